Background: an optimization exercise with open tools, aiming at small area. Do not read the settings as production practice. At most, simulation tests tie the RTL to the original design; equivalence was not proved. Runs are listed by start time; runs that overlapped did not see each other's results, and the first one shown may already differ from the original design. Some runs may be left out. An edit can pass the tests and still lose a function that they never use. No functional check of the RTL was part of runs 3 to 6.

**run.sh**
```bash
#!/bin/bash
# synth_recipe.tcl (not shown) runs the flow's synth.tcl, then flattens the netlist and writes it again
# the make line also repeats each setting of config.mk as NAME=value (left out here)
make -C /OpenROAD-flow-scripts/flow DESIGN_CONFIG=/design/flow/config.mk WORK_HOME=/design/flow/orfs CLKGATE_MAP_FILE= SYNTH_SCRIPT=/design/flow/synth_recipe.tcl finish
```
**config.mk**
```make
export PLATFORM = sky130hd
export DESIGN_NAME = sram_logger
export DESIGN_NICKNAME = sram_logger
export VERILOG_FILES = /design/flow/design.v
export SDC_FILE = /design/flow/constraint.sdc
export NUM_CORES = 4
export LEC_CHECK = 0
export CAP_MARGIN = 20
export CORE_MARGIN = 2
export CORE_UTILIZATION = 40
export SLEW_MARGIN = 20
```
**constraint.sdc**
```tcl
create_clock -name core_clock -period 10.0 [get_ports {CLK_48MHZ}]
set_input_delay 2.0000 -clock core_clock [delete_from_list [all_inputs] [get_ports {CLK_48MHZ}]]
set_output_delay 2.0000 -clock core_clock [all_outputs]
set_load 0.01 [all_outputs]
```
**design.v**
```verilog
module memory_controller( CLK_48MHZ,RESET,SRAM_STATUS,READ_CMD, GEIG_DATA, MAG_DATA
,READ_ADDRESS,READ_CHIP_SELECT,WRITE_ADDRESS,WRITE_CHIP_SELECT
,NEXT_READ,NEXT_WRITE,DATA_OUT,ADDRESS_OUT,CHIP_SELECT,CMD_OUT);
input CLK_48MHZ,RESET,SRAM_STATUS, READ_CMD;
input [79:0] GEIG_DATA;
input [79:0] MAG_DATA;
output [17:0] READ_ADDRESS;
output READ_CHIP_SELECT;
output [17:0] WRITE_ADDRESS;
output WRITE_CHIP_SELECT;
output NEXT_READ, NEXT_WRITE;
output [15:0] DATA_OUT;
output [17:0] ADDRESS_OUT;
output CHIP_SELECT;
output [1:0] CMD_OUT;
reg [79:0] geig_prev;
reg [79:0] geig_buffer;
parameter new_geig_cmd =2'b01;
parameter num_geig_cycles = 5;
reg [79:0] mag_prev;
reg [79:0] mag_buffer;
parameter new_mag_cmd =2'b10;
parameter num_mag_cycles = 5;
reg [79:0] data_buffer;
reg read_prev;
parameter new_read_cmd = 2'b11;
reg [7:0] schedule;
reg [2:0] num_cycles;
reg [2:0] write_count;
reg busy_hold;
reg next_write;
reg next_read;
reg [17:0] address_out;
reg chip_select;
reg [15:0] data_out;
reg [1:0] cmd_out;
assign NEXT_WRITE = next_write;
assign NEXT_READ = next_read;
assign CMD_OUT = cmd_out;
assign ADDRESS_OUT=address_out;
assign CHIP_SELECT=chip_select;
assign DATA_OUT = data_out;
reg [17:0] r_address;
reg r_chip_select;
reg [17:0] w_address;
reg w_chip_select;
assign READ_ADDRESS = r_address;
assign READ_CHIP_SELECT = r_chip_select;
assign WRITE_ADDRESS = w_address;
assign WRITE_CHIP_SELECT = w_chip_select;
always @(posedge CLK_48MHZ or negedge RESET)
begin
if (RESET==1'b0) begin
    schedule = 8'b00000000;
    busy_hold = 1'b0;
    write_count=4'b0000;
    next_write<=0;
    next_read<=0;
    cmd_out<=2'b00;
    num_cycles=0;
    address_out<=17'b0;
    chip_select<=1'b0;
    data_out<=0;
    mag_prev=80'b0;
    geig_prev=80'b0;
    geig_buffer=80'b0;
    mag_buffer=80'b0;
    data_buffer=80'b0;
    read_prev=1'b0;
    r_address<=18'b0;
    r_chip_select<=1'b0;
    w_address<=18'b0;
    w_chip_select<=1'b0;
end else begin
if (schedule[1:0] ==2'b00) begin
    schedule=schedule>>2;
end
if (geig_prev!=GEIG_DATA) begin
    geig_buffer = GEIG_DATA;
    geig_prev = GEIG_DATA;
    if (schedule[1:0] == 2'b00) begin
        schedule[1:0] = new_geig_cmd;
    end else if (schedule[3:2] ==2'b00) begin
        schedule[3:2] = new_geig_cmd;
    end else if (schedule[5:4] == 2'b00) begin
        schedule[5:4] = new_geig_cmd;
    end else begin
        schedule[7:6] = new_geig_cmd;
    end
end else begin
    geig_prev= GEIG_DATA;
end
if (mag_prev!=MAG_DATA) begin
    mag_buffer = MAG_DATA;
    mag_prev = MAG_DATA;
    if (schedule[1:0] == 2'b00) begin
        schedule[1:0] = new_mag_cmd;
    end else if (schedule[3:2] ==2'b00) begin
        schedule[3:2] = new_mag_cmd;
    end else if (schedule[5:4] == 2'b00) begin
        schedule[5:4] = new_mag_cmd;
    end else begin
        schedule[7:6] = new_mag_cmd;
    end
end else begin
    mag_prev=MAG_DATA;
end
if ((READ_CMD ==1'b1) && (read_prev ==1'b0) && (RESET==1'b1))begin
    read_prev=READ_CMD;
    if (schedule[1:0] == 2'b00) begin
        schedule[1:0] = new_read_cmd;
    end else if (schedule[3:2] ==2'b00) begin
        schedule[3:2] = new_read_cmd;
    end else if (schedule[5:4] == 2'b00) begin
        schedule[5:4] = new_read_cmd;
    end else begin
        schedule[7:6] = new_read_cmd;
    end
end else begin
    read_prev = READ_CMD;
end
if (((schedule[1:0] == new_geig_cmd) || (schedule[1:0] == new_mag_cmd)) && (RESET==1'b1)) begin
    if ((schedule[1:0] == new_geig_cmd) && (write_count==0)) begin
        num_cycles=num_geig_cycles;
        data_buffer[79:0] = geig_buffer;
    end else if ((schedule[1:0] == new_mag_cmd) && (write_count==0)) begin
        num_cycles = num_mag_cycles;
        data_buffer[79:0]=mag_buffer;
    end
    if (write_count<num_cycles) begin
        if ((busy_hold==1) && (SRAM_STATUS==1)) begin
            cmd_out<=2'b00;
        end
        if ((busy_hold==1'b1)&&(SRAM_STATUS==1'b0)) begin
            next_write<=1'b1;
            if (next_write==1'b0) begin
                if (w_address == 18'b111111111111111111) begin
                    w_address <= 18'b000000000000000000;
                    w_chip_select <= !w_chip_select;
                end else begin
                    w_address <= w_address+1;
                end
            end
            data_buffer = data_buffer >>16;
            busy_hold=1'b0;
            write_count=write_count+1;
        end else if ((SRAM_STATUS==1'b0) && (busy_hold==0)) begin
            next_write<=1'b0;
            cmd_out<=2'b10;
            address_out<=WRITE_ADDRESS;
            chip_select<=WRITE_CHIP_SELECT;
            data_out<=data_buffer[15:0];
            busy_hold=1'b1;
        end
    end else if (write_count==num_cycles) begin
        write_count=0;
        schedule=schedule>>2;
    end
end else if ((schedule[1:0]==new_read_cmd) && (RESET==1'b1)) begin
    if (READ_ADDRESS == WRITE_ADDRESS) begin 
        schedule=schedule>>2;
    end else begin
        if ((SRAM_STATUS==1'b1) && (busy_hold==1)) begin
            cmd_out<=2'b00;
        end    
        if ((SRAM_STATUS==1'b0) && (busy_hold==1)) begin
            next_read<=1'b1;
            if (next_read==1'b0) begin
                if (r_address == 18'b111111111111111111) begin
                    r_address <= 18'b000000000000000000;
                    r_chip_select <= !r_chip_select;
                end else begin
                    r_address <= r_address+1;
                end
            end
            busy_hold=0;
            schedule=schedule>>2;
        end else if ((SRAM_STATUS==1'b0) && (busy_hold==0)) begin
            next_read<=1'b0;
            cmd_out<=2'b01;
            address_out<=READ_ADDRESS;
            chip_select<=READ_CHIP_SELECT;
            busy_hold=1'b1;
        end
    end
end
end  
end
endmodule
module sram_interface(CLK_48MHZ,RESET,ADDRESS_IN,DATA_IN,CMD_IN, CHIP_SELECT,
SRAM_D_IN, SRAM_D_OUT, SRAM_D_OE,
SRAM_A0,SRAM_A1,SRAM_A2,SRAM_A3,SRAM_A4,SRAM_A5,SRAM_A6,SRAM_A7,SRAM_A8,SRAM_A9,SRAM_A10,SRAM_A11,
SRAM_A12,SRAM_A13, SRAM_A14, SRAM_A15, SRAM_A16, SRAM_A17,
SRAM_SRBS0,SRAM_SRBS1,SRAM_SRBS2,SRAM_SRBS3,SRAM_CE,SRAM_WE,SRAM_OE,
STATUS,DATA_READ);
input CLK_48MHZ, RESET;
input [17:0] ADDRESS_IN;
input CHIP_SELECT;
input [15:0] DATA_IN;
input [1:0] CMD_IN;
output SRAM_A0,SRAM_A1,SRAM_A2,SRAM_A3,SRAM_A4,SRAM_A5,SRAM_A6,SRAM_A7,SRAM_A8,SRAM_A9,SRAM_A10,SRAM_A11,
SRAM_A12, SRAM_A13, SRAM_A14, SRAM_A15, SRAM_A16, SRAM_A17;
output SRAM_SRBS0,SRAM_SRBS1,SRAM_SRBS2,SRAM_SRBS3,SRAM_CE,SRAM_WE,SRAM_OE;
output STATUS;
output [15:0] DATA_READ;
input [31:0] SRAM_D_IN;
output [15:0] SRAM_D_OUT;
output SRAM_D_OE;
wire SRAM_D0,SRAM_D1,SRAM_D2,SRAM_D3,SRAM_D4,SRAM_D5,SRAM_D6,SRAM_D7,SRAM_D8,SRAM_D9,SRAM_D10,SRAM_D11,
SRAM_D12,SRAM_D13,SRAM_D14,SRAM_D15,SRAM_D16,SRAM_D17,SRAM_D18,SRAM_D19,SRAM_D20,SRAM_D21,SRAM_D22,SRAM_D23,
SRAM_D24,SRAM_D25,SRAM_D26,SRAM_D27,SRAM_D28,SRAM_D29,SRAM_D30,SRAM_D31;
assign {SRAM_D31,SRAM_D30,SRAM_D29,SRAM_D28,SRAM_D27,SRAM_D26,SRAM_D25,SRAM_D24,
        SRAM_D23,SRAM_D22,SRAM_D21,SRAM_D20,SRAM_D19,SRAM_D18,SRAM_D17,SRAM_D16,
        SRAM_D15,SRAM_D14,SRAM_D13,SRAM_D12,SRAM_D11,SRAM_D10,SRAM_D9,SRAM_D8,
        SRAM_D7,SRAM_D6,SRAM_D5,SRAM_D4,SRAM_D3,SRAM_D2,SRAM_D1,SRAM_D0} = SRAM_D_IN;
reg [15:0] dout;     
reg [15:0] dread;    
reg [17:0] address;  
reg ce,we,oe,srbs0,srbs1,srbs2,srbs3;    
reg weVAL;                   
reg busy;                    
reg write_cycle;             
reg [3:0] write_counter;     
reg read_cycle;              
reg [3:0] read_counter;      
assign SRAM_A0 = address[0];
assign SRAM_A1 = address[1];
assign SRAM_A2 = address[2];
assign SRAM_A3 = address[3];
assign SRAM_A4 = address[4];
assign SRAM_A5 = address[5];
assign SRAM_A6 = address[6];
assign SRAM_A7 = address[7];
assign SRAM_A8 = address[8];
assign SRAM_A9 = address[9];
assign SRAM_A10 = address[10];
assign SRAM_A11 = address[11];
assign SRAM_A12 = address[12];
assign SRAM_A13 = address[13];
assign SRAM_A14 = address[14];
assign SRAM_A15 = address[15];
assign SRAM_A16 = address[16];
assign SRAM_A17 = address[17];
assign SRAM_D_OUT = dout;
assign SRAM_D_OE = weVAL;
assign DATA_READ[0] = dread[0];
assign DATA_READ[1] = dread[1];
assign DATA_READ[2] = dread[2];
assign DATA_READ[3] = dread[3];
assign DATA_READ[4] = dread[4];
assign DATA_READ[5] = dread[5];
assign DATA_READ[6] = dread[6];
assign DATA_READ[7] = dread[7];
assign DATA_READ[8] = dread[8];
assign DATA_READ[9] = dread[9];
assign DATA_READ[10] = dread[10];
assign DATA_READ[11] = dread[11];
assign DATA_READ[12] = dread[12];
assign DATA_READ[13] = dread[13];
assign DATA_READ[14] = dread[14];
assign DATA_READ[15] = dread[15];
assign SRAM_CE = ce;
assign SRAM_WE = we;
assign SRAM_OE = oe;
assign SRAM_SRBS0 = srbs0;
assign SRAM_SRBS1 = srbs1;
assign SRAM_SRBS2 = srbs2;
assign SRAM_SRBS3 = srbs3;
assign STATUS=busy;
always @(negedge CLK_48MHZ or negedge RESET)
begin
if (RESET==1'b0) begin
    dout = 16'b0;
    dread <= 16'b0;
    address = 18'b0;
    ce = 1'b0;
    we = 1'b1;
    oe = 1'b1;
    srbs0 = 1'b1;
    srbs1 = 1'b1;
    srbs2 = 1'b1;
    srbs3 = 1'b1;
    weVAL = 1'b0;
    write_cycle =1'b0;
    write_counter = 4'b0;
    read_counter = 4'b0;
    read_cycle = 1'b0;
    busy = 1'b0;
end else begin
    if (busy==0) begin
        if (CMD_IN==2) begin
            write_cycle=1;
        end else if (CMD_IN==1) begin
            read_cycle=1;
        end
    end
    if (write_cycle==1'b1) begin
        if (write_counter==0) begin
            busy=1'b1;
            address = ADDRESS_IN;
            if (CHIP_SELECT==1'b0) begin
                srbs0=1'b0;
                srbs1=1'b0;
                srbs2=1'b1;
                srbs3=1'b1;
            end else begin
                srbs0=1'b1;
                srbs1=1'b1;
                srbs2=1'b0;
                srbs3=1'b0;
            end
            oe=1'b1;
            we=1'b0;
            ce=1'b0;
            weVAL=1'b1;
            dout=DATA_IN;
            write_counter=write_counter+1;
        end else if (write_counter==1) begin
            srbs0=1'b1;
            srbs1=1'b1;
            srbs2=1'b1;
            srbs3=1'b1;
            oe=1'b1;
            we=1'b1;
            ce=1'b0;
            weVAL=1'b0;
            write_counter=0;
            write_cycle=1'b0;
            busy=1'b0;
        end
    end  
    if (read_cycle==1'b1) begin
        if (read_counter==0) begin
            busy=1'b1;
            address = ADDRESS_IN;  
            ce=1'b0;
            oe=1'b0;
            we=1'b1;
            if (CHIP_SELECT==1'b0) begin
                srbs0=1'b0;
                srbs1=1'b0;
                srbs2=1'b1;
                srbs3=1'b1;
            end else begin
                srbs0=1'b1;
                srbs1=1'b1;
                srbs2=1'b0;
                srbs3=1'b0;
            end
            read_counter=read_counter+1;
        end else if (read_counter==1) begin
            if (CHIP_SELECT==1'b0) begin
                dread[0]<=SRAM_D0;
                dread[1]<=SRAM_D1;
                dread[2]<=SRAM_D2;
                dread[3]<=SRAM_D3;
                dread[4]<=SRAM_D4;
                dread[5]<=SRAM_D5;
                dread[6]<=SRAM_D6;
                dread[7]<=SRAM_D7;
                dread[8]<=SRAM_D8;
                dread[9]<=SRAM_D9;
                dread[10]<=SRAM_D10;
                dread[11]<=SRAM_D11;
                dread[12]<=SRAM_D12;
                dread[13]<=SRAM_D13;
                dread[14]<=SRAM_D14;
                dread[15]<=SRAM_D15;
            end else begin
                dread[0]<=SRAM_D16;
                dread[1]<=SRAM_D17;
                dread[2]<=SRAM_D18;
                dread[3]<=SRAM_D19;
                dread[4]<=SRAM_D20;
                dread[5]<=SRAM_D21;
                dread[6]<=SRAM_D22;
                dread[7]<=SRAM_D23;
                dread[8]<=SRAM_D24;
                dread[9]<=SRAM_D25;
                dread[10]<=SRAM_D26;
                dread[11]<=SRAM_D27;
                dread[12]<=SRAM_D28;
                dread[13]<=SRAM_D29;
                dread[14]<=SRAM_D30;
                dread[15]<=SRAM_D31;
            end
            read_counter=read_counter+1;
        end else if (read_counter == 2) begin
            oe=1'b1;
            we=1'b1;
            srbs0=1'b1;
            srbs1=1'b1;
            srbs2=1'b1;
            srbs3=1'b1;
            ce=1'b0;
            read_cycle=1'b0;
            read_counter=0;
            busy=1'b0;
        end
    end  
end  
end  
endmodule
module sram_logger(
    input         CLK_48MHZ,
    input         RESET,           
    input         READ_CMD,
    input  [79:0] GEIG_DATA,
    input  [79:0] MAG_DATA,
    input  [31:0] SRAM_D_IN,
    output [17:0] SRAM_A,
    output [3:0]  SRAM_SRBS,
    output        SRAM_CE,
    output        SRAM_WE,
    output        SRAM_OE,
    output [15:0] SRAM_D_OUT,
    output        SRAM_D_OE,
    output [15:0] DATA_READ,
    output [17:0] W_ADDRESS,
    output        W_CHIP_SELECT,
    output [17:0] R_ADDRESS,
    output        R_CHIP_SELECT
);
wire        sram_status;
wire        chip_select;
wire [15:0] data_out;
wire [17:0] address_out;
wire [1:0]  cmd_out;
memory_controller memory_controller_0(
    .CLK_48MHZ         ( CLK_48MHZ ),
    .RESET             ( RESET ),
    .SRAM_STATUS       ( sram_status ),
    .READ_CMD          ( READ_CMD ),
    .GEIG_DATA         ( GEIG_DATA ),
    .MAG_DATA          ( MAG_DATA ),
    .READ_ADDRESS      ( R_ADDRESS ),
    .READ_CHIP_SELECT  ( R_CHIP_SELECT ),
    .WRITE_ADDRESS     ( W_ADDRESS ),
    .WRITE_CHIP_SELECT ( W_CHIP_SELECT ),
    .NEXT_READ         ( ),
    .NEXT_WRITE        ( ),
    .DATA_OUT          ( data_out ),
    .ADDRESS_OUT       ( address_out ),
    .CHIP_SELECT       ( chip_select ),
    .CMD_OUT           ( cmd_out )
);
sram_interface sram_interface_0(
    .CLK_48MHZ   ( CLK_48MHZ ),
    .RESET       ( RESET ),
    .ADDRESS_IN  ( address_out ),
    .DATA_IN     ( data_out ),
    .CMD_IN      ( cmd_out ),
    .CHIP_SELECT ( chip_select ),
    .SRAM_D_IN   ( SRAM_D_IN ),
    .SRAM_D_OUT  ( SRAM_D_OUT ),
    .SRAM_D_OE   ( SRAM_D_OE ),
    .SRAM_A0 ( SRAM_A[0] ),   .SRAM_A1 ( SRAM_A[1] ),   .SRAM_A2 ( SRAM_A[2] ),
    .SRAM_A3 ( SRAM_A[3] ),   .SRAM_A4 ( SRAM_A[4] ),   .SRAM_A5 ( SRAM_A[5] ),
    .SRAM_A6 ( SRAM_A[6] ),   .SRAM_A7 ( SRAM_A[7] ),   .SRAM_A8 ( SRAM_A[8] ),
    .SRAM_A9 ( SRAM_A[9] ),   .SRAM_A10 ( SRAM_A[10] ), .SRAM_A11 ( SRAM_A[11] ),
    .SRAM_A12 ( SRAM_A[12] ), .SRAM_A13 ( SRAM_A[13] ), .SRAM_A14 ( SRAM_A[14] ),
    .SRAM_A15 ( SRAM_A[15] ), .SRAM_A16 ( SRAM_A[16] ), .SRAM_A17 ( SRAM_A[17] ),
    .SRAM_SRBS0 ( SRAM_SRBS[0] ), .SRAM_SRBS1 ( SRAM_SRBS[1] ),
    .SRAM_SRBS2 ( SRAM_SRBS[2] ), .SRAM_SRBS3 ( SRAM_SRBS[3] ),
    .SRAM_CE ( SRAM_CE ),
    .SRAM_WE ( SRAM_WE ),
    .SRAM_OE ( SRAM_OE ),
    .STATUS  ( sram_status ),
    .DATA_READ ( DATA_READ )
);
endmodule
```
==> results of run 1 <==
[synthesized netlist by cell type (all sizes together) (5+ instances only)]
| library cell | instances | area, um2 |
|---|---|---|
| ha | 21 | 262.8 |
| nand3 | 19 | 95.09 |
| nor2b | 6 | 37.54 |
| xor2 | 103 | 902.1 |
| o21ai | 164 | 820.8 |
| and2 | 9 | 56.30 |
| mux2 | 108 | 1220 |
| clkbuf | 95 | 356.6 |
| or2 | 7 | 43.80 |
| nor3 | 11 | 60.06 |
| a21oi | 95 | 475.5 |
| o31ai | 5 | 37.54 |
| xnor2 | 105 | 919.6 |
| nand2 | 463 | 1738 |
| dfrtn | 63 | 1577 |
| a22o | 5 | 43.79 |
| o31a | 7 | 61.31 |
| dfstp | 6 | 157.7 |
| buf | 45 | 316.6 |
| nand4 | 35 | 219.0 |
| and3 | 6 | 37.54 |
| a31oi | 77 | 481.7 |
| nor2 | 71 | 284.0 |
| and4 | 5 | 43.79 |
| o221ai | 66 | 584.3 |
| inv | 27 | 101.4 |
| nor4 | 31 | 209.0 |
| mux2i | 35 | 350.3 |
| dfrtp | 493 | 12340 |
[registers in the layout, indices dropped and copies added (netlist names), 4 cells and up]
register,flops
sram_interface_0.dout,16
sram_interface_0.dread,16
memory_controller_0.schedule,8
memory_controller_0.mag_prev,80
memory_controller_0.data_out,16
memory_controller_0.address_out,18
sram_interface_0.read_counter,4
memory_controller_0.mag_buffer,80
sram_interface_0.write_counter,4
memory_controller_0.r_address,18
memory_controller_0.geig_buffer,80
memory_controller_0.w_address,18
memory_controller_0.geig_prev,80
memory_controller_0.data_buffer,80
sram_interface_0.address,18
[worst min-delay path by stage]
stage / start / to / slack (ns) / depth (start not counted)
after floorplan: sram_interface_0.write_counter[2] / sram_interface_0.write_counter[2] / 0.39 / 1
after global placement: sram_interface_0.write_counter[3] / sram_interface_0.write_counter[3] / 0.33 / 0
after detailed placement: sram_interface_0.write_counter[3] / sram_interface_0.write_counter[3] / 0.33 / 0
after CTS: sram_interface_0.write_counter[3] / sram_interface_0.write_counter[3] / 0.33 / 0
after global routing: sram_interface_0.write_counter[3] / sram_interface_0.write_counter[3] / 0.34 / 0
final: sram_interface_0.write_counter[3] / sram_interface_0.write_counter[3] / 0.32 / 0
[cell type report]
cell class / count / area share, %
Antenna cell: 7 / 0.05902
Tap cell: 782 / 3.297
Timing Repair Buffer: 312 / 10.52
Clock buffer: 86 / 5.721
Multi-Input combinational cell: 1497 / 31.47
Sequential cell: 562 / 47.41
Clock inverter: 32 / 1.189
Inverter: 26 / 0.3289
[logic make-up after synthesis]
| group | synth area share [%] |
|---|---|
| and+or+nand+nor | 12.09 |
| DFF | 58.22 |
| AOI/OAI and AO/OA | 11.32 |
| xor gates and xnor gates | 7.538 |
| buffers and inverters | 3.205 |
| muxes | 6.497 |
| adders and majority gates | 1.129 |
[stage by stage]
| step | hold WS [ns] | cell area [um2] | utilization, % | instances | setup slack (ns) |
|---|---|---|---|---|---|
| 2_1_floorplan | 0.3893 | 24170 | - | 2226 | 2.391 |
| 3_3_place_gp | 0.3257 | 27590 | 45.97 | 3179 | 1.965 |
| 3_5_place_dp | 0.3256 | 27590 | 45.97 | 3179 | 1.953 |
| 4_1_cts | 0.3266 | 29640 | 49.39 | 3296 | 1.300 |
| 5_1_grt | 0.3399 | 29660 | 49.42 | 3299 | 1.274 |
| 6_report | 0.3227 | 29680 | 49.45 | 3304 | 1.327 |
[routing by layer]
metal	vias up	wire length, um	GRT usage [%]
met1	8835	33170	33.24
li1	8182	-	-
met3	87	4876	4.829
met5	-	0	0
met4	0	1673	5.818
met2	539	32920	35.46
==> impl_metrics.ini, run 1 <==
[layout]
area_growth_pct = 22.79
layout_commonest_cell = dfrtp_1
drive_above_1_share_pct = 10.06
register_area_um2 = 14070
fill_cells = 5382
mostFrequentLayoutCells = 493 x dfrtp_1, 461 x nand2_1, 289 x clkdlybuf4s50_1
multi_input_area_um2 = 9340
layout.nets = 2680

[floorplan]
die_h_um = 249.8
die_x_um = 249.8
rows = 90
design.core.area_um2 = 60020
die_area_um2 = 62400
io_pins = 291
start_util_pct = 40.27

[worst_setup_path]
end_kind = primary output
worstSetupPathType = reg2out
reg2reg_slack_ns = 2.25
timing.rr.start = memory_controller_0.cmd_out[0]
startpoint = sram_interface_0.oe
critical-path-top-delay-family = buffers and inverters
endpoint = SRAM_OE
startpoint_type = register
critPathBufInv = 1
reg2reg_to = sram_interface_0.srbs1
reg2reg_depth = 8
cp_max_fo = 2
path_depth = 1
slowest_delay_ns = 0.54
arrival_ns = 6.67
cp_cell_sequence = clkdlybuf4s50_1
cp_slowest_cell = clkdlybuf4s50_1
required_ns = 8.00

[drt]
dr.pass1.iters = 5
wl_mm = 72.64
avgRoutedWirePerCell_um = 21.98
num_vias = 17643
vias_per_cell = 5.340
final_antenna_net_count = 0
first_iter_violations = 1636
drcViolationCount = 0

[clocking]
clockBufferDepth = 3
root_buffer = clkbuf_16
cts_tree = built
post_cts_resized = 0
clock_latency_ns = 0.65
cts_buffers = 59
cts.sinks = 562
hold_buffers = 0
cts_max_level = 2
cts_setup_buffers = 0
path_clk_slew_ns = 0.04

[min_path]
hold_path_class = reg2reg

[synth]
ys_types = 64
synthesis.area_um2 = 24170
yosysSeqAreaShare_pct = 58.22
synth-edff-count = 0
synth_seq_cells = 562
ys.flop_type = dfrtp_1
avgSynthCellArea_um2 = 10.86
netlist_instances = 2226
yosysWarnings = 2
ys_async_sr_fraction_pct = 100.0

[placement]
dp_hpwl_mm = 52.65
routabilityCongestion = 0.8867
port_buffers = 290

[sta]
tns_ns = 0
rsz0062_at_grt = no
tightest_slew_ns = 1.023
slew_viol_final = 0
setup_viol_count_final = 0
hold_viol_final = 0
clock_skew_ns = 0.07826
relSlewSlack_pct = 31.68

[global_route]
grt_usage_pct = 23.05
antenna_found_initial = 5
globalRoute.totalOverflow = 0
grt_max_degree = 169
grt_pass1_wl_mm = 109.8
grt_pass1_vias = 17355

[flow_run]
maxCapViolCount = 0

[status]
status = no timing/DRC/antenna violations
Power of run 1 is not shown: the default activity estimate is doubtful for this run.
==> run 2: changes to the inputs <==
==> design.v (replaced) <==
module sram_logger(
    input         CLK_48MHZ,
    input         RESET,           
    input         READ_CMD,
    input  [79:0] GEIG_DATA,
    input  [79:0] MAG_DATA,
    input  [31:0] SRAM_D_IN,
    output [17:0] SRAM_A,
    output [3:0]  SRAM_SRBS,
    output        SRAM_CE,
    output        SRAM_WE,
    output        SRAM_OE,
    output [15:0] SRAM_D_OUT,
    output        SRAM_D_OE,
    output [15:0] DATA_READ,
    output [17:0] W_ADDRESS,
    output        W_CHIP_SELECT,
    output [17:0] R_ADDRESS,
    output        R_CHIP_SELECT
);
reg [79:0] geig_prev;
reg [79:0] mag_prev;
reg        read_prev;
reg [7:0]  schedule;      
reg [2:0]  write_count;   
reg [1:0]  phase;         
reg [79:0] data_buffer;   
reg [17:0] w_address;
reg        w_chip_select;
reg [17:0] r_address;
reg        r_chip_select;
reg [17:0] sram_a;
reg        sram_cs;       
reg        sram_we;
reg        sram_oe;
reg [15:0] dread;
wire geig_new = (GEIG_DATA != geig_prev);
wire mag_new  = (MAG_DATA != mag_prev);
wire read_new = READ_CMD & ~read_prev;
reg [7:0] sched_ins;
always @(*) begin
    sched_ins = schedule;
    if (geig_new) begin
        if (sched_ins[1:0] == 2'b00)      sched_ins[1:0] = 2'd1;
        else if (sched_ins[3:2] == 2'b00) sched_ins[3:2] = 2'd1;
        else if (sched_ins[5:4] == 2'b00) sched_ins[5:4] = 2'd1;
        else                              sched_ins[7:6] = 2'd1;
    end
    if (mag_new) begin
        if (sched_ins[1:0] == 2'b00)      sched_ins[1:0] = 2'd2;
        else if (sched_ins[3:2] == 2'b00) sched_ins[3:2] = 2'd2;
        else if (sched_ins[5:4] == 2'b00) sched_ins[5:4] = 2'd2;
        else                              sched_ins[7:6] = 2'd2;
    end
    if (read_new) begin
        if (sched_ins[1:0] == 2'b00)      sched_ins[1:0] = 2'd3;
        else if (sched_ins[3:2] == 2'b00) sched_ins[3:2] = 2'd3;
        else if (sched_ins[5:4] == 2'b00) sched_ins[5:4] = 2'd3;
        else                              sched_ins[7:6] = 2'd3;
    end
end
wire head_write = sched_ins[0] ^ sched_ins[1];
wire head_read  = sched_ins[0] & sched_ins[1];
wire head_geig  = sched_ins[0];            
wire [79:0] src = head_geig ? GEIG_DATA : MAG_DATA;
wire write_done  = head_write & (write_count == 3'd5);
wire write_word  = head_write & ~write_count[2] | head_write & (write_count == 3'd4);
wire read_drop   = head_read & (r_address == w_address);
wire read_go     = head_read & ~read_drop;
wire write_step3 = write_word & (phase == 2'd2);
wire read_step3  = read_go & (phase == 2'd3);
wire shift       = write_done | read_drop | read_step3;
wire [18:0] addr_inc = {sram_cs, sram_a} + 19'd1;
always @(posedge CLK_48MHZ or negedge RESET) begin
    if (!RESET) begin
        geig_prev     <= 80'b0;
        mag_prev      <= 80'b0;
        read_prev     <= 1'b0;
        schedule      <= 8'b0;
        write_count   <= 3'b0;
        phase         <= 2'b0;
        w_address     <= 18'b0;
        w_chip_select <= 1'b0;
        r_address     <= 18'b0;
        r_chip_select <= 1'b0;
    end else begin
        geig_prev <= GEIG_DATA;
        mag_prev  <= MAG_DATA;
        read_prev <= READ_CMD;
        schedule  <= shift ? {2'b00, sched_ins[7:2]} : sched_ins;
        if (write_done)
            write_count <= 3'd0;
        else if (write_step3)
            write_count <= write_count + 3'd1;
        if (write_step3 | read_step3)
            phase <= 2'd0;
        else if (write_word | read_go)
            phase <= phase + 2'd1;
        if (write_step3)
            {w_chip_select, w_address} <= addr_inc;
        if (read_step3)
            {r_chip_select, r_address} <= addr_inc;
    end
end
always @(posedge CLK_48MHZ) begin
    if (head_write & (write_count == 3'd0) & (phase == 2'd0))
        data_buffer[15:0] <= src[15:0];
    if (head_write & (write_count == 3'd0))
        data_buffer[79:16] <= src[79:16];
end
wire [7:0] head = schedule;
wire cyc_write = (head[0] ^ head[1]);
wire cyc_read  = (head[0] & head[1]);
always @(negedge CLK_48MHZ or negedge RESET) begin
    if (!RESET) begin
        sram_a  <= 18'b0;
        sram_we <= 1'b1;
        sram_oe <= 1'b1;
        dread   <= 16'b0;
    end else begin
        if (phase == 2'd1)
            sram_a <= cyc_read ? r_address : w_address;
        sram_we <= ~(cyc_write & (phase == 2'd1));
        sram_oe <= ~(cyc_read & (phase == 2'd1 | phase == 2'd2));
        if (cyc_read & (phase == 2'd2))
            dread <= sram_cs ? SRAM_D_IN[31:16] : SRAM_D_IN[15:0];
    end
end
always @(negedge CLK_48MHZ) begin
    if (phase == 2'd1)
        sram_cs <= cyc_read ? r_chip_select : w_chip_select;
end
wire sram_active = ~sram_we | ~sram_oe;
assign SRAM_A        = sram_a;
assign SRAM_SRBS     = {~(sram_active & sram_cs), ~(sram_active & sram_cs),
                        ~(sram_active & ~sram_cs), ~(sram_active & ~sram_cs)};
assign SRAM_CE       = 1'b0;
assign SRAM_WE       = sram_we;
assign SRAM_OE       = sram_oe;
assign SRAM_D_OE     = ~sram_we;
assign SRAM_D_OUT    = (write_count == 3'd0) ? data_buffer[15:0]  :
                       (write_count == 3'd1) ? data_buffer[31:16] :
                       (write_count == 3'd2) ? data_buffer[47:32] :
                       (write_count == 3'd3) ? data_buffer[63:48] :
                                               data_buffer[79:64];
assign DATA_READ     = dread;
assign W_ADDRESS     = w_address;
assign W_CHIP_SELECT = w_chip_select;
assign R_ADDRESS     = r_address;
assign R_CHIP_SELECT = r_chip_select;
endmodule
==> run 2 against run 1 <==
- design area is 36% lower
- critical path depth is 2 higher
- die area is 40% lower
- sequential cell count is 233 lower
- sequential share of layout area is 1.8 points lower
- critical path type unchanged
- core utilization is 3.8 points higher
- final cell count is 41% lower
- synthesized area is 40% lower
- register-to-register slack better by 0.50 ns
- via count is 44% lower
- clock-buffer cell count is 38 lower
==> impl_metrics.ini, run 2 <==
[sta]
clock_skew_ns = 0.06278
tns_ns = 0
relSlewSlack_pct = 31.12
slew_viol_final = 0
setup_viol_count_final = 0
hold_viol_final = 0
tightest_slew_ns = 1.033
hold_ws_ns = 0.4806
rsz0062_at_grt = no

[floorplan]
rows = 69
start_util_pct = 40.54
die_area_um2 = 37580
io_pins = 291
die_x_um = 193.9
die_h_um = 193.9
design.core.area_um2 = 35570

[worst_setup_path]
reg2reg_slack_ns = 2.75
startpoint = sram_cs
worstSetupPathType = reg2out
timing.rr.start = schedule[1]
cp_max_fo = 18
cp_slowest_cell = clkdlybuf4s50_1
critPathBufInv = 2
reg2reg_to = dread[10]
end_kind = primary output
cp_cell_sequence = buf_4, nand2b_1, clkdlybuf4s50_1
critical-path-top-delay-family = buffers and inverters
reg2reg_depth = 4
startpoint_type = register
slowest_delay_ns = 0.53
required_ns = 8.00
arrival_ns = 6.95

[clocking]
cts_tree = built
cts_buffers = 37
cts.sinks = 329
clock_latency_ns = 0.57
root_buffer = clkbuf_16
clockBufferDepth = 3
hold_buffers = 0
post_cts_resized = 0
cts_setup_buffers = 0
cts_max_level = 2
path_clk_slew_ns = 0.04

[min_path]
min-delay-start = dread[13]
hold_path_class = reg2reg
min_to = dread[13]
whs_path_depth = 2

[global_route]
grt_pass1_wl_mm = 62.42
grt_max_degree = 127
grt_usage_pct = 21.61
globalRoute.totalOverflow = 0
antenna_found_initial = 5
grt_pass1_vias = 10059

[flow_run]
maxCapViolCount = 0

[synth]
synth_top_cell_area_share_pct = 36.79
ys_top_cells_by_count = 212 x dfrtp_1, 135 x xnor2_1, 87 x nor2_1
synth_seq_cells = 329
yosysTopAreaCell = dfrtp_1
ys_types = 55
synth-edff-count = 81
ys_async_sr_fraction_pct = 75.38
avgSynthCellArea_um2 = 12.52
ys.flop_type = dfrtp_1
ys_top_cells_by_area = dfrtp_1 37%, edfxtp_1 17%, xnor2_1 8.2%
yosysMostFrequentCell = dfrtp_1
netlist_instances = 1152
yosysSeqAreaShare_pct = 59.93
synthesis.area_um2 = 14420
yosysWarnings = 1

[layout]
multi_input_area_um2 = 5450
insertedDiodeCount = 0
layout.nets = 1657
area_growth_pct = 31.44
largest_registers = data_buffer x80, geig_prev x80, mag_prev x80
mostFrequentLayoutCells = 288 x clkdlybuf4s50_1, 212 x dfrtp_1, 135 x xnor2_1
design_area_um2 = 18950
layout_commonest_cell = clkdlybuf4s50_1
drive_above_1_share_pct = 9.892
fill_cells = 3137
register_area_um2 = 8641

[drt]
final_antenna_net_count = 0
avgRoutedWirePerCell_um = 20.93
dr.pass1.iters = 5
num_vias = 9870
wl_mm = 40.55
first_iter_violations = 598
vias_per_cell = 5.096
drcViolationCount = 0

[placement]
dp_hpwl_mm = 29.95
routabilityCongestion = 0.8232
port_buffers = 289
dpl_cell_area_um2 = 17740

[status]
status = no timing/DRC/antenna violations
## run 2: per-layer routing
| metal | track usage, % | wire [um] |
|---|---|---|
| met1 | 30.03 | 18270 |
| met2 | 35.50 | 19260 |
| met3 | 4.157 | 2296 |
| met4 | 4.433 | 674 |
| met5 | 0 | 51 |
## run 2: per-stage QoR
step                utilization [%]  cells  worst slack (ns)
global placement              49.88   1867             1.661
floorplan                         -   1152             1.439
finish                        53.28   1937             1.054
global route                  53.28   1937            0.9345
detailed placement            49.88   1867             1.638
CTS                           53.20   1936             1.037
## run 2: cell type report
class                      instances  share of cell area (%)
clock buffer                      48                   5.427
clock inverter                    22                  0.8318
inverter                          20                  0.3961
multi-input combinational        754                   28.76
sequential                       329                   45.59
tap                              461                   3.044
timing repair buffer             303                   15.95
## run 2: cells by family after synthesis
family,Yosys count,synth area share (%)
xor+xnor,191,11.60
mux,135,10.10
flops,329,59.93
other cells,1,0.02601
buf+inv,69,2.300
fa+ha+maj,14,1.215
compound gates,164,6.638
simple gates,249,8.192
## run 2: worst reg2reg max path, stage by stage, from the launching register on
cell     delay (ns)
dfrtp_1        0.44
ha_1           0.18
buf_4          0.36
and2_1         0.88
a21oi_1        0.18
## run 2: how the worst max path moves through the flow
stage               slack (ns)  depth (start not counted)            to
global placement          1.66                          3  SRAM_SRBS[1]
detailed placement        1.64                          3  SRAM_SRBS[0]
global route              0.93                          3  SRAM_SRBS[1]
floorplan                 1.44                          4  SRAM_SRBS[3]
finish                    1.05                          3  SRAM_SRBS[0]
CTS                       1.04                          3  SRAM_SRBS[0]
Power of run 2 is not shown: the default activity estimate is doubtful for this run.
==> run 3: changes to the inputs <==
--- a/design.v
+++ b/design.v
@@ -31,11 +31,12 @@
 reg        r_chip_select;
 reg [17:0] sram_a;
 reg        sram_cs;       
-reg        sram_we;
-reg        sram_oe;
+reg        sram_wr;       
+reg        sram_rd;       
 reg [15:0] dread;
-wire geig_new = (GEIG_DATA != geig_prev);
-wire mag_new  = (MAG_DATA != mag_prev);
+reg  first;
+wire geig_new = first ? (|GEIG_DATA) : (GEIG_DATA != geig_prev);
+wire mag_new  = first ? (|MAG_DATA)  : (MAG_DATA != mag_prev);
 wire read_new = READ_CMD & ~read_prev;
 reg [7:0] sched_ins;
 always @(*) begin
@@ -73,8 +74,7 @@
 wire [18:0] addr_inc = {sram_cs, sram_a} + 19'd1;
 always @(posedge CLK_48MHZ or negedge RESET) begin
     if (!RESET) begin
-        geig_prev     <= 80'b0;
-        mag_prev      <= 80'b0;
+        first         <= 1'b1;
         read_prev     <= 1'b0;
         schedule      <= 8'b0;
         write_count   <= 3'b0;
@@ -84,8 +84,7 @@
         r_address     <= 18'b0;
         r_chip_select <= 1'b0;
     end else begin
-        geig_prev <= GEIG_DATA;
-        mag_prev  <= MAG_DATA;
+        first     <= 1'b0;
         read_prev <= READ_CMD;
         schedule  <= shift ? {2'b00, sched_ins[7:2]} : sched_ins;
         if (write_done)
@@ -103,6 +102,10 @@
     end
 end
 always @(posedge CLK_48MHZ) begin
+    geig_prev <= GEIG_DATA;
+    mag_prev  <= MAG_DATA;
+end
+always @(posedge CLK_48MHZ) begin
     if (head_write & (write_count == 3'd0) & (phase == 2'd0))
         data_buffer[15:0] <= src[15:0];
     if (head_write & (write_count == 3'd0))
@@ -114,14 +117,14 @@
 always @(negedge CLK_48MHZ or negedge RESET) begin
     if (!RESET) begin
         sram_a  <= 18'b0;
-        sram_we <= 1'b1;
-        sram_oe <= 1'b1;
+        sram_wr <= 1'b0;
+        sram_rd <= 1'b0;
         dread   <= 16'b0;
     end else begin
         if (phase == 2'd1)
             sram_a <= cyc_read ? r_address : w_address;
-        sram_we <= ~(cyc_write & (phase == 2'd1));
-        sram_oe <= ~(cyc_read & (phase == 2'd1 | phase == 2'd2));
+        sram_wr <= cyc_write & (phase == 2'd1);
+        sram_rd <= cyc_read & (phase == 2'd1 | phase == 2'd2);
         if (cyc_read & (phase == 2'd2))
             dread <= sram_cs ? SRAM_D_IN[31:16] : SRAM_D_IN[15:0];
     end
@@ -130,14 +133,14 @@
     if (phase == 2'd1)
         sram_cs <= cyc_read ? r_chip_select : w_chip_select;
 end
-wire sram_active = ~sram_we | ~sram_oe;
+wire sram_active = sram_wr | sram_rd;
 assign SRAM_A        = sram_a;
 assign SRAM_SRBS     = {~(sram_active & sram_cs), ~(sram_active & sram_cs),
                         ~(sram_active & ~sram_cs), ~(sram_active & ~sram_cs)};
 assign SRAM_CE       = 1'b0;
-assign SRAM_WE       = sram_we;
-assign SRAM_OE       = sram_oe;
-assign SRAM_D_OE     = ~sram_we;
+assign SRAM_WE       = ~sram_wr;
+assign SRAM_OE       = ~sram_rd;
+assign SRAM_D_OE     = sram_wr;
 assign SRAM_D_OUT    = (write_count == 3'd0) ? data_buffer[15:0]  :
                        (write_count == 3'd1) ? data_buffer[31:16] :
                        (write_count == 3'd2) ? data_buffer[47:32] :
==> flow/run.sh (new file) <==
#!/bin/bash
# The standard layout (standard.sh, all steps from synthesis to finish),
# with one change: the port buffers that ORFS inserts on every input and output
# are sky130_fd_sc_hd__buf_1 instead of the tool's default pick.
# make's full output goes to flow_make.log in this folder; each ORFS step also
# keeps its own log under orfs/logs/.
set -euo pipefail
export BUFFER_PORTS_ARGS="-buffer_cell sky130_fd_sc_hd__buf_1"
bash standard.sh finish > flow_make.log 2>&1
==> standard.sh (new file) <==
#!/bin/bash
# synth_recipe.tcl (not shown) runs the flow's synth.tcl, then flattens the netlist and writes it again
# the make line also repeats each setting of config.mk as NAME=value (left out here)
make -C /OpenROAD-flow-scripts/flow DESIGN_CONFIG=/design/flow/config.mk WORK_HOME=/design/flow/orfs CLKGATE_MAP_FILE= SYNTH_SCRIPT=/design/flow/synth_recipe.tcl "${@:-finish}"
--- a/config.mk
+++ b/config.mk
@@ -8,4 +8,5 @@
 export CAP_MARGIN = 20
 export CORE_MARGIN = 2
 export CORE_UTILIZATION = 40
+export CTS_BUF_LIST = sky130_fd_sc_hd__clkbuf_8
 export SLEW_MARGIN = 20
removed: run.sh
==> run 3 against run 2 <==
- still clean on timing, DRC and antenna
- synthesized cell count grew 6.0%
- die area shrank 0.38%
- register-to-register slack lost 0.04 ns
- design area shrank 9.9%
- worst setup slack gained 0.35 ns
- clock-buffer cell count grew 24
- via count grew 9.1%
- critical path type unchanged
- largest cell class unchanged
==> impl_metrics.ini, run 3 <==
[status]
status = no timing/DRC/antenna violations

[floorplan]
design.core.area_um2 = 35480
die_x_um = 193.5
rows = 69
start_util_pct = 40.48
die_area_um2 = 37440
die_h_um = 193.5
io_pins = 291

[synth]
avgSynthCellArea_um2 = 11.76
yosysMostFrequentCell = dfxtp_1
ys_top_cells_by_count = 160 x dfxtp_1, 103 x xnor2_1, 85 x nor2_1
netlist_instances = 1221
ys_async_sr_fraction_pct = 26.97
ys.flop_type = dfxtp_1
synth-edff-count = 81
synthesis.area_um2 = 14360
yosysWarnings = 1
synth_top_cell_area_share_pct = 22.30
yosysSeqAreaShare_pct = 54.75
ys_types = 67
ys_top_cells_by_area = dfxtp_1 22%, edfxtp_1 17%, dfrtp_1 9.1%
synth_seq_cells = 330
yosysTopAreaCell = dfxtp_1

[sta]
relSlewSlack_pct = 34.97
hold_viol_final = 0
worst_slack_ns = 1.406
tightest_slew_ns = 0.9754
rsz0062_at_grt = no
slew_viol_final = 0
setup_viol_count_final = 0
clock_skew_ns = 0.06275
tns_ns = 0

[global_route]
grt_max_degree = 65
grt_usage_pct = 24.23
grt_pass1_wl_mm = 68.01
grt_pass1_vias = 10612
antenna_found_initial = 3
globalRoute.totalOverflow = 0

[clocking]
root_buffer = clkbuf_8
hold_buffers = 0
cts_max_level = 2
cts_setup_buffers = 0
clock_latency_ns = 0.62
cts_buffers = 55
path_clk_slew_ns = 0.04
cts.sinks = 330
post_cts_resized = 0
cts_tree = built
clockBufferDepth = 3

[layout]
drive_above_1_share_pct = 13.25
largest_registers = data_buffer x80, geig_prev x80, mag_prev x80
area_growth_pct = 18.91
insertedDiodeCount = 0
design_area_um2 = 17080
mostFrequentLayoutCells = 288 x buf_1, 160 x dfxtp_1, 103 x xnor2_1
layout.cells.non_filler = 2046
layout_commonest_cell = buf_1
layout.nets = 1747

[drt]
avgRoutedWirePerCell_um = 22.46
num_vias = 10768
dr.pass1.iters = 5
vias_per_cell = 5.263
wl_mm = 45.96
final_antenna_net_count = 0
drcViolationCount = 0
first_iter_violations = 684

[worst_setup_path]
critPathBufInv = 2
required_ns = 8.00
arrival_ns = 6.59
end_kind = primary output
slowest_delay_ns = 0.35
startpoint_type = register
critical-path-top-delay-family = buffers and inverters
cp_cell_sequence = buf_4, o21bai_1, buf_1
worstSetupPathType = reg2out
cp_max_fo = 18
cp_slowest_cell = edfxtp_1

[placement]
port_buffers = 289
routabilityCongestion = 0.9364
dpl_cell_area_um2 = 15930
dp_hpwl_mm = 35.25
dp_cells = 1943
pre_cts_ws_ns = 2.007

[flow_run]
maxCapViolCount = 0

[min_path]
hold_path_class = reg2reg
==> run 3: changes by cell type in the layout (fill, tap and decap cells not counted), sizes merged, moves of 18 or more <==
cell           previous run  this run
buf                      15       300
clkbuf                   48        73
clkdlybuf4s50           288         0
dfrtp                   212        52
dfxtp                     0       160
inv                      25        69
mux2                     84       112
nand2                    58        18
nand2b                    3        21
nor2b                     1        55
nor4                     17        52
o21ai                    46         6
xnor2                   135       103
xor2                     56        32
==> run 3: logic make-up (layout without fill, tap and decap cells) <==
family / count (synthesis) / in the layout / synth area share [%]
flip-flops: 330 / 330 / 54.75
adder cells (fa/ha/maj): 14 / 14 / 1.202
XOR/XNOR: 135 / 135 / 8.232
multiplexers: 173 / 173 / 13.40
other: 1 / 2 / 0.02611
AO/OA/AOI/OAI: 158 / 158 / 7.632
buffers and inverters: 90 / 453 / 2.753
AND/OR/NAND/NOR: 320 / 320 / 12.00
==> run 3: tightest hold or removal path, delay by kind of cell, from the launching register on <==
kind / cells / cell delay [ns]
AND/OR/NAND/NOR: 1 / 0.05
flip-flops: 1 / 0.40
AO/OA/AOI/OAI: 1 / 0.11
==> run 3: stage by stage <==
step                utilization (%)  hold slack, ns
floorplan                         -          0.5057
global placement              44.89          0.4783
detailed placement            44.89          0.4889
CTS                           48.11          0.4888
global route                  48.13          0.5120
finish                        48.13          0.4834
==> run 3: worst paths after layout <==
| kind | startpoint | to | slack [ns] | cells past startpoint |
|---|---|---|---|---|
| min | dread[12] | dread[12] | 0.48 | 2 |
| max | sram_cs | SRAM_SRBS[0] | 1.41 | 3 |
| max in group asynchronous | RESET | dread[13] | 2.91 | 2 |
| max reg2reg | sram_a[2] | r_address[17] | 2.71 | 7 |
| min reg2reg | dread[12] | dread[12] | 0.48 | 2 |
| min in group asynchronous | RESET | r_address[10] | 1.34 | 1 |
==> run 3: cell type report <==
class                   count  area (um2)
flip-flops and latches    330        7864
multi-input cells         802        6133
clock inverters            32       155.1
inverters                  48       180.2
well taps                 461       576.8
fillers                  3305       18400
clock buffers              72       991.0
repair buffers            301        1179
==> run 3: metal layers <==
layer / routed length [um] / up-vias / track usage (%)
met5: 40 / - / 0
met3: 3447 / 95 / 4.916
met1: 20630 / 5188 / 34.18
met2: 20510 / 445 / 37.50
met4: 1326 / 6 / 7.436
li1: - / 5034 / -
Power of run 3 is not shown: the default activity estimate is doubtful for this run.
==> run 4: changes to the inputs <==
==> run.sh (new file) <==
#!/bin/bash
# synth_recipe.tcl (not shown) runs the flow's synth.tcl, then flattens the netlist and writes it again
# the make line also repeats each setting of config.mk as NAME=value (left out here)
make -C /OpenROAD-flow-scripts/flow DESIGN_CONFIG=/design/flow/config.mk WORK_HOME=/design/flow/orfs CLKGATE_MAP_FILE= SYNTH_SCRIPT=/design/flow/synth_recipe.tcl finish
removed: flow/run.sh
removed: standard.sh
==> run 4 against run 3 <==
- still clean
- critical path depth did not move
- via count rose by 0.77%
- global-route usage rose by 0.95 points
- synthesized cell count did not move
- clock-buffer cell count fell by 8
- clock skew rose by 0.0036 ns
- first-iteration DRC count rose by 20%
- sequential cell count did not move
- worst setup slack got worse by 0.50 ns
- routed wire length rose by 4.7%
- largest cell class unchanged
- highest routed layer is now met4
==> impl_metrics.ini, run 4 <==
[sta]
tightest_slew_ns = 1.041
slew_viol_final = 0
relSlewSlack_pct = 30.62
setup_viol_count_final = 0
clock_skew_ns = 0.06633
hold_viol_final = 0
tns_ns = 0
rsz0062_at_grt = no

[drt]
vias_per_cell = 5.296
num_vias = 10851
first_iter_violations = 819
avgRoutedWirePerCell_um = 23.49
drcViolationCount = 0
dr.pass1.iters = 5
wl_mm = 48.13
final_antenna_net_count = 0

[placement]
port_buffers = 289
dp_hpwl_mm = 37.23
routabilityCongestion = 0.9246

[clocking]
hold_buffers = 0
cts.sinks = 330
cts_buffers = 56
clock_latency_ns = 0.62
cts_setup_buffers = 0
root_buffer = clkbuf_8
cts_tree = built
path_clk_slew_ns = 0.04
clockBufferDepth = 3
cts_max_level = 2
post_cts_resized = 0

[worst_setup_path]
reg2reg_to = dread[5]
worstSetupPathType = reg2out
endpoint = SRAM_SRBS[3]
cp_max_fo = 14
arrival_ns = 7.09
end_kind = primary output
reg2reg_slack_ns = 2.65
reg2reg_depth = 4
required_ns = 8.00
timing.rr.start = schedule[0]
startpoint_type = register
startpoint = sram_cs

[layout]
insertedDiodeCount = 0
layout_commonest_cell = clkdlybuf4s50_1
drive_above_1_share_pct = 12.53
area_growth_pct = 31.07
largest_registers = data_buffer x80, geig_prev x80, mag_prev x80
layout.nets = 1748
mostFrequentLayoutCells = 288 x clkdlybuf4s50_1, 160 x dfxtp_1, 103 x xnor2_1

[global_route]
grt_pass1_wl_mm = 70.37
grt_max_degree = 71
antenna_found_initial = 0
grt_pass1_vias = 10723
grt_usage_pct = 25.19
globalRoute.totalOverflow = 0

[floorplan]
rows = 69
die_x_um = 193.5
die_area_um2 = 37440
design.core.area_um2 = 35480
die_h_um = 193.5
start_util_pct = 40.48
io_pins = 291

[synth]
netlist_instances = 1221
ys_top_cells_by_area = dfxtp_1 22%, edfxtp_1 17%, dfrtp_1 9.1%
ys.flop_type = dfxtp_1
synthesis.area_um2 = 14360
yosysTopAreaCell = dfxtp_1
avgSynthCellArea_um2 = 11.76
yosysSeqAreaShare_pct = 54.75
ys_async_sr_fraction_pct = 26.97
ys_types = 67
synth_seq_cells = 330
ys_top_cells_by_count = 160 x dfxtp_1, 103 x xnor2_1, 85 x nor2_1
synth_top_cell_area_share_pct = 22.30
yosysMostFrequentCell = dfxtp_1
synth-edff-count = 81
yosysWarnings = 1

[min_path]
hold_path_class = reg2reg

[status]
status = no timing/DRC/antenna violations

[flow_run]
maxCapViolCount = 0
-- run 4: how the worst min path moves through the flow --
stage / startpoint / endpoint / slack (ns) / depth (start not counted)
floorplan: schedule[7] / schedule[7] / 0.51 / 2
global placement: dread[0] / dread[0] / 0.48 / 2
detailed placement: dread[8] / dread[8] / 0.49 / 2
CTS: dread[8] / dread[8] / 0.49 / 2
global route: dread[6] / dread[6] / 0.51 / 2
finish: dread[3] / dread[3] / 0.48 / 2
-- run 4: area by class of cell --
cell class | instances | area [um2]
Fill cell | 3130 | 16660
Sequential cell | 330 | 7864
Multi-Input combinational cell | 802 | 6131
Timing Repair Buffer | 301 | 2980
Clock buffer | 64 | 880.8
Tap cell | 461 | 576.8
Clock inverter | 43 | 212.7
Inverter | 48 | 180.2
-- run 4: cell families (layout without fill, tap and decap cells) --
family / after synthesis / count (layout) / share of synthesized area, %
and+or+nand+nor: 320 / 320 / 12.00
buffers and inverters: 90 / 456 / 2.753
other: 1 / 2 / 0.02611
DFF: 330 / 330 / 54.75
adders and majority gates: 14 / 14 / 1.202
xor gates and xnor gates: 135 / 135 / 8.232
muxes: 173 / 173 / 13.40
AOI/OAI and AO/OA: 158 / 158 / 7.632
-- run 4: critical path: stages, from the launching register on --
cell and delay (ns):
edfxtp_1 0.50, buf_4 0.27, o21ai_0 0.13, clkdlybuf4s50_1 0.58
-- run 4: routing by layer --
metal / global-route usage (%) / wire length (um) / vias up
li1: - / - / 5046
met1: 35.82 / 22180 / 5215
met2: 38.74 / 21270 / 505
met3: 5.248 / 3456 / 85
met4: 7.323 / 1232 / 0
met5: 0 / 0 / -
-- run 4: stage by stage --
step           hold WS [ns]  setup slack, ns  instance area [um2]  util, %  std cells
2_1_floorplan        0.5057            1.309                14370        -       1222
3_3_place_gp         0.4783            1.546                17730    49.98       1943
3_5_place_dp         0.4860            1.531                17730    49.98       1943
4_1_cts              0.4858           0.8848                18820    53.05       2049
5_1_grt              0.5135           0.8474                18830    53.06       2049
6_report             0.4812           0.9065                18830    53.06       2049
Power of run 4 is not shown: the default activity estimate is doubtful for this run.
==> run 5: changes to the inputs <==
--- a/design.v
+++ b/design.v
@@ -24,7 +24,7 @@
 reg [7:0]  schedule;      
 reg [2:0]  write_count;   
 reg [1:0]  phase;         
-reg [79:0] data_buffer;   
+reg [63:0] data_buffer;   
 reg [17:0] w_address;
 reg        w_chip_select;
 reg [17:0] r_address;
@@ -108,8 +108,10 @@
 always @(posedge CLK_48MHZ) begin
     if (head_write & (write_count == 3'd0) & (phase == 2'd0))
         data_buffer[15:0] <= src[15:0];
+    if (head_write & (write_count == 3'd0) & (phase == 2'd2))
+        data_buffer[15:0] <= src[79:64];
     if (head_write & (write_count == 3'd0))
-        data_buffer[79:16] <= src[79:16];
+        data_buffer[63:16] <= src[63:16];
 end
 wire [7:0] head = schedule;
 wire cyc_write = (head[0] ^ head[1]);
@@ -141,11 +143,10 @@
 assign SRAM_WE       = ~sram_wr;
 assign SRAM_OE       = ~sram_rd;
 assign SRAM_D_OE     = sram_wr;
-assign SRAM_D_OUT    = (write_count == 3'd0) ? data_buffer[15:0]  :
-                       (write_count == 3'd1) ? data_buffer[31:16] :
-                       (write_count == 3'd2) ? data_buffer[47:32] :
-                       (write_count == 3'd3) ? data_buffer[63:48] :
-                                               data_buffer[79:64];
+assign SRAM_D_OUT    = (write_count[1:0] == 2'd1) ? data_buffer[31:16] :
+                       (write_count[1:0] == 2'd2) ? data_buffer[47:32] :
+                       (write_count[1:0] == 2'd3) ? data_buffer[63:48] :
+                                                    data_buffer[15:0];
 assign DATA_READ     = dread;
 assign W_ADDRESS     = w_address;
 assign W_CHIP_SELECT = w_chip_select;
==> flow/run.sh (new file) <==
#!/bin/bash
# The standard layout (standard.sh, all steps from synthesis to finish),
# with two changes:
#  - the port buffers that ORFS inserts on every input and output are
#    sky130_fd_sc_hd__buf_1 instead of the tool's default pick;
#  - clock tree synthesis clusters more flip-flops per leaf buffer and adds no
#    dummy loads.
# make's full output goes to flow_make.log in this folder; each ORFS step also
# keeps its own log under orfs/logs/.
set -euo pipefail
export BUFFER_PORTS_ARGS="-buffer_cell sky130_fd_sc_hd__buf_1"
export CTS_ARGS="-sink_clustering_enable -repair_clock_nets -sink_clustering_size 15 -sink_clustering_max_diameter 60 -buf_list sky130_fd_sc_hd__clkbuf_8 -dont_use_dummy_load"
bash standard.sh finish > flow_make.log 2>&1
==> standard.sh (new file) <==
#!/bin/bash
# synth_recipe.tcl (not shown) runs the flow's synth.tcl, then flattens the netlist and writes it again
# the make line also repeats each setting of config.mk as NAME=value (left out here)
make -C /OpenROAD-flow-scripts/flow DESIGN_CONFIG=/design/flow/config.mk WORK_HOME=/design/flow/orfs CLKGATE_MAP_FILE= SYNTH_SCRIPT=/design/flow/synth_recipe.tcl "${@:-finish}"
--- a/config.mk
+++ b/config.mk
@@ -8,5 +8,4 @@
 export CAP_MARGIN = 20
 export CORE_MARGIN = 2
 export CORE_UTILIZATION = 40
-export CTS_BUF_LIST = sky130_fd_sc_hd__clkbuf_8
 export SLEW_MARGIN = 20
removed: run.sh
==> run 5 against run 4 <==
- clock skew decreased by 0.0015 ns
- synthesized area decreased by 4.6%
- still clean on timing, DRC and antenna
- clock-buffer cell count decreased by 35
- routed wire length decreased by 12%
- core utilization decreased by 6.5 points
- worst setup slack improved by 0.53 ns
- sequential share of layout area increased by 5.4 points
- critical path depth unchanged
- via count decreased by 3.4%
- critical endpoint is now SRAM_SRBS[0]
- worst hold slack got worse by 0.0042 ns
- global-route usage decreased by 2.2 points
==> impl_metrics.ini, run 5 <==
[synth]
synth-edff-count = 65
ys_top_cells_by_area = dfxtp_1 23%, edfxtp_1 14%, dfrtp_1 9.5%
synthesis.area_um2 = 13700
netlist_instances = 1264
synth_seq_cells = 314
yosysTopAreaCell = dfxtp_1
yosysMostFrequentCell = dfxtp_1
yosysWarnings = 1
synth_top_cell_area_share_pct = 23.37
ys.flop_type = dfxtp_1
yosysSeqAreaShare_pct = 53.88
ys_types = 73
ys_top_cells_by_count = 160 x dfxtp_1, 115 x xnor2_1, 111 x nand2_1
ys_async_sr_fraction_pct = 28.34
avgSynthCellArea_um2 = 10.84

[sta]
slew_viol_final = 0
setup_viol_count_final = 0
tns_ns = 0
hold_viol_final = 0
relSlewSlack_pct = 27.36
clock_skew_ns = 0.06483
tightest_slew_ns = 1.090
rsz0062_at_grt = no

[floorplan]
start_util_pct = 40.77
rows = 67
design.core.area_um2 = 33620
die_area_um2 = 35760
die_h_um = 189.1
die_x_um = 189.1
io_pins = 291

[drt]
first_iter_violations = 751
drcViolationCount = 0
wl_mm = 42.32
top_layer = met5
num_vias = 10481
dr.pass1.iters = 7
final_antenna_net_count = 0
wl_met2_mm = 19.55
avgRoutedWirePerCell_um = 21.19
dr_wl_met3_mm = 3.015
met1_length_mm = 18.06
vias_per_cell = 5.248

[layout]
drive_above_1_share_pct = 6.529
largest_registers = geig_prev x80, mag_prev x80, data_buffer x64
mostFrequentLayoutCells = 288 x buf_1, 160 x dfxtp_1, 115 x xnor2_1
layout.nets = 1757
layout_commonest_cell = buf_1
fill_cells = 3240
design_area_um2 = 15640
final_util_pct = 46.53
area_growth_pct = 14.12

[worst_setup_path]
required_ns = 8.00
timing.rr.start = schedule[1]
startpoint_type = register
critical-path-top-delay-family = buffers and inverters
slowest_delay_ns = 0.31
path_depth = 3
arrival_ns = 6.56
reg2reg_slack_ns = 2.69
cp_slowest_cell = edfxtp_1
cp_max_fo = 19
reg2reg_to = dread[11]
worstSetupPathType = reg2out
critPathBufInv = 2
cp_cell_sequence = buf_4, o21bai_1, buf_1
reg2reg_depth = 4
end_kind = primary output

[placement]
dp_hpwl_mm = 33.20
dpl_cell_area_um2 = 15210
port_buffers = 289
routabilityCongestion = 0.9508

[clocking]
cts_buffers = 29
clock_latency_ns = 0.60
clockBufferDepth = 3
post_cts_resized = 0
path_clk_slew_ns = 0.05
hold_buffers = 0
root_buffer = clkbuf_8
cts_max_level = 1
cts_setup_buffers = 0
cts.sinks = 314
cts_tree = built

[min_path]
whs_path_depth = 2
min-delay-start = dread[8]
hold_path_class = reg2reg
min_to = dread[8]

[global_route]
grt_pass1_wl_mm = 61.85
grt_pass1_vias = 9944
grt_usage_pct = 23.03
antenna_found_initial = 6
grt_max_degree = 86
globalRoute.totalOverflow = 0

[flow_run]
maxCapViolCount = 0

[status]
status = no timing/DRC/antenna violations
==> run 5: worst max path at each step <==
| stage | from | end | slack [ns] |
|---|---|---|---|
| 2_1_floorplan | sram_cs | SRAM_SRBS[3] | 1.31 |
| 3_3_place_gp | sram_cs | SRAM_SRBS[0] | 2.07 |
| 3_5_place_dp | sram_cs | SRAM_SRBS[1] | 2.03 |
| 4_1_cts | sram_cs | SRAM_SRBS[1] | 1.40 |
| 5_1_grt | sram_cs | SRAM_SRBS[0] | 1.34 |
| 6_report | sram_cs | SRAM_SRBS[0] | 1.44 |
==> run 5: per-layer routing <==
metal,GRT usage [%],vias to the layer above
met5,0,-
met4,9.465,8
met3,4.245,77
met2,37.12,420
met1,30.53,4935
li1,-,5041
==> run 5: logic make-up (layout without fill, tap and decap cells) <==
kind of cell,after synthesis,count (layout),share of synthesized area (%)
and+or+nand+nor,357,357,12.86
AOI/OAI and AO/OA,221,221,10.16
other,1,4,0.02736
muxes,94,94,8.263
DFF,314,314,53.88
xor gates and xnor gates,162,162,10.35
buffers and inverters,102,384,3.268
adders and majority gates,13,13,1.187
==> run 5: area by class of cell <==
type	instances	area (um2)	area share [%]
sequential	314	7383	47.21
multi-input combinational	849	5894	37.69
timing repair buffer	302	1199	7.664
tap	448	560.5	3.584
clock buffer	29	399.1	2.552
inverter	52	195.2	1.248
antenna	2	5.005	0.03200
clock inverter	1	3.754	0.02400
==> run 5: worst reg2reg max path, cell delays in order, from the launching register on <==
cell     delay, ns
dfrtp_1       0.47
ha_1          0.20
buf_4         0.37
and2_1        0.87
a21oi_1       0.16
==> run 5: through the flow <==
step	setup WS, ns	cells	hold WS [ns]
final	1.440	1997	0.4770
after global routing	1.337	1996	0.5074
after CTS	1.400	1994	0.4804
after detailed placement	2.032	1965	0.4804
after global placement	2.067	1965	0.4728
after floorplan	1.309	1265	0.4560
Power of run 5 is not shown: the default activity estimate is doubtful for this run.
==> run 6: changes to the inputs <==
--- a/flow/run.sh
+++ b/flow/run.sh
@@ -9,5 +9,5 @@
 # keeps its own log under orfs/logs/.
 set -euo pipefail
 export BUFFER_PORTS_ARGS="-buffer_cell sky130_fd_sc_hd__buf_1"
-export CTS_ARGS="-sink_clustering_enable -repair_clock_nets -sink_clustering_size 15 -sink_clustering_max_diameter 60 -buf_list sky130_fd_sc_hd__clkbuf_8 -dont_use_dummy_load"
+export CTS_ARGS="-sink_clustering_enable -repair_clock_nets -sink_clustering_size 24 -sink_clustering_max_diameter 60 -buf_list sky130_fd_sc_hd__clkbuf_16 -dont_use_dummy_load"
 bash standard.sh finish > flow_make.log 2>&1
==> run 6 against run 5 <==
- worst hold slack worse by 0.0018 ns
- critical endpoint unchanged
- still clean on timing, DRC and antenna
- synthesized area unchanged
- sequential share of layout area fell by 0.82 points
- global-route usage barely moved
- die area did not move
- design area grew 1.8%
==> impl_metrics.ini, run 6 <==
[floorplan]
die_h_um = 189.1
die_x_um = 189.1
io_pins = 291
rows = 67
die_area_um2 = 35760
start_util_pct = 40.77
design.core.area_um2 = 33620

[synth]
netlist_instances = 1264
ys_types = 73
ys.flop_type = dfxtp_1
ys_top_cells_by_area = dfxtp_1 23%, edfxtp_1 14%, dfrtp_1 9.5%
ys_top_cells_by_count = 160 x dfxtp_1, 115 x xnor2_1, 111 x nand2_1
yosysSeqAreaShare_pct = 53.88
ys_async_sr_fraction_pct = 28.34
yosysWarnings = 1
synth_top_cell_area_share_pct = 23.37
synth_seq_cells = 314
yosysMostFrequentCell = dfxtp_1
synth-edff-count = 65
yosysTopAreaCell = dfxtp_1
synthesis.area_um2 = 13700
avgSynthCellArea_um2 = 10.84

[clocking]
cts_tree = built
root_buffer = clkbuf_16
post_cts_resized = 0
clock_latency_ns = 0.57
clockBufferDepth = 3
cts.sinks = 314
path_clk_slew_ns = 0.05
cts_max_level = 1
hold_buffers = 0
cts_setup_buffers = 0
cts_buffers = 27

[drt]
avgRoutedWirePerCell_um = 21.31
dr.pass1.iters = 5
wl_mm = 42.52
first_iter_violations = 813
num_vias = 10525
vias_per_cell = 5.276
final_antenna_net_count = 0
drcViolationCount = 0

[sta]
tns_ns = 0
hold_viol_final = 0
rsz0062_at_grt = no
relSlewSlack_pct = 26.31
clock_skew_ns = 0.06610
setup_viol_count_final = 0
slew_viol_final = 0
tightest_slew_ns = 1.105

[min_path]
whs_path_depth = 2
hold_path_class = reg2reg
min-delay-start = dread[2]

[placement]
port_buffers = 289
routabilityCongestion = 0.9508
dp_hpwl_mm = 33.20

[global_route]
grt_max_degree = 86
antenna_found_initial = 6
grt_pass1_vias = 9957
grt_usage_pct = 23.08
globalRoute.totalOverflow = 0
grt_pass1_wl_mm = 61.94

[worst_setup_path]
cp_cell_sequence = buf_4, o21bai_1, buf_1
reg2reg_depth = 4
slowest_delay_ns = 0.31
startpoint = sram_cs
required_ns = 8.00
startpoint_type = register
worstSetupPathType = reg2out
cp_slowest_cell = edfxtp_1
arrival_ns = 6.53
end_kind = primary output
cp_max_fo = 19
timing.rr.start = schedule[1]

[layout]
area_growth_pct = 16.14
largest_registers = geig_prev x80, mag_prev x80, data_buffer x64
layout_commonest_cell = buf_1
mostFrequentLayoutCells = 288 x buf_1, 160 x dfxtp_1, 115 x xnor2_1
layout.nets = 1755
drive_above_1_share_pct = 6.408
fill_cells = 3211

[status]
status = no timing/DRC/antenna violations

[flow_run]
maxCapViolCount = 0
==> run 6: path summary, 6_finish.rpt <==
path                       slack, ns            to
min reg2reg                     0.48      dread[2]
max in group asynchronous       3.07    sram_a[14]
max                             1.47  SRAM_SRBS[0]
min                             0.48      dread[2]
min in group asynchronous       1.44  r_address[6]
max reg2reg                     2.74     dread[11]
==> run 6: logic make-up after synthesis <==
logic type	share of synthesized area [%]
buffers and inverters	3.268
multiplexers	8.263
other	0.02736
flip-flops	53.88
AO/OA/AOI/OAI	10.16
AND/OR/NAND/NOR	12.86
XOR/XNOR	10.35
adder cells (fa/ha/maj)	1.187
==> run 6: stage by stage <==
| stage | setup WS (ns) | std cells | utilization [%] | cell area (um2) | hold slack [ns] |
|---|---|---|---|---|---|
| floorplan | 1.309 | 1265 | - | 13710 | 0.4560 |
| global placement | 2.067 | 1965 | 45.26 | 15210 | 0.4728 |
| detailed placement | 2.032 | 1965 | 45.26 | 15210 | 0.4804 |
| CTS | 1.444 | 1992 | 47.27 | 15890 | 0.4802 |
| global route | 1.379 | 1994 | 47.34 | 15910 | 0.5069 |
| finish | 1.471 | 1995 | 47.35 | 15920 | 0.4753 |
==> run 6: cell type report <==
type	instances	area, um2	area share, %
Sequential cell	314	7383	46.39
Multi-Input combinational cell	849	5894	37.03
Timing Repair Buffer	302	1199	7.531
Clock buffer	27	675.6	4.245
Tap cell	448	560.5	3.522
Inverter	52	195.2	1.226
Antenna cell	2	5.005	0.03144
Clock inverter	1	3.754	0.02358
==> run 6: layer usage <==
metal  vias up  share of wire, %  global-route usage (%)
met2       431                45                   37.01
met1      4956                43                   30.34
met3        90               6.9                   4.263
li1       5040                 -                       -
met5         -              0.13                       0
met4         8               4.9                   10.52
==> run 6: worst max-delay path, delay by kind of cell (launching register included) <==
kind	cells	cell delay [ns]
AO/OA/AOI/OAI	1	0.19
buffers and inverters	2	0.45
flip-flops	1	0.31
Power of run 6 is not shown: the default activity estimate is doubtful for this run.
==> run 7: changes to the inputs <==
--- a/design.v
+++ b/design.v
@@ -34,9 +34,9 @@
 reg        sram_wr;       
 reg        sram_rd;       
 reg [15:0] dread;
-reg  first;
-wire geig_new = first ? (|GEIG_DATA) : (GEIG_DATA != geig_prev);
-wire mag_new  = first ? (|MAG_DATA)  : (MAG_DATA != mag_prev);
+reg  started;             
+wire geig_new = started ? (GEIG_DATA != geig_prev) : (|GEIG_DATA);
+wire mag_new  = started ? (MAG_DATA != mag_prev)   : (|MAG_DATA);
 wire read_new = READ_CMD & ~read_prev;
 reg [7:0] sched_ins;
 always @(*) begin
@@ -74,7 +74,7 @@
 wire [18:0] addr_inc = {sram_cs, sram_a} + 19'd1;
 always @(posedge CLK_48MHZ or negedge RESET) begin
     if (!RESET) begin
-        first         <= 1'b1;
+        started       <= 1'b0;
         read_prev     <= 1'b0;
         schedule      <= 8'b0;
         write_count   <= 3'b0;
@@ -84,7 +84,7 @@
         r_address     <= 18'b0;
         r_chip_select <= 1'b0;
     end else begin
-        first     <= 1'b0;
+        started   <= 1'b1;
         read_prev <= READ_CMD;
         schedule  <= shift ? {2'b00, sched_ins[7:2]} : sched_ins;
         if (write_done)
==> flow/run.sh (replaced) <==
#!/bin/bash
# The standard layout (standard.sh), with these changes:
#  1. after the standard synthesis, the combinational cells are re-mapped by
#     ABC with an area-oriented script (resynth.ys, area.abc); the register
#     instances, their names and cell types are left as the standard synthesis
#     made them;
#  2. the port buffers that ORFS inserts on every input and output are
#     sky130_fd_sc_hd__buf_1 instead of the tool's default pick;
#  3. clock tree synthesis clusters up to 15 flip-flops per clkbuf_8 leaf
#     buffer and adds no dummy loads.
# Each tool's full output goes to a log of its own in this folder:
# synth_make.log, resynth_models.log, resynth.log, layout_make.log (and each
# ORFS step also keeps its log under orfs/logs/).
set -euo pipefail
here=$(pwd)
res=$here/orfs/results/$FLOW_PLATFORM/sram_logger/base
lib=$FLOW_HOME/platforms/$FLOW_PLATFORM/lib/sky130_fd_sc_hd__tt_025C_1v80.lib

bash standard.sh synth > synth_make.log 2>&1
cp "$res/1_2_yosys.v" standard_synth.v

# Function models of the library's combinational cells.
seq=$(awk '/^    cell \(/{c=$2} /^        (ff|latch|statetable) *\(/{print c}' "$lib" | tr -d '"();' | sort -u | tr '\n' ' ')
yosys -l resynth_models.log -p "read_liberty -ignore_miss_func $lib; delete $seq; write_verilog -noattr comb_models.v" > /dev/null 2>&1
dontuse=$(sed -n '/^export DONT_USE_CELLS += /,/^#/p' "$FLOW_HOME/platforms/$FLOW_PLATFORM/config.mk" | grep -o 'sky130_fd_sc_hd__[a-z0-9_]*' | sed 's/^/-dont_use /' | tr '\n' ' ')
printf 'set_driving_cell sky130_fd_sc_hd__buf_1\nset_load 5\n' > abc.constr
sed -e "s#@LIB@#$lib#g" -e "s#@IN@#$here/standard_synth.v#" -e "s#@OUT@#$here/resynth.v#" \
    -e "s#@SCR@#$here/flow/area.abc#" -e "s#@CONSTR@#$here/abc.constr#" -e "s#@DONTUSE@#$dontuse#" \
    -e "s#@MODELS@#$here/comb_models.v#" -e "s#@TOP@#$FLOW_TOP#g" flow/resynth.ys > resynth_run.ys
yosys -l resynth.log -s resynth_run.ys > /dev/null 2>&1
cp resynth.v "$res/1_2_yosys.v"
touch "$res/1_2_yosys.v"

export BUFFER_PORTS_ARGS="-buffer_cell sky130_fd_sc_hd__buf_1"
export CTS_ARGS="-sink_clustering_enable -repair_clock_nets -sink_clustering_size 15 -sink_clustering_max_diameter 60 -buf_list sky130_fd_sc_hd__clkbuf_8 -dont_use_dummy_load"
export RECOVER_POWER=100
bash standard.sh finish > layout_make.log 2>&1
==> flow/area.abc (new file) <==
&get -n
&st
&syn2
&dch
&nf -R 1000 -p
&put
==> flow/resynth.ys (new file) <==
# Re-map the combinational logic of the standard synthesis netlist for area.
# Every register instance (its name and cell type) is kept exactly as the
# standard synthesis made it: only the cells between registers and ports are
# replaced.  Run by run.sh with the paths substituted.
read_liberty -lib @LIB@
read_verilog -overwrite @MODELS@
read_verilog @IN@
hierarchy -top @TOP@
flatten
rename -hide w:*.*
opt_clean -purge
techmap
opt -fast
abc -liberty @LIB@ @DONTUSE@ -script @SCR@ -constr @CONSTR@
opt_clean -purge
read_liberty -lib -overwrite @LIB@
hierarchy -top @TOP@
hilomap -singleton -hicell sky130_fd_sc_hd__conb_1 HI -locell sky130_fd_sc_hd__conb_1 LO
insbuf -buf sky130_fd_sc_hd__buf_4 A X
splitnets
opt_clean -purge
stat -liberty @LIB@
check -assert -mapped
write_verilog -noattr -nohex -nodec @OUT@
==> run 7 against run 6 <==
- the layout now fails its checks (max-capacitance violations, max-slew violations)
- die area shrank 6.6%
- worst setup slack got worse by 0.18 ns
- clock-buffer cell count is 1 higher
- final cell count is 8.0% lower
- core utilization down 0.35 points
- sequential cell count did not move
- global-route usage rose by 1.9 points
- non-clock buffer count is 1 lower
- critical endpoint is now data_buffer[1]
- largest cell class unchanged
==> impl_metrics.ini, run 7 <==
[status]
status = failed layout checks
so_faults = max-capacitance violations, max-slew violations

[synth]
synthesis.area_um2 = 12790
yosysWarnings = 1
avgSynthCellArea_um2 = 11.55
netlist_instances = 1107

[drt]
vias_per_cell = 5.515
wl_mm = 41.99
drcViolationCount = 0
num_vias = 10125
dr.pass1.iters = 5
avgRoutedWirePerCell_um = 22.87
first_iter_violations = 792
final_antenna_net_count = 0

[clocking]
cts_max_level = 1
root_buffer = clkbuf_8
cts.sinks = 314
cts_setup_buffers = 0
path_clk_slew_ns = 0.07
cts_tree = built
hold_buffers = 0
cts_buffers = 28
clock_latency_ns = 0.58
clockBufferDepth = 3
post_cts_resized = 0

[placement]
port_buffers = 289
routabilityCongestion = 0.9634
dp_hpwl_mm = 32.33
dpl_cell_area_um2 = 14450

[flow_run]
maxCapViolCount = 3

[worst_setup_path]
arrival_ns = 9.00
required_ns = 10.29
reg2reg_slack_ns = 1.97
cp_cell_sequence = clkbuf_1, o21ai_0, nor4_1, nand4_1, nor4_1, nand4_1, o21ai_0, and3_1, nand2b_1, nor2_1, nand2_1, clkinv_2, nand2_1, clkbuf_1, mux4_2
slowest_delay_ns = 1.14
path_depth = 15
cp_max_fo = 49
reg2reg_depth = 5
reg2reg_to = sram_a[14]
startpoint = GEIG_DATA[61]
timing.rr.start = phase[0]
critical-path-top-delay-family = simple AND/OR/NAND/NOR gates
critPathBufInv = 3
startpoint_type = primary input
endpoint = data_buffer[1]
cp_slowest_cell = nand2_1
worstSetupPathType = in2reg
end_kind = register

[global_route]
grt_pass1_vias = 9698
antenna_found_initial = 1
grt_max_degree = 73
grt_pass1_wl_mm = 62.08
globalRoute.totalOverflow = 0
grt_usage_pct = 24.96

[floorplan]
io_pins = 291
die_area_um2 = 33410
design.core.area_um2 = 31560
die_h_um = 182.8
die_x_um = 182.8
rows = 65
start_util_pct = 40.52

[layout]
register_area_um2 = 7382
drive_above_1_share_pct = 3.978
largest_registers = geig_prev x80, mag_prev x80, data_buffer x64
multi_input_area_um2 = 5142
design_area_um2 = 14830
fill_cells = 2995
layout_commonest_cell = buf_1
area_growth_pct = 15.98
mostFrequentLayoutCells = 187 x buf_1, 160 x dfxtp_1, 109 x clkbuf_1
layout.nets = 1630
final_util_pct = 46.99

[sta]
relSlewSlack_pct = -34.67
hold_viol_final = 0
rsz0062_at_grt = no
setup_viol_count_final = 0
finalCritPeriodShare_pct = 87.05
clock_skew_ns = 0.06474
hold_ws_ns = 0.4255
max_freq_mhz = 114.9
tightest_slew_ns = 2.020
min_period_ns = 8.705
tns_ns = 0
slew_viol_final = 103

[min_path]
hold_path_class = reg2reg
[run 7: area by class of cell]
cell class	instances	share of cell area, %
multi-input cells	723	34.68
diodes	1	0.01687
flip-flops and latches	314	49.78
inverters	66	1.679
clock inverters	1	0.02531
well taps	402	3.392
repair buffers	301	7.830
clock buffers	28	2.599
[run 7: stage by stage]
step	setup slack, ns	instances
floorplan	1.575	1107
global placement	2.183	1806
detailed placement	2.107	1806
CTS	1.637	1834
global route	1.036	1835
finish	1.295	1836
[run 7: worst min path at each step]
stage | cells after the start | endpoint | slack [ns] | startpoint
floorplan | 2 | dread[0] | 0.48 | dread[0]
global placement | 2 | dread[2] | 0.43 | dread[2]
detailed placement | 2 | dread[5] | 0.43 | dread[5]
CTS | 2 | dread[5] | 0.43 | dread[5]
global route | 2 | dread[11] | 0.46 | dread[11]
finish | 2 | dread[5] | 0.43 | dread[5]
[run 7: routing by layer]
layer	share of wire [%]	vias up	track usage (%)
met3	8.6	73	5.004
li1	-	4669	-
met4	3.3	0	7.488
met5	0	-	0
met1	44	4865	35.38
met2	44	518	38.87
[run 7: worst min-delay path, delay by kind of cell, from the launching register on]
kind / cells / cell delay, ns
flops: 1 / 0.40
compound gates: 1 / 0.06
simple gates: 1 / 0.04
Power of run 7 is not shown: the default activity estimate is doubtful for this run.
==> run 8: changes to the inputs <==
--- a/flow/run.sh
+++ b/flow/run.sh
@@ -33,5 +33,4 @@
 
 export BUFFER_PORTS_ARGS="-buffer_cell sky130_fd_sc_hd__buf_1"
 export CTS_ARGS="-sink_clustering_enable -repair_clock_nets -sink_clustering_size 15 -sink_clustering_max_diameter 60 -buf_list sky130_fd_sc_hd__clkbuf_8 -dont_use_dummy_load"
-export RECOVER_POWER=100
 bash standard.sh finish > layout_make.log 2>&1
==> run 8 against run 7 <==
- now clean on timing, DRC and antenna
- non-clock buffer count unchanged
- first-iteration DRC count increased by 14%
- final cell count unchanged
- worst setup slack improved by 0.36 ns
==> impl_metrics.ini, run 8 <==
[layout]
design_area_um2 = 14870
layout.nets = 1630
largest_registers = geig_prev x80, mag_prev x80, data_buffer x64
layout_commonest_cell = buf_1
register_area_um2 = 7382
multi_input_area_um2 = 5150
drive_above_1_share_pct = 4.676
fill_cells = 2989
mostFrequentLayoutCells = 288 x buf_1, 160 x dfxtp_1, 85 x nor2_1
area_growth_pct = 16.27

[drt]
vias_per_cell = 5.493
avgRoutedWirePerCell_um = 22.80
first_iter_violations = 903
wl_mm = 41.86
final_antenna_net_count = 0
dr.pass1.iters = 5
num_vias = 10086
drcViolationCount = 0

[synth]
synthesis.area_um2 = 12790
yosysWarnings = 1
netlist_instances = 1107
avgSynthCellArea_um2 = 11.55

[sta]
hold_viol_final = 0
tightest_slew_ns = 0.9555
setup_viol_count_final = 0
tns_ns = 0
rsz0062_at_grt = no
relSlewSlack_pct = 35.62
clock_skew_ns = 0.06452
slew_viol_final = 0

[clocking]
cts.sinks = 314
hold_buffers = 0
root_buffer = clkbuf_8
path_clk_slew_ns = 0.04
clockBufferDepth = 3
cts_max_level = 1
post_cts_resized = 0
clock_latency_ns = 0.59
cts_tree = built
cts_buffers = 28
cts_setup_buffers = 0

[worst_setup_path]
critical-path-top-delay-family = flip-flops
timing.rr.start = sram_a[0]
cp_cell_sequence = o21bai_1, buf_1
required_ns = 8.00
arrival_ns = 6.34
startpoint = sram_cs
path_depth = 2
reg2reg_depth = 10
cp_slowest_cell = edfxtp_1
end_kind = primary output
endpoint = SRAM_SRBS[0]
startpoint_type = register
reg2reg_to = w_chip_select
worstSetupPathType = reg2out
reg2reg_slack_ns = 2.12
cp_max_fo = 4
slowest_delay_ns = 0.42
critPathBufInv = 1

[placement]
port_buffers = 289
dpl_cell_area_um2 = 14450
dp_hpwl_mm = 32.33
routabilityCongestion = 0.9634

[global_route]
antenna_found_initial = 1
globalRoute.totalOverflow = 0
grt_max_degree = 73
grt_usage_pct = 24.96
grt_pass1_wl_mm = 62.08
grt_pass1_vias = 9698

[floorplan]
start_util_pct = 40.52
die_area_um2 = 33410
rows = 65
die_h_um = 182.8
io_pins = 291
die_x_um = 182.8
design.core.area_um2 = 31560

[status]
status = no timing/DRC/antenna violations

[flow_run]
maxCapViolCount = 0

[min_path]
hold_path_class = reg2reg
run 8: tightest hold or removal path, cell delays in order (launching register included):
cell     delay [ns]
dfrtn_1        0.40
nand2_1        0.04
o21ai_0        0.06
run 8: layout make-up:
cell class                      instances  area share, %
Sequential cell                       314          49.65
Tap cell                              402          3.383
Inverter                               66          1.675
Clock inverter                          1        0.02525
Timing Repair Buffer                  301          8.012
Multi-Input combinational cell        723          34.64
Clock buffer                           28          2.592
Antenna cell                            1        0.01683
run 8: worst min path at each step:
stage          cells past startpoint   endpoint  slack [ns]  startpoint
3_3_place_gp                       2   dread[2]        0.43    dread[2]
4_1_cts                            2   dread[5]        0.43    dread[5]
2_1_floorplan                      2   dread[0]        0.48    dread[0]
3_5_place_dp                       2   dread[5]        0.43    dread[5]
6_report                           2   dread[5]        0.43    dread[5]
5_1_grt                            2  dread[11]        0.46   dread[11]
run 8: stage by stage:
step,hold slack [ns],setup slack (ns),util (%),cells
4_1_cts,0.4307,1.637,47.02,1834
6_report,0.4255,1.659,47.11,1836
5_1_grt,0.4587,1.572,47.11,1835
3_5_place_dp,0.4308,2.107,45.80,1806
3_3_place_gp,0.4253,2.183,45.80,1806
2_1_floorplan,0.4767,1.575,-,1107
run 8: per-layer routing:
| layer | GRT usage, % | vias up | wire [um] | part of all wire [%] |
|---|---|---|---|---|
| met3 | 5.004 | 65 | 3616 | 8.6 |
| li1 | - | 4669 | - | - |
| met5 | 0 | - | 0 | 0 |
| met2 | 38.87 | 493 | 18530 | 44 |
| met1 | 35.38 | 4859 | 18460 | 44 |
| met4 | 7.488 | 0 | 1254 | 3.0 |
Power of run 8 is not shown: the default activity estimate is doubtful for this run.
==> run 9: changes to the inputs <==
--- a/config.mk
+++ b/config.mk
@@ -5,7 +5,7 @@
 export SDC_FILE = /design/flow/constraint.sdc
 export NUM_CORES = 4
 export LEC_CHECK = 0
-export CAP_MARGIN = 20
+export CAP_MARGIN = 0
 export CORE_MARGIN = 2
-export CORE_UTILIZATION = 40
-export SLEW_MARGIN = 20
+export CORE_UTILIZATION = 65
+export SLEW_MARGIN = 0
==> run 9 against run 8 <==
- still clean
- worst hold slack got worse by 0.0015 ns
- worst setup slack got worse by 0.62 ns
- synthesized cell count unchanged
- die area decreased by 38%
- final cell count decreased by 7.9%
- design area decreased by 1.8%
- synthesized area unchanged
- clock skew decreased by 0.017 ns
==> impl_metrics.ini, run 9 <==
[global_route]
grt_usage_pct = 34.33
grt_max_degree = 86
grt_pass1_vias = 9326
globalRoute.totalOverflow = 0
grt_pass1_wl_mm = 52.56
antenna_found_initial = 0

[synth]
yosysWarnings = 1
avgSynthCellArea_um2 = 11.55
synthesis.area_um2 = 12790
netlist_instances = 1107

[drt]
dr_wl_met3_mm = 3.288
avgRoutedWirePerCell_um = 21.50
met1_length_mm = 13.92
final_antenna_net_count = 0
top_layer = met4
drcViolationCount = 0
num_vias = 10078
first_iter_violations = 594
dr.pass1.iters = 5
vias_per_cell = 5.960
wl_met2_mm = 17.32
wl_mm = 36.36

[worst_setup_path]
worstSetupPathType = reg2out
reg2reg_depth = 10
arrival_ns = 6.96
required_ns = 8.00
end_kind = primary output
cp_max_fo = 19
startpoint_type = register

[sta]
tightest_slew_ns = 1.082
rsz0062_at_grt = no
clock_skew_ns = 0.04785
tns_ns = 0
hold_viol_final = 0
setup_viol_count_final = 0
relSlewSlack_pct = 27.11
slew_viol_final = 0

[layout]
insertedDiodeCount = 0
mostFrequentLayoutCells = 288 x buf_1, 160 x dfxtp_1, 85 x nor2_1
drive_above_1_share_pct = 3.997
layout.cells.non_filler = 1691
largest_registers = geig_prev x80, mag_prev x80, data_buffer x64
fill_cells = 1462
layout.nets = 1623
area_growth_pct = 14.19
layout_commonest_cell = buf_1
final_util_pct = 75.26

[floorplan]
die_x_um = 144.3
die_area_um2 = 20810
design.core.area_um2 = 19400
rows = 51
start_util_pct = 65.91
die_h_um = 144.3
io_pins = 291

[clocking]
cts_max_level = 1
cts_buffers = 25
cts_setup_buffers = 0
clockBufferDepth = 3
path_clk_slew_ns = 0.06
cts.sinks = 314
cts_tree = built
post_cts_resized = 0
clock_latency_ns = 0.57
hold_buffers = 0
root_buffer = clkbuf_8

[placement]
dp_hpwl_mm = 27.77
port_buffers = 289
dp_cells = 1666
routabilityCongestion = 0.9456

[flow_run]
maxCapViolCount = 0

[min_path]
hold_path_class = reg2reg
whs_path_depth = 2

[status]
status = no timing/DRC/antenna violations
run 9: cell types whose count changed in the layout (fill, tap and decap cells not counted), sizes merged:
cell    before  now
buf        300  296
clkbuf      29   26
diode        1    0
run 9: cell type report:
cell class	count	area (um2)	share of cell area (%)
clock inverter	1	3.754	0.02571
inverter	66	247.7	1.697
tap	265	331.6	2.271
clock buffer	25	344.1	2.357
sequential	314	7382	50.56
multi-input combinational	723	5142	35.22
timing repair buffer	297	1149	7.867
run 9: final timing paths:
kind	start	to	slack (ns)
max	sram_cs	SRAM_SRBS[3]	1.04
min	dread[14]	dread[14]	0.42
min reg2reg	dread[14]	dread[14]	0.42
max in group asynchronous	RESET	dread[5]	2.79
max reg2reg	sram_a[0]	w_chip_select	2.08
min in group asynchronous	RESET	r_address[11]	1.63
run 9: layer usage:
layer | vias up | global-route usage (%)
li1 | 4656 | -
met1 | 4795 | 44.03
met2 | 527 | 57.09
met3 | 100 | 6.556
met4 | 0 | 15.43
met5 | - | 0
run 9: critical path, cell delays in order (launching register included):
cell	delay (ns)
edfxtp_1	0.94
o21ai_0	0.25
buf_1	0.19
run 9: metrics by stage:
| step | hold slack [ns] | setup WS, ns | area (um2) |
|---|---|---|---|
| after global routing | 0.4453 | 0.8733 | 14600 |
| after detailed placement | 0.4309 | 1.606 | 14260 |
| after global placement | 0.4221 | 1.640 | 14260 |
| after CTS | 0.4314 | 0.9953 | 14600 |
| after floorplan | 0.4767 | 1.575 | 12790 |
| final | 0.4240 | 1.040 | 14600 |
Power of run 9 is not shown: the default activity estimate is doubtful for this run.
==> run 10: changes to the inputs <==
--- a/config.mk
+++ b/config.mk
@@ -7,5 +7,5 @@
 export LEC_CHECK = 0
 export CAP_MARGIN = 0
 export CORE_MARGIN = 2
-export CORE_UTILIZATION = 65
+export CORE_UTILIZATION = 80
 export SLEW_MARGIN = 0
==> run 10 against run 9 <==
- still clean
- critical path depth is the same
- core utilization grew 17 points
- clock-buffer cell count shrank 1
- design area shrank 0.53%
- final cell count shrank 2.9%
- global-route usage grew 15 points
- register-to-register slack lost 0.19 ns
- synthesized cell count is the same
- worst setup slack lost 0.016 ns
- die area shrank 18%
- critical path type unchanged
- highest routed layer unchanged
==> impl_metrics.ini, run 10 <==
[sta]
tns_ns = 0
tightest_slew_ns = 1.307
slew_viol_final = 0
setup_viol_count_final = 0
hold_viol_final = 0
relSlewSlack_pct = 12.89
clock_skew_ns = 0.04531
rsz0062_at_grt = no
hold_ws_ns = 0.4266

[clocking]
cts_max_level = 1
clock_latency_ns = 0.57
path_clk_slew_ns = 0.06
cts.sinks = 314
cts_setup_buffers = 0
post_cts_resized = 0
cts_tree = built
clockBufferDepth = 3
cts_buffers = 24
hold_buffers = 0
root_buffer = clkbuf_8

[layout]
area_growth_pct = 13.58
largest_registers = geig_prev x80, mag_prev x80, data_buffer x64
drive_above_1_share_pct = 3.862
final_util_pct = 92.09
layout.nets = 1621
mostFrequentLayoutCells = 288 x buf_1, 160 x dfxtp_1, 85 x nor2_1
layout_commonest_cell = buf_1

[worst_setup_path]
cp_cell_sequence = o21ai_0, buf_1
cp_slowest_cell = edfxtp_1
startpoint_type = register
required_ns = 8.00
cp_max_fo = 19
critical-path-top-delay-family = flip-flops
worstSetupPathType = reg2out
critPathBufInv = 1
end_kind = primary output
slowest_delay_ns = 0.94
arrival_ns = 6.98

[drt]
dr.pass1.iters = 8
final_antenna_net_count = 0
wl_mm = 42.35
num_vias = 11490
drcViolationCount = 0
vias_per_cell = 6.998
first_iter_violations = 1784
avgRoutedWirePerCell_um = 25.79

[synth]
synthesis.area_um2 = 12790
avgSynthCellArea_um2 = 11.55
netlist_instances = 1107
yosysWarnings = 1

[floorplan]
start_util_pct = 81.08
die_h_um = 130.4
design.core.area_um2 = 15770
die_x_um = 130.4
io_pins = 291
rows = 46
die_area_um2 = 17010

[global_route]
grt_usage_pct = 49.70
grt_pass1_wl_mm = 61.93
globalRoute.totalOverflow = 0
grt_pass1_vias = 11218
grt_max_degree = 86
antenna_found_initial = 2

[status]
status = no timing/DRC/antenna violations

[placement]
dp_hpwl_mm = 29.94
routabilityCongestion = 0.9882
port_buffers = 289

[min_path]
hold_path_class = reg2reg

[flow_run]
maxCapViolCount = 0
[run 10: stage by stage]
step / cell area (um2) / instances / setup slack, ns
2_1_floorplan: 12790 / 1107 / 1.575
5_1_grt: 14520 / 1640 / 0.8544
3_3_place_gp: 14190 / 1616 / 1.658
3_5_place_dp: 14190 / 1616 / 1.583
6_report: 14520 / 1642 / 1.024
4_1_cts: 14520 / 1640 / 1.008
[run 10: routing by layer]
| metal | track usage, % | part of all wire, % |
|---|---|---|
| met1 | 55.82 | 30 |
| met2 | 78.38 | 45 |
| met3 | 15.47 | 14 |
| met4 | 41.05 | 11 |
| met5 | 0 | 0 |
[run 10: area by class of cell]
cell class	count	area, um2
Multi-Input combinational cell	723	5142
Sequential cell	314	7382
Fill cell	635	1247
Inverter	66	247.7
Clock inverter	1	3.754
Timing Repair Buffer	296	1141
Antenna cell	2	5.005
Tap cell	216	270.3
Clock buffer	24	330.3
[run 10: worst reg2reg max path, cell delays in order, from the launching register on]
cell	delay [ns]
dfrtn_1	0.56
nand4_1	0.25
nor2b_1	0.29
nand3_1	0.18
nor2b_1	0.33
nand4_1	0.26
nor2_1	0.27
and3_1	0.32
nand4_1	0.19
xor2_1	0.23
o21ai_0	0.10
[run 10: worst paths after layout]
| check | cells past startpoint | to | slack [ns] | from |
|---|---|---|---|---|
| max | 2 | SRAM_SRBS[2] | 1.02 | sram_cs |
| min | 2 | dread[11] | 0.43 | dread[11] |
| max reg2reg | 10 | w_chip_select | 1.89 | sram_a[0] |
| min reg2reg | 2 | dread[11] | 0.43 | dread[11] |
| max in group asynchronous | 2 | dread[13] | 2.62 | RESET |
| min in group asynchronous | 1 | r_address[12] | 1.57 | RESET |
Power of run 10 is not shown: the default activity estimate is doubtful for this run.
==> run 11: changes to the inputs <==
--- a/flow/run.sh
+++ b/flow/run.sh
@@ -6,7 +6,7 @@
 #     made them;
 #  2. the port buffers that ORFS inserts on every input and output are
 #     sky130_fd_sc_hd__buf_1 instead of the tool's default pick;
-#  3. clock tree synthesis clusters up to 15 flip-flops per clkbuf_8 leaf
+#  3. clock tree synthesis clusters up to 10 flip-flops per clkbuf_4 leaf
 #     buffer and adds no dummy loads.
 # Each tool's full output goes to a log of its own in this folder:
 # synth_make.log, resynth_models.log, resynth.log, layout_make.log (and each
@@ -32,5 +32,5 @@
 touch "$res/1_2_yosys.v"
 
 export BUFFER_PORTS_ARGS="-buffer_cell sky130_fd_sc_hd__buf_1"
-export CTS_ARGS="-sink_clustering_enable -repair_clock_nets -sink_clustering_size 15 -sink_clustering_max_diameter 60 -buf_list sky130_fd_sc_hd__clkbuf_8 -dont_use_dummy_load"
+export CTS_ARGS="-sink_clustering_enable -repair_clock_nets -sink_clustering_size 10 -sink_clustering_max_diameter 50 -buf_list sky130_fd_sc_hd__clkbuf_4 -dont_use_dummy_load"
 bash standard.sh finish > layout_make.log 2>&1
--- a/config.mk
+++ b/config.mk
@@ -7,5 +7,5 @@
 export LEC_CHECK = 0
 export CAP_MARGIN = 0
 export CORE_MARGIN = 2
-export CORE_UTILIZATION = 80
+export CORE_UTILIZATION = 65
 export SLEW_MARGIN = 0
==> run 11 against run 10 <==
- sequential cell count did not move
- worst hold slack got worse by 0.0028 ns
- synthesized cell count did not move
- first-iteration DRC count fell by 56%
- routed wire length fell by 15%
- clock-buffer cell count rose by 15
- global-route usage fell by 15 points
- core utilization fell by 17 points
==> impl_metrics.ini, run 11 <==
[clocking]
cts_max_level = 2
hold_buffers = 0
clockBufferDepth = 3
cts_buffers = 39
path_clk_slew_ns = 0.06
cts_tree = built
root_buffer = clkbuf_4
clock_latency_ns = 0.63
cts_setup_buffers = 0
post_cts_resized = 0
cts.sinks = 314

[floorplan]
design.core.area_um2 = 19400
die_area_um2 = 20810
die_x_um = 144.3
io_pins = 291
start_util_pct = 65.91
rows = 51
die_h_um = 144.3

[sta]
tightest_slew_ns = 1.084
slew_viol_final = 0
setup_viol_count_final = 0
tns_ns = 0
clock_skew_ns = 0.07600
rsz0062_at_grt = no
hold_viol_final = 0
relSlewSlack_pct = 26.98

[worst_setup_path]
startpoint_type = register
reg2reg_to = w_chip_select
end_kind = primary output
path_depth = 2
timing.rr.start = sram_a[0]
critical-path-top-delay-family = flip-flops
reg2reg_slack_ns = 2.09
cp_cell_sequence = o21ai_0, buf_1
cp_slowest_cell = edfxtp_1
worstSetupPathType = reg2out
required_ns = 8.00
reg2reg_depth = 10
arrival_ns = 7.00
endpoint = SRAM_SRBS[3]
cp_max_fo = 19
slowest_delay_ns = 0.94
startpoint = sram_cs
critPathBufInv = 1

[layout]
largest_registers = geig_prev x80, mag_prev x80, data_buffer x64
layout_commonest_cell = buf_1
area_growth_pct = 13.81
layout.nets = 1637
multi_input_area_um2 = 5142
fill_cells = 1460
register_area_um2 = 7382
drive_above_1_share_pct = 4.931
mostFrequentLayoutCells = 288 x buf_1, 160 x dfxtp_1, 85 x nor2_1

[placement]
dp_hpwl_mm = 27.77
port_buffers = 289
routabilityCongestion = 0.9456

[global_route]
use_met3_pct = 6.026
top_usage_layer = met2
grt_usage_pct = 34.62
grt_pass1_vias = 9419
antenna_found_initial = 1
use_met1_pct = 45.30
globalRoute.totalOverflow = 0
grt_max_degree = 86
grt_pass1_wl_mm = 53.00
use_met2_pct = 58.07

[drt]
first_iter_violations = 784
avgRoutedWirePerCell_um = 21.22
vias_per_cell = 5.940
num_vias = 10134
wl_mm = 36.20
drcViolationCount = 0
final_antenna_net_count = 0
dr.pass1.iters = 5

[synth]
avgSynthCellArea_um2 = 11.55
netlist_instances = 1107
synthesis.area_um2 = 12790
yosysWarnings = 1

[min_path]
min-delay-start = dread[14]
hold_path_class = reg2reg

[status]
status = no timing/DRC/antenna violations

[flow_run]
maxCapViolCount = 0
## run 11: area by class of cell
type	count	area share, %
multi-input combinational	723	35.34
clock buffer	39	2.012
sequential	314	50.73
inverter	66	1.702
clock inverter	1	0.02580
timing repair buffer	297	7.893
tap	265	2.279
antenna	1	0.01720
## run 11: per-layer routing
layer	routed length, um	share of wire (%)
met5	0	0
met1	14140	39
met2	17460	48
met3	3125	8.6
met4	1463	4.0
## run 11: worst min-delay path by stage
stage | depth (start not counted) | slack, ns | end
after CTS | 2 | 0.43 | dread[9]
after floorplan | 2 | 0.48 | dread[0]
final | 2 | 0.42 | dread[14]
after global placement | 2 | 0.42 | dread[11]
after detailed placement | 2 | 0.43 | dread[9]
after global routing | 2 | 0.45 | dread[4]
## run 11: tightest hold or removal path, stage by stage (launching register included)
cell and delay, ns:
dfrtn_1 0.40, nand2_1 0.04, o21ai_0 0.06
## run 11: stage by stage
stage	area [um2]	setup slack (ns)	std cells	hold WS (ns)	util, %
CTS	14550	0.9420	1705	0.4317	75.00
global placement	14260	1.640	1666	0.4221	73.49
global route	14550	0.8185	1706	0.4453	75.01
floorplan	12790	1.575	1107	0.4767	-
finish	14550	0.9951	1706	0.4239	75.01
detailed placement	14260	1.606	1666	0.4309	73.49
Power of run 11 is not shown: the default activity estimate is doubtful for this run.
==> run 12: changes to the inputs <==
==> flow/area.abc (replaced) <==
&get -n
&st
&syn2
&dch
&nf -R 1000 -p -C 32 -F 8 -A 4
&put
--- a/config.mk
+++ b/config.mk
@@ -7,5 +7,5 @@
 export LEC_CHECK = 0
 export CAP_MARGIN = 0
 export CORE_MARGIN = 2
-export CORE_UTILIZATION = 65
+export CORE_UTILIZATION = 70
 export SLEW_MARGIN = 0
==> run 12 against run 11 <==
- sequential cell count unchanged
- routed wire length increased by 3.1%
- clock-buffer cell count decreased by 2
- worst hold slack improved by 0.0053 ns
- final cell count decreased by 5.3%
- first-iteration DRC count increased by 9.3%
- worst setup slack got worse by 0.019 ns
- die area decreased by 7.4%
- register-to-register slack got worse by 0.06 ns
- synthesized cell count decreased by 4.8%
- design area decreased by 0.77%
==> impl_metrics.ini, run 12 <==
[synth]
synthesis.area_um2 = 12720
netlist_instances = 1054
yosysWarnings = 1
avgSynthCellArea_um2 = 12.07

[drt]
avgRoutedWirePerCell_um = 23.10
final_antenna_net_count = 0
dr.pass1.iters = 5
vias_per_cell = 6.300
drcViolationCount = 0
wl_mm = 37.33
num_vias = 10180
first_iter_violations = 857

[min_path]
min_to = dread[13]
min-delay-start = dread[13]
hold_path_class = reg2reg
whs_path_depth = 2

[worst_setup_path]
reg2reg_to = w_chip_select
startpoint_type = register
slowest_delay_ns = 0.96
cp_max_fo = 19
required_ns = 8.00
cp_cell_sequence = o21ai_0, buf_1
reg2reg_slack_ns = 2.03
arrival_ns = 7.02
timing.rr.start = sram_a[0]
cp_slowest_cell = edfxtp_1
worstSetupPathType = reg2out
end_kind = primary output
reg2reg_depth = 10

[floorplan]
io_pins = 291
rows = 49
die_h_um = 138.8
die_area_um2 = 19270
start_util_pct = 71.05
die_x_um = 138.8
design.core.area_um2 = 17900

[clocking]
clock_latency_ns = 0.64
cts_setup_buffers = 0
root_buffer = clkbuf_4
hold_buffers = 0
cts_tree = built
cts_max_level = 2
clockBufferDepth = 3
path_clk_slew_ns = 0.07
post_cts_resized = 0
cts.sinks = 314
cts_buffers = 37

[placement]
dp_cells = 1577
port_buffers = 289
routabilityCongestion = 1.078
dp_hpwl_mm = 28.74

[sta]
tightest_slew_ns = 1.173
hold_viol_final = 0
relSlewSlack_pct = 20.99
tns_ns = 0
rsz0062_at_grt = no
slew_viol_final = 0
setup_viol_count_final = 0
hold_ws_ns = 0.4292
clock_skew_ns = 0.06690

[layout]
largest_registers = geig_prev x80, mag_prev x80, data_buffer x64
layout.nets = 1582
mostFrequentLayoutCells = 288 x buf_1, 160 x dfxtp_1, 84 x xor2_1
fill_cells = 1169
area_growth_pct = 13.53
drive_above_1_share_pct = 5.848
layout.cells.non_filler = 1616
layout_commonest_cell = buf_1

[global_route]
grt_pass1_vias = 10095
grt_max_degree = 85
grt_pass1_wl_mm = 56.50
antenna_found_initial = 2
grt_usage_pct = 38.65
globalRoute.totalOverflow = 0

[flow_run]
maxCapViolCount = 0

[status]
status = no timing/DRC/antenna violations
==> run 12: how the worst max path moves through the flow <==
stage	from	end	slack [ns]	cells after the start
2_1_floorplan	sram_cs	SRAM_SRBS[3]	1.57	2
3_3_place_gp	sram_cs	SRAM_SRBS[2]	1.64	2
3_5_place_dp	sram_cs	SRAM_SRBS[2]	1.59	2
4_1_cts	sram_cs	SRAM_SRBS[2]	0.92	2
5_1_grt	sram_cs	SRAM_SRBS[3]	0.85	2
6_report	sram_cs	SRAM_SRBS[2]	0.98	2
==> run 12: final cells by class <==
class / instances / area (um2) / area share, %
Sequential cell: 314 / 7382 / 51.12
Multi-Input combinational cell: 672 / 5096 / 35.29
Timing Repair Buffer: 297 / 1149 / 7.954
Tap cell: 229 / 286.5 / 1.984
Clock buffer: 37 / 277.8 / 1.924
Inverter: 64 / 240.2 / 1.664
Antenna cell: 2 / 5.005 / 0.03466
Clock inverter: 1 / 3.754 / 0.02599
==> run 12: per-stage QoR <==
stage | area [um2] | utilization (%) | setup slack [ns]
after floorplan | 12730 | - | 1.575
after global placement | 14160 | 79.08 | 1.642
after detailed placement | 14160 | 79.08 | 1.591
after CTS | 14440 | 80.63 | 0.9243
after global routing | 14440 | 80.65 | 0.8514
final | 14440 | 80.66 | 0.9763
==> run 12: critical path: cells and delay by family (launching register included) <==
kind            cells  cell delay, ns
flops               1            0.96
buf+inv             1            0.19
compound gates      1            0.25
==> run 12: metal layers <==
metal / up-vias / wire, um / track usage [%]
li1: 4547 / - / -
met1: 4827 / 13140 / 48.90
met2: 681 / 18090 / 63.88
met3: 125 / 4086 / 7.631
met4: 0 / 2019 / 19.99
met5: - / 0 / 0
Power of run 12 is not shown: the default activity estimate is doubtful for this run.
==> run 13: changes to the inputs <==
--- a/config.mk
+++ b/config.mk
@@ -7,5 +7,5 @@
 export LEC_CHECK = 0
 export CAP_MARGIN = 0
 export CORE_MARGIN = 2
-export CORE_UTILIZATION = 70
+export CORE_UTILIZATION = 75
 export SLEW_MARGIN = 0
==> run 13 against run 12 <==
- core utilization rose by 6.4 points
- critical path depth did not move
- clock-buffer cell count did not move
- design area barely moved
- register-to-register slack got worse by 0.06 ns
- synthesized cell count did not move
- die area fell by 6.5%
- sequential cell count did not move
- final cell count fell by 0.50%
- global-route usage rose by 7.5 points
- critical path type unchanged
- worst hold slack improved by 0.0067 ns
==> impl_metrics.ini, run 13 <==
[worst_setup_path]
required_ns = 8.00
reg2reg_slack_ns = 1.97
reg2reg_to = w_chip_select
worstSetupPathType = reg2out
startpoint_type = register
end_kind = primary output
arrival_ns = 7.08
cp_max_fo = 19
timing.rr.start = sram_a[0]
reg2reg_depth = 10

[clocking]
post_cts_resized = 0
hold_buffers = 0
path_clk_slew_ns = 0.07
clockBufferDepth = 3
cts_setup_buffers = 0
cts_buffers = 37
clock_latency_ns = 0.67
cts_max_level = 2
root_buffer = clkbuf_4
cts.sinks = 314
cts_tree = built

[layout]
area_growth_pct = 13.54
drive_above_1_share_pct = 5.984
layout.nets = 1584
largest_registers = geig_prev x80, mag_prev x80, data_buffer x64
fill_cells = 862
mostFrequentLayoutCells = 288 x buf_1, 160 x dfxtp_1, 84 x xor2_1
layout_commonest_cell = buf_1

[min_path]
min_to = dread[9]
hold_path_class = reg2reg
min-delay-start = dread[9]
whs_path_depth = 2

[synth]
netlist_instances = 1054
avgSynthCellArea_um2 = 12.07
synthesis.area_um2 = 12720
yosysWarnings = 1

[drt]
first_iter_violations = 1140
final_antenna_net_count = 0
avgRoutedWirePerCell_um = 25.47
vias_per_cell = 6.747
wl_mm = 40.96
drcViolationCount = 0
dr.pass1.iters = 6
num_vias = 10849

[sta]
slew_viol_final = 0
hold_viol_final = 0
tns_ns = 0
clock_skew_ns = 0.08277
rsz0062_at_grt = no
tightest_slew_ns = 1.332
relSlewSlack_pct = 11.18
setup_viol_count_final = 0

[global_route]
grt_usage_pct = 46.15
globalRoute.totalOverflow = 0
grt_pass1_vias = 10805
antenna_found_initial = 2
grt_pass1_wl_mm = 61.28
grt_max_degree = 51

[floorplan]
die_area_um2 = 18020
design.core.area_um2 = 16580
rows = 47
io_pins = 291
start_util_pct = 76.70
die_x_um = 134.2
die_h_um = 134.2

[status]
status = no timing/DRC/antenna violations

[placement]
dp_hpwl_mm = 30.32
routabilityCongestion = 1.037
port_buffers = 289

[flow_run]
maxCapViolCount = 0
==> run 13: critical path: stages (launching register included) <==
cell      delay (ns)
edfxtp_1        0.95
o21ai_0         0.28
buf_1           0.20
==> run 13: stage by stage <==
| step | util, % | std cells | worst slack (ns) | hold slack (ns) | instance area (um2) |
|---|---|---|---|---|---|
| detailed placement | 85.39 | 1570 | 1.559 | 0.4397 | 14160 |
| floorplan | - | 1054 | 1.575 | 0.4767 | 12730 |
| finish | 87.08 | 1608 | 0.9222 | 0.4358 | 14440 |
| global route | 87.08 | 1608 | 0.7935 | 0.4546 | 14440 |
| global placement | 85.39 | 1570 | 1.654 | 0.4219 | 14160 |
| CTS | 87.07 | 1607 | 0.9148 | 0.4409 | 14440 |
==> run 13: layout make-up <==
cell class | instances | area (um2) | area share (%)
Timing Repair Buffer | 299 | 1164 | 8.058
Clock inverter | 1 | 3.754 | 0.02599
Tap cell | 220 | 275.3 | 1.906
Antenna cell | 1 | 2.502 | 0.01733
Multi-Input combinational cell | 672 | 5096 | 35.29
Clock buffer | 37 | 277.8 | 1.923
Inverter | 64 | 240.2 | 1.663
Sequential cell | 314 | 7382 | 51.12
==> run 13: worst max-delay path by stage <==
| stage | start | endpoint | slack [ns] | cells past startpoint |
|---|---|---|---|---|
| 4_1_cts | sram_cs | SRAM_SRBS[3] | 0.91 | 2 |
| 3_3_place_gp | sram_cs | SRAM_SRBS[3] | 1.65 | 2 |
| 2_1_floorplan | sram_cs | SRAM_SRBS[3] | 1.57 | 2 |
| 3_5_place_dp | sram_cs | SRAM_SRBS[3] | 1.56 | 2 |
| 5_1_grt | sram_cs | SRAM_SRBS[3] | 0.79 | 2 |
| 6_report | sram_cs | SRAM_SRBS[3] | 0.92 | 2 |
==> run 13: metal layers <==
layer / part of all wire (%) / vias up / track usage (%)
li1: - / 4533 / -
met1: 32 / 5116 / 54.87
met2: 47 / 933 / 75.51
met3: 13 / 265 / 11.98
met4: 7.8 / 2 / 28.71
met5: 0.032 / - / 0
Power of run 13 is not shown: the default activity estimate is doubtful for this run.
==> run 14: changes to the inputs <==
--- a/design.v
+++ b/design.v
@@ -34,6 +34,7 @@
 reg        sram_wr;       
 reg        sram_rd;       
 reg [15:0] dread;
+reg [15:0] dout;          
 reg  started;             
 wire geig_new = started ? (GEIG_DATA != geig_prev) : (|GEIG_DATA);
 wire mag_new  = started ? (MAG_DATA != mag_prev)   : (|MAG_DATA);
@@ -113,6 +114,10 @@
     if (head_write & (write_count == 3'd0))
         data_buffer[63:16] <= src[63:16];
 end
+wire [15:0] write_word_data = (write_count[1:0] == 2'd1) ? data_buffer[31:16] :
+                              (write_count[1:0] == 2'd2) ? data_buffer[47:32] :
+                              (write_count[1:0] == 2'd3) ? data_buffer[63:48] :
+                                                           data_buffer[15:0];
 wire [7:0] head = schedule;
 wire cyc_write = (head[0] ^ head[1]);
 wire cyc_read  = (head[0] & head[1]);
@@ -122,7 +127,10 @@
         sram_wr <= 1'b0;
         sram_rd <= 1'b0;
         dread   <= 16'b0;
+        dout    <= 16'b0;
     end else begin
+        if (cyc_write & (phase == 2'd1))
+            dout <= write_word_data;
         if (phase == 2'd1)
             sram_a <= cyc_read ? r_address : w_address;
         sram_wr <= cyc_write & (phase == 2'd1);
@@ -143,10 +151,7 @@
 assign SRAM_WE       = ~sram_wr;
 assign SRAM_OE       = ~sram_rd;
 assign SRAM_D_OE     = sram_wr;
-assign SRAM_D_OUT    = (write_count[1:0] == 2'd1) ? data_buffer[31:16] :
-                       (write_count[1:0] == 2'd2) ? data_buffer[47:32] :
-                       (write_count[1:0] == 2'd3) ? data_buffer[63:48] :
-                                                    data_buffer[15:0];
+assign SRAM_D_OUT    = dout;
 assign DATA_READ     = dread;
 assign W_ADDRESS     = w_address;
 assign W_CHIP_SELECT = w_chip_select;
--- a/config.mk
+++ b/config.mk
@@ -7,5 +7,5 @@
 export LEC_CHECK = 0
 export CAP_MARGIN = 0
 export CORE_MARGIN = 2
-export CORE_UTILIZATION = 75
+export CORE_UTILIZATION = 70
 export SLEW_MARGIN = 0
==> run 14 against run 13 <==
- clock-buffer cell count increased by 3
- clock skew fell by 0.0098 ns
- synthesized cell count grew 8.3%
- core utilization is 6.2 points lower
- worst setup slack gained 0.010 ns
- critical path depth unchanged
- final cell count is 6.7% higher
==> impl_metrics.ini, run 14 <==
[synth]
avgSynthCellArea_um2 = 11.71
synthesis.area_um2 = 13360
yosysWarnings = 1
netlist_instances = 1141

[global_route]
grt_max_degree = 76
antenna_found_initial = 2
grt_usage_pct = 40.19
globalRoute.totalOverflow = 0
grt_pass1_wl_mm = 60.30
grt_pass1_vias = 10670

[placement]
port_buffers = 289
dp_hpwl_mm = 30.59
routabilityCongestion = 1.055
dpl_cell_area_um2 = 14830

[sta]
rsz0062_at_grt = no
slew_viol_final = 0
tightest_slew_ns = 1.064
hold_viol_final = 0
tns_ns = 0
clock_skew_ns = 0.07294
setup_viol_count_final = 0
relSlewSlack_pct = 29.10

[clocking]
cts.sinks = 330
root_buffer = clkbuf_4
path_clk_slew_ns = 0.07
cts_tree = built
post_cts_resized = 0
cts_setup_buffers = 0
cts_max_level = 2
hold_buffers = 0
cts_buffers = 40
clock_latency_ns = 0.65
clockBufferDepth = 3

[worst_setup_path]
worstSetupPathType = reg2out
reg2reg_slack_ns = 1.74
required_ns = 8.00
cp_slowest_cell = edfxtp_1
cp_cell_sequence = o21ai_0, buf_1
slowest_delay_ns = 0.96
critPathBufInv = 1
critical-path-top-delay-family = flip-flops
startpoint_type = register
arrival_ns = 7.07
cp_max_fo = 19
end_kind = primary output

[floorplan]
start_util_pct = 71.44
io_pins = 291
die_x_um = 142.2
design.core.area_um2 = 18710
die_area_um2 = 20210
rows = 50
die_h_um = 142.2

[drt]
vias_per_cell = 6.452
final_antenna_net_count = 0
num_vias = 11066
drcViolationCount = 0
avgRoutedWirePerCell_um = 23.40
wl_mm = 40.13
dr.pass1.iters = 7
first_iter_violations = 1128

[min_path]
hold_path_class = reg2reg

[layout]
largest_registers = geig_prev x80, mag_prev x80, data_buffer x64
mostFrequentLayoutCells = 288 x buf_1, 160 x dfxtp_1, 86 x nand2_1
drive_above_1_share_pct = 4.936
design_area_um2 = 15140
area_growth_pct = 13.27
layout.nets = 1676
layout_commonest_cell = buf_1
fill_cells = 1171

[flow_run]
maxCapViolCount = 0

[status]
status = no timing/DRC/antenna violations
-- run 14: per-stage QoR --
stage	setup WS, ns	cells	utilization (%)	hold slack [ns]
floorplan	1.575	1141	-	0.4671
global placement	1.658	1673	79.29	0.4242
detailed placement	1.607	1673	79.29	0.4285
CTS	0.9136	1713	80.90	0.4295
global route	0.7895	1714	80.91	0.4486
finish	0.9326	1715	80.92	0.4222
-- run 14: worst reg2reg max path: stages, from the launching register on --
cell and delay [ns]:
dfrtn_1 0.55, nand4_1 0.21, nor2b_1 0.30, nand3_1 0.18, nor2_1 0.30, and3_1 0.33, nand4_1 0.19, nand2b_1 0.23
nor2b_1 0.32, nand3_1 0.17, nor2b_1 0.17, mux2_1 0.28
-- run 14: layout make-up --
| type | instances | area [um2] | share of cell area [%] |
|---|---|---|---|
| Antenna cell | 2 | 5.005 | 0.03306 |
| Clock buffer | 40 | 300.3 | 1.984 |
| Clock inverter | 1 | 3.754 | 0.02480 |
| Inverter | 56 | 210.2 | 1.389 |
| Multi-Input combinational cell | 751 | 5364 | 35.44 |
| Sequential cell | 330 | 7782 | 51.41 |
| Tap cell | 234 | 292.8 | 1.934 |
| Timing Repair Buffer | 301 | 1179 | 7.786 |
-- run 14: final timing paths --
kind,start,endpoint,cells after the start
max reg2reg,sram_a[0],w_address[17],11
max,sram_cs,SRAM_SRBS[2],2
max in group asynchronous,RESET,sram_a[14],2
min,dread[10],dread[10],2
min in group asynchronous,RESET,w_address[5],1
min reg2reg,dread[10],dread[10],2
-- run 14: metal layers --
| metal | GRT usage (%) | part of all wire [%] |
|---|---|---|
| met5 | 0 | 0 |
| met1 | 51.97 | 36 |
| met3 | 7.773 | 12 |
| met2 | 65.09 | 47 |
| met4 | 20.84 | 5.6 |
Power of run 14 is not shown: the default activity estimate is doubtful for this run.
==> run 15: changes to the inputs <==
--- a/design.v
+++ b/design.v
@@ -35,9 +35,8 @@
 reg        sram_rd;       
 reg [15:0] dread;
 reg [15:0] dout;          
-reg  started;             
-wire geig_new = started ? (GEIG_DATA != geig_prev) : (|GEIG_DATA);
-wire mag_new  = started ? (MAG_DATA != mag_prev)   : (|MAG_DATA);
+wire geig_new = (GEIG_DATA != geig_prev);
+wire mag_new  = (MAG_DATA != mag_prev);
 wire read_new = READ_CMD & ~read_prev;
 reg [7:0] sched_ins;
 always @(*) begin
@@ -75,7 +74,8 @@
 wire [18:0] addr_inc = {sram_cs, sram_a} + 19'd1;
 always @(posedge CLK_48MHZ or negedge RESET) begin
     if (!RESET) begin
-        started       <= 1'b0;
+        geig_prev     <= 80'b0;
+        mag_prev      <= 80'b0;
         read_prev     <= 1'b0;
         schedule      <= 8'b0;
         write_count   <= 3'b0;
@@ -85,7 +85,8 @@
         r_address     <= 18'b0;
         r_chip_select <= 1'b0;
     end else begin
-        started   <= 1'b1;
+        geig_prev <= GEIG_DATA;
+        mag_prev  <= MAG_DATA;
         read_prev <= READ_CMD;
         schedule  <= shift ? {2'b00, sched_ins[7:2]} : sched_ins;
         if (write_done)
@@ -102,17 +103,17 @@
             {r_chip_select, r_address} <= addr_inc;
     end
 end
-always @(posedge CLK_48MHZ) begin
-    geig_prev <= GEIG_DATA;
-    mag_prev  <= MAG_DATA;
-end
-always @(posedge CLK_48MHZ) begin
-    if (head_write & (write_count == 3'd0) & (phase == 2'd0))
-        data_buffer[15:0] <= src[15:0];
-    if (head_write & (write_count == 3'd0) & (phase == 2'd2))
-        data_buffer[15:0] <= src[79:64];
-    if (head_write & (write_count == 3'd0))
-        data_buffer[63:16] <= src[63:16];
+always @(posedge CLK_48MHZ or negedge RESET) begin
+    if (!RESET)
+        data_buffer <= 64'b0;
+    else begin
+        if (head_write & (write_count == 3'd0) & (phase == 2'd0))
+            data_buffer[15:0] <= src[15:0];
+        if (head_write & (write_count == 3'd0) & (phase == 2'd2))
+            data_buffer[15:0] <= src[79:64];
+        if (head_write & (write_count == 3'd0))
+            data_buffer[63:16] <= src[63:16];
+    end
 end
 wire [15:0] write_word_data = (write_count[1:0] == 2'd1) ? data_buffer[31:16] :
                               (write_count[1:0] == 2'd2) ? data_buffer[47:32] :
@@ -139,8 +140,10 @@
             dread <= sram_cs ? SRAM_D_IN[31:16] : SRAM_D_IN[15:0];
     end
 end
-always @(negedge CLK_48MHZ) begin
-    if (phase == 2'd1)
+always @(negedge CLK_48MHZ or negedge RESET) begin
+    if (!RESET)
+        sram_cs <= 1'b0;
+    else if (phase == 2'd1)
         sram_cs <= cyc_read ? r_chip_select : w_chip_select;
 end
 wire sram_active = sram_wr | sram_rd;
==> run 15 against run 14 <==
- still clean on timing, DRC and antenna
- worst setup slack better by 0.72 ns
- critical path depth is the same
- routed wire length shrank 12%
- worst hold slack improved by 0.0074 ns
- global-route usage decreased by 5.4 points
- design area is 3.3% higher
- register-to-register slack improved by 0.15 ns
- sequential cell count decreased by 1
- highest routed layer unchanged
==> impl_metrics.ini, run 15 <==
[worst_setup_path]
required_ns = 8.00
worstSetupPathType = reg2out
cp_max_fo = 3
arrival_ns = 6.35
end_kind = primary output
startpoint_type = register

[synth]
avgSynthCellArea_um2 = 12.27
yosysWarnings = 1
synthesis.area_um2 = 13750
netlist_instances = 1121

[sta]
slew_viol_final = 0
tns_ns = 0
clock_skew_ns = 0.08023
hold_viol_final = 0
tightest_slew_ns = 1.235
rsz0062_at_grt = no
setup_viol_count_final = 0
relSlewSlack_pct = 17.46

[drt]
wl_mm = 35.48
num_vias = 10197
drcViolationCount = 0
first_iter_violations = 770
vias_per_cell = 5.891
avgRoutedWirePerCell_um = 20.50
dr.pass1.iters = 7
final_antenna_net_count = 0

[layout]
mostFrequentLayoutCells = 288 x buf_1, 276 x dfrtp_1, 137 x nor2_1
final_util_pct = 80.64
layout.nets = 1661
drive_above_1_share_pct = 5.533
area_growth_pct = 13.78
layout_commonest_cell = buf_1
largest_registers = geig_prev x80, mag_prev x80, data_buffer x64
design_area_um2 = 15640
fill_cells = 1270

[floorplan]
die_area_um2 = 20780
rows = 51
die_h_um = 144.2
io_pins = 291
start_util_pct = 70.88
design.core.area_um2 = 19400
die_x_um = 144.2

[global_route]
globalRoute.totalOverflow = 0
antenna_found_initial = 2
grt_usage_pct = 34.82
grt_pass1_vias = 9897
grt_max_degree = 98
grt_pass1_wl_mm = 54.19

[min_path]
hold_path_class = reg2reg

[clocking]
clockBufferDepth = 3
clock_latency_ns = 0.67
cts_max_level = 2
hold_buffers = 0
path_clk_slew_ns = 0.07
cts_buffers = 39
post_cts_resized = 0
root_buffer = clkbuf_4
cts_tree = built
cts.sinks = 329
cts_setup_buffers = 0

[flow_run]
maxCapViolCount = 0

[placement]
port_buffers = 289
routabilityCongestion = 0.8655
dp_hpwl_mm = 25.69
dpl_cell_area_um2 = 15350

[status]
status = no timing/DRC/antenna violations
run 15: per-layer routing:
| layer | GRT usage (%) | vias up | share of wire, % |
|---|---|---|---|
| met4 | 9.300 | 0 | 2.2 |
| met2 | 53.46 | 459 | 46 |
| met1 | 51.29 | 5015 | 43 |
| met5 | 0 | - | 0 |
| li1 | - | 4663 | - |
| met3 | 8.079 | 60 | 9.4 |
run 15: cell type report:
class | instances | area (um2) | share of cell area, %
Antenna cell | 2 | 5.005 | 0.03199
Timing Repair Buffer | 307 | 1249 | 7.982
Multi-Input combinational cell | 782 | 5507 | 35.20
Sequential cell | 329 | 8233 | 52.63
Clock buffer | 39 | 292.8 | 1.872
Inverter | 7 | 26.28 | 0.1680
Tap cell | 265 | 331.6 | 2.119
run 15: worst max-delay path: stages, from the launching register on:
cell	delay (ns)
dfrtn_1	0.37
o21ai_0	0.22
buf_1	0.18
run 15: path summary, 6_finish.rpt:
kind,cells past startpoint,from,to,slack [ns]
min,2,dread[7],dread[7],0.43
max,2,sram_rd,SRAM_SRBS[3],1.65
max in group asynchronous,2,RESET,dout[6],2.76
min reg2reg,2,dread[7],dread[7],0.43
max reg2reg,12,sram_a[0],w_chip_select,1.89
min in group asynchronous,1,RESET,mag_prev[1],1.42
run 15: metrics by stage:
stage | worst slack, ns | hold slack, ns | instances
6_report | 1.652 | 0.4297 | 1731
4_1_cts | 1.621 | 0.4337 | 1729
2_1_floorplan | 0.1683 | 0.4570 | 1121
3_5_place_dp | 1.870 | 0.4326 | 1690
3_3_place_gp | 1.950 | 0.4214 | 1690
5_1_grt | 1.521 | 0.4479 | 1731
Power of run 15 is not shown: the default activity estimate is doubtful for this run.
==> run 16: changes to the inputs <==
==> design.v: back to that of run 7 <==
==> flow/area.abc (replaced) <==
&get -n
&st
&syn2
&dch
&nf -R 1000 -p -C 32 -F 16 -A 8 -E 10
&put
==> run 16 against run 15 <==
- critical path type unchanged
- core utilization is 0.077 points higher
- critical path depth stayed put
- still clean on timing, DRC and antenna
- global-route usage is 5.4 points higher
- largest cell class unchanged
- die area is 7.6% lower
- register-to-register slack worse by 0.08 ns
- non-clock buffer count is 9 lower
- first-iteration DRC count is 17% higher
==> impl_metrics.ini, run 16 <==
[status]
status = no timing/DRC/antenna violations

[drt]
first_iter_violations = 899
wl_mm = 38.57
vias_per_cell = 6.374
dr.pass1.iters = 5
final_antenna_net_count = 0
drcViolationCount = 0
num_vias = 10428
avgRoutedWirePerCell_um = 23.57

[synth]
synthesis.area_um2 = 12680
yosysWarnings = 1
netlist_instances = 1073
avgSynthCellArea_um2 = 11.82

[worst_setup_path]
startpoint_type = register
cp_cell_sequence = o21ai_0, buf_1
critical-path-top-delay-family = flip-flops
reg2reg_slack_ns = 1.81
worstSetupPathType = reg2out
end_kind = primary output
arrival_ns = 7.05
cp_max_fo = 19
required_ns = 8.00
slowest_delay_ns = 0.96
cp_slowest_cell = edfxtp_1
critPathBufInv = 1

[sta]
slew_viol_final = 0
relSlewSlack_pct = 18.42
setup_viol_count_final = 0
tightest_slew_ns = 1.224
hold_viol_final = 0
clock_skew_ns = 0.06432
tns_ns = 0
rsz0062_at_grt = no

[layout]
mostFrequentLayoutCells = 288 x buf_1, 160 x dfxtp_1, 98 x nor2_1
drive_above_1_share_pct = 5.836
largest_registers = geig_prev x80, mag_prev x80, data_buffer x64
layout_commonest_cell = buf_1
layout.cells.non_filler = 1636
final_util_pct = 80.72
design_area_um2 = 14400
layout.nets = 1602
area_growth_pct = 13.58

[global_route]
globalRoute.totalOverflow = 0
antenna_found_initial = 1
grt_pass1_vias = 10339
grt_max_degree = 85
grt_usage_pct = 40.23
grt_pass1_wl_mm = 58.50

[clocking]
cts_buffers = 37
root_buffer = clkbuf_4
post_cts_resized = 0
path_clk_slew_ns = 0.07
cts_max_level = 2
cts_tree = built
clock_latency_ns = 0.63
clockBufferDepth = 3
hold_buffers = 0
cts.sinks = 314
cts_setup_buffers = 0

[floorplan]
design.core.area_um2 = 17840
rows = 49
start_util_pct = 71.07
die_h_um = 138.6
io_pins = 291
die_x_um = 138.6
die_area_um2 = 19210

[flow_run]
maxCapViolCount = 0

[placement]
port_buffers = 289
routabilityCongestion = 1.007
dpl_cell_area_um2 = 14120
dp_cells = 1597
dp_hpwl_mm = 29.49

[min_path]
hold_path_class = reg2reg
## run 16: through the flow
step	hold slack [ns]	setup slack (ns)
CTS	0.4338	0.9242
floorplan	0.4767	1.575
global route	0.4735	0.7827
detailed placement	0.4328	1.570
global placement	0.4249	1.654
finish	0.4260	0.9462
## run 16: cell type report
type	count	area, um2
fill	1179	3440
inverter	67	251.5
antenna	2	5.005
clock inverter	1	3.754
sequential	314	7382
timing repair buffer	298	1156
clock buffer	37	277.8
multi-input combinational	688	5039
tap	229	286.5
## run 16: tightest hold or removal path, delay by kind of cell (launching register included)
family             cells  cell delay [ns]
and+or+nand+nor        1             0.04
AOI/OAI and AO/OA      1             0.06
DFF                    1             0.41
## run 16: worst paths after layout
| path | endpoint | cells past startpoint | start |
|---|---|---|---|
| setup / recovery | SRAM_SRBS[2] | 2 | sram_cs |
| hold / removal | dread[6] | 2 | dread[6] |
| setup reg to reg | w_chip_select | 11 | sram_a[0] |
| hold reg to reg | dread[6] | 2 | dread[6] |
| max in group asynchronous | dread[9] | 2 | RESET |
| min in group asynchronous | r_address[13] | 1 | RESET |
## run 16: metal layers
metal | GRT usage [%] | routed length, um | up-vias
li1 | - | - | 4607
met1 | 51.41 | 13890 | 4948
met2 | 66.23 | 18530 | 720
met3 | 7.217 | 3837 | 153
met4 | 21.64 | 2310 | 0
met5 | 0 | 0 | -
Power of run 16 is not shown: the default activity estimate is doubtful for this run.
==> run 17: changes to the inputs <==
==> run.sh (new file) <==
#!/bin/bash
# synth_recipe.tcl (not shown) runs the flow's synth.tcl, then flattens the netlist and writes it again
# the make line also repeats each setting of config.mk as NAME=value (left out here)
make -C /OpenROAD-flow-scripts/flow DESIGN_CONFIG=/design/flow/config.mk WORK_HOME=/design/flow/orfs CLKGATE_MAP_FILE= SYNTH_SCRIPT=/design/flow/synth_recipe.tcl finish
--- a/config.mk
+++ b/config.mk
@@ -7,5 +7,8 @@
 export LEC_CHECK = 0
 export CAP_MARGIN = 0
 export CORE_MARGIN = 2
-export CORE_UTILIZATION = 70
+export CORE_UTILIZATION = 65
+export CTS_BUF_LIST = sky130_fd_sc_hd__clkbuf_8
+export CTS_CLUSTER_DIAMETER = 60
+export CTS_CLUSTER_SIZE = 15
 export SLEW_MARGIN = 0
removed: flow/run.sh
removed: flow/area.abc
removed: flow/resynth.ys
removed: standard.sh
==> run 17 against run 16 <==
- still clean
- routed wire length up 3.2%
- register-to-register slack improved by 0.90 ns
- worst setup slack improved by 0.054 ns
- design area is 20% higher
- highest routed layer unchanged
==> impl_metrics.ini, run 17 <==
[worst_setup_path]
required_ns = 8.00
reg2reg_slack_ns = 2.71
end_kind = primary output
timing.rr.start = schedule[1]
reg2reg_to = dread[7]
worstSetupPathType = reg2out
reg2reg_depth = 4
arrival_ns = 7.00
startpoint_type = register
cp_max_fo = 18

[drt]
vias_per_cell = 6.069
num_vias = 11203
drcViolationCount = 0
wl_mm = 39.81
final_antenna_net_count = 0
first_iter_violations = 877
dr.pass1.iters = 5
avgRoutedWirePerCell_um = 21.57

[floorplan]
design.core.area_um2 = 20430
io_pins = 291
die_area_um2 = 22150
rows = 52
die_x_um = 148.8
start_util_pct = 66.73
die_h_um = 148.8

[global_route]
grt_pass1_vias = 10929
grt_max_degree = 92
grt_usage_pct = 35.65
antenna_found_initial = 0
grt_pass1_wl_mm = 60.46
globalRoute.totalOverflow = 0

[clocking]
hold_buffers = 0
cts.sinks = 314
post_cts_resized = 0
path_clk_slew_ns = 0.05
cts_max_level = 1
clockBufferDepth = 3
clock_latency_ns = 0.59
cts_setup_buffers = 0
cts_buffers = 25
root_buffer = clkbuf_8
cts_tree = built

[synth]
avgSynthCellArea_um2 = 10.69
yosysWarnings = 1
ys_top_cells_by_count = 160 x dfxtp_1, 105 x xnor2_1, 94 x nor2_1
synthesis.area_um2 = 13630
synth-xor-area-share_pct = 8.729
ys.flop_type = dfxtp_1
synth-compound-area-share_pct = 10.42
yosysMostFrequentCell = dfxtp_1
yosysTopAreaCell = dfxtp_1
ys_types = 59
yosys.area_share.simple_pct = 12.38
synth_top_cell_area_share_pct = 23.50
synth_mux_area_share_pct = 9.491
synth_top_family_by_area = simple AND/OR/NAND/NOR gates
yosysSeqAreaShare_pct = 54.15
netlist_instances = 1275
ys_async_sr_fraction_pct = 28.34
synthAdderAreaFrac_pct = 1.193
synth_seq_cells = 314
synth-edff-count = 65
ys_top_cells_by_area = dfxtp_1 23%, edfxtp_1 14%, dfrtp_1 9.7%

[sta]
hold_viol_final = 0
setup_viol_count_final = 0
rsz0062_at_grt = no
clock_skew_ns = 0.06331
relSlewSlack_pct = 24.11
tightest_slew_ns = 1.138
tns_ns = 0
slew_viol_final = 0

[min_path]
min-delay-start = dread[9]
hold_path_class = reg2reg
min_to = dread[9]
whs_path_depth = 2

[layout]
layout_commonest_cell = clkdlybuf4s50_1
final_util_pct = 84.26
insertedDiodeCount = 0
layout.nets = 1766
fill_cells = 1207
largest_registers = geig_prev x80, mag_prev x80, data_buffer x64
area_growth_pct = 26.28
drive_above_1_share_pct = 5.013
multi_input_area_um2 = 5774
register_area_um2 = 7382
mostFrequentLayoutCells = 288 x clkdlybuf4s50_1, 160 x dfxtp_1, 105 x xnor2_1

[placement]
port_buffers = 289
dp_hpwl_mm = 30.53
routabilityCongestion = 1.015

[flow_run]
maxCapViolCount = 0

[status]
status = no timing/DRC/antenna violations
run 17: cells by family (layout without fill, tap and decap cells):
| family | after synthesis | after routing |
|---|---|---|
| AOI/OAI and AO/OA | 232 | 232 |
| xor gates and xnor gates | 135 | 135 |
| and+or+nand+nor | 341 | 341 |
| adders and majority gates | 13 | 13 |
| muxes | 122 | 122 |
| DFF | 314 | 314 |
| other | 2 | 2 |
| buffers and inverters | 116 | 417 |
run 17: how the worst max path moves through the flow:
| stage | startpoint | to | slack, ns | cells after the start |
|---|---|---|---|---|
| after floorplan | sram_cs | SRAM_SRBS[3] | 1.31 | 4 |
| after global placement | sram_cs | SRAM_SRBS[0] | 1.61 | 3 |
| after detailed placement | sram_cs | SRAM_SRBS[0] | 1.60 | 3 |
| after CTS | sram_cs | SRAM_SRBS[0] | 0.99 | 3 |
| after global routing | sram_cs | SRAM_SRBS[1] | 0.92 | 3 |
| final | sram_cs | SRAM_SRBS[0] | 1.00 | 3 |
run 17: layout make-up:
type	instances	share of cell area, %
clock inverter	21	0.7923
inverter	71	1.548
clock buffer	25	1.999
timing repair buffer	300	17.27
tap	270	1.962
sequential	314	42.88
multi-input combinational	845	33.54
run 17: critical path, cell delays in order, from the launching register on:
cell	delay, ns
edfxtp_1	0.35
buf_4	0.30
o21bai_1	0.19
clkdlybuf4s50_1	0.57
run 17: stage by stage:
stage	setup WS, ns	instances	area (um2)	hold WS [ns]
after floorplan	1.309	1275	13630	0.4560
after global placement	1.614	1801	16740	0.4701
after detailed placement	1.596	1801	16740	0.4812
after CTS	0.9917	1846	17210	0.4817
after global routing	0.9169	1846	17210	0.4967
final	1.000	1846	17210	0.4758
run 17: metal layers:
layer  global-route usage, %  wire length [um]
met1                   44.47             14540
met2                   60.56             19110
met3                   5.382              3817
met4                   18.57              2344
met5                       0                 0
Power of run 17 is not shown: the default activity estimate is doubtful for this run.
